This design comes from an exercise in tuning for small area on the open sky130 flow, not from production work.
RTL that was checked went through simulation tests only; none was proved equivalent to the original.
Runs are listed by start time; runs that overlapped did not see each other's results, and the first one shown may already differ from the original design.
The series may have gaps, and a smaller design here may also do less where the tests do not look.
Function not checked in runs 2 and 3: the RTL went through the layout flow alone.
No activity file was given, so power comes from the tool's default toggle rates.

**flow/design.v**
```verilog
`timescale 1ns / 1ps
module ControlUnit (
    input  logic [31:0] instrCode,
    output logic        regFileWe,
    output logic [ 3:0] aluControl,
    output logic        aluSrcMuxSel,
    output logic        dataWe,
    output logic  [2:0]   RFWDSrcMuxSel,
    output logic        branch,
    output logic        jal,
    output logic        jalr
);
    wire [6:0] opcode = instrCode[6:0];
    wire [3:0] operators = {
        instrCode[30], instrCode[14:12]
    };   
    logic [8:0] signals;
    assign {regFileWe, aluSrcMuxSel, dataWe, RFWDSrcMuxSel, branch, jal,jalr} = signals;
    always_comb begin
        signals = 9'b0;
        case (opcode)
            7'b0110011: signals =  9'b1_0_0_000_0_0_0;
            7'b0100011: signals =  9'b0_1_1_000_0_0_0;
            7'b0000011: signals =  9'b1_1_0_001_0_0_0;
            7'b0010011: signals =  9'b1_1_0_000_0_0_0;
            7'b1100011: signals =  9'b0_0_0_000_1_0_0;
            7'b0110111:signals =  9'b1_0_0_010_0_0_0;
            7'b0010111:signals =  9'b1_0_0_011_0_0_0;
            7'b1101111: signals =  9'b1_0_0_100_0_1_0;
            7'b1100111:signals =  9'b1_0_0_100_0_1_1;
        endcase
    end
    always_comb begin
        aluControl = 4'bx;
        case (opcode)
            7'b0110011: aluControl = operators;   
            7'b0100011: aluControl = 4'b0000;
            7'b0000011: aluControl = 4'b0000;
            7'b0010011: begin
                if (operators == 4'b1101)
                    aluControl = operators;   
                else aluControl = {1'b0, operators[2:0]};   
            end
            7'b1100111: aluControl = 4'b0000;   
            default: aluControl = operators;
        endcase
    end
endmodule
`timescale 1ns / 1ps
module DataPath (
    input  logic        clk,
    input  logic        reset,
    input  logic        regFileWe,
    input  logic [ 3:0] aluControl,
    input  logic        aluSrcMuxSel,
    input  logic [2:0]  RFWDSrcMuxSel,
    input  logic        branch,
    input  logic        jal,
    input  logic        jalr,
    output logic [31:0] instrMemAddr,
    input  logic [31:0] instrCode,
    output logic [31:0] dataAddr,
    output logic [31:0] dataWData,
    input  logic [31:0] dataRData
);
    logic [31:0] aluResult, RFData1, RFData2;
    logic [31:0] PCSrcData, PCOutData, PC_Imm_Adder_SrcMuxOut;
    logic [31:0] immExt, aluSrcMuxOut, RFWDSrcMuxOut;
    logic btaken, PCSrcMuxSel;
    logic [31:0] PC_Imm_AdderResults, PC_4_AdderResult, PCSrcMuxOut;
    assign instrMemAddr = PCOutData;
    assign dataAddr     = aluResult;
    assign dataWData    = RFData2;
    assign PCSrcMuxSel = jal | (btaken & branch);
    RegisterFile U_RegFile (
        .clk(clk),
        .we(regFileWe),
        .RAddr1(instrCode[19:15]),
        .RAddr2(instrCode[24:20]),
        .WAddr(instrCode[11:7]),
        .WData(RFWDSrcMuxOut),
        .RData1(RFData1),
        .RData2(RFData2)
    );
    mux_2x1 U_ALUSrcMux (
        .sel(aluSrcMuxSel),
        .x0 (RFData2),
        .x1 (immExt),
        .y  (aluSrcMuxOut)
    );
    mux_5x1 U_RFWDSrcMux (
        .sel(RFWDSrcMuxSel),
        .x0 (aluResult),
        .x1 (dataRData),
        .x2(immExt),
        .x3(PC_Imm_AdderResults),
        .x4(PC_4_AdderResult),
        .y  (RFWDSrcMuxOut)
    );
    alu U_ALU (
        .aluControl(aluControl),
        .a(RFData1),
        .b(aluSrcMuxOut),
        .btaken(btaken),
        .result(aluResult)
    );
    extend U_ImmExtend (
        .instrCode(instrCode),
        .immExt(immExt)
    );
    mux_2x1 U_PC_Imm_Adder_SrcMux (
        .sel(jalr),
        .x0 (PCOutData),
        .x1 (RFData1),
        .y  (PC_Imm_Adder_SrcMuxOut)
    );
    adder U_PC_Imm_Adder (
        .a(immExt),
        .b(PC_Imm_Adder_SrcMuxOut),
        .y(PC_Imm_AdderResults)
    );
    adder U_PC_4_Adder (
        .a(32'd4),
        .b(PCOutData),
        .y(PC_4_AdderResult)
    );
    mux_2x1 U_PCSrcMux (
        .sel(PCSrcMuxSel),
        .x0 (PC_4_AdderResult),
        .x1 ({PC_Imm_AdderResults[31:1], PC_Imm_AdderResults[0] & ~jalr}),
        .y  (PCSrcMuxOut)
    );
    register U_PC (
        .clk(clk),
        .reset(reset),
        .d(PCSrcMuxOut),
        .q(PCOutData)
    );
endmodule
module alu (
    input  logic [ 3:0] aluControl,
    input  logic [31:0] a,
    input  logic [31:0] b,
    output logic        btaken,
    output logic [31:0] result
);
    always_comb begin
        case (aluControl)
            4'b0000:    result = a + b;
            4'b1000:    result = a - b;
            4'b0001:    result = a << b[4:0];
            4'b0101:    result = a >> b[4:0];
            4'b1101:    result = $signed(a) >>> b[4:0];
            4'b0010:    result = ($signed(a) < $signed(b)) ? 1 : 0;
            4'b0011:   result = (a < b) ? 1 : 0;
            4'b0100:    result = a ^ b;
            4'b0110:     result = a | b;
            4'b0111:    result = a & b;
            default: result = 32'bx;
        endcase
    end
    always_comb begin : branch_processor
        btaken = 1'b0;
        case (aluControl[2:0])
            3'b000:    btaken = (a == b);
            3'b001:    btaken = (a != b);
            3'b100:    btaken = ($signed(a) < $signed(b));
            3'b101:    btaken = ($signed(a) >= $signed(b));
            3'b110:   btaken = (a < b);
            3'b111:   btaken = (a >= b);
            default: btaken = 1'b0;
        endcase
    end
endmodule
module register (
    input  logic        clk,
    input  logic        reset,
    input  logic [31:0] d,
    output logic [31:0] q
);
    always_ff @(posedge clk, posedge reset) begin
        if (reset) q <= 0;
        else q <= d;
    end
endmodule
module adder (
    input  logic [31:0] a,
    input  logic [31:0] b,
    output logic [31:0] y
);
    assign y = a + b;
endmodule
module RegisterFile (
    input  logic        clk,
    input  logic        we,
    input  logic [ 4:0] RAddr1,
    input  logic [ 4:0] RAddr2,
    input  logic [ 4:0] WAddr,
    input  logic [31:0] WData,
    output logic [31:0] RData1,
    output logic [31:0] RData2
);
    logic [31:0] RegFile[0:2**5-1];
    always_ff @(posedge clk) begin
        if (we) RegFile[WAddr] <= WData;
    end
    assign RData1 = (RAddr1 != 0) ? RegFile[RAddr1] : 32'b0;
    assign RData2 = (RAddr2 != 0) ? RegFile[RAddr2] : 32'b0;
endmodule
module mux_2x1 (
    input  logic        sel,
    input  logic [31:0] x0,
    input  logic [31:0] x1,
    output logic [31:0] y
);
    always_comb begin
        case (sel)
            1'b0:    y = x0;
            1'b1:    y = x1;
            default: y = 32'bx;
        endcase
    end
endmodule
module extend (
    input  logic [31:0] instrCode,
    output logic [31:0] immExt
);
    wire [6:0] opcode = instrCode[6:0];
    wire [2:0] func3 = instrCode[14:12];
    always_comb begin
        immExt = 32'bx;
        case (opcode)
            7'b0110011: immExt = 32'bx;
            7'b0000011: immExt = {{20{instrCode[31]}}, instrCode[31:20]};
            7'b0100011:
            immExt = {{20{instrCode[31]}}, instrCode[31:25], instrCode[11:7]};
            7'b0010011: begin
                case (func3)
                    3'b001:  immExt = {27'b0, instrCode[24:20]};
                    3'b101:  immExt = {27'b0, instrCode[24:20]};
                    default: immExt = {{20{instrCode[31]}}, instrCode[31:20]};
                endcase
            end
            7'b1100011:
            immExt = {
                {20{instrCode[31]}},
                instrCode[7],
                instrCode[30:25],
                instrCode[11:8],
                1'b0
            };
            7'b0110111: immExt ={instrCode[31:12], 12'b0};
            7'b0010111: immExt ={instrCode[31:12], 12'b0};
            7'b1101111:  
                immExt = {
                {12{instrCode[31]}},
                instrCode[19:12],
                instrCode[20],
                instrCode[30:21],
                1'b0
            };
            7'b1100111: immExt = {{20{instrCode[31]}}, instrCode[31:20]};
            default: immExt = 32'bx;
        endcase
    end
endmodule
module mux_5x1 (
    input logic [2:0] sel,
    input logic [31:0] x0,
    input logic [31:0] x1,
    input logic [31:0] x2,
    input logic [31:0] x3,
    input logic [31:0] x4,
    output logic [31:0] y
);
    always_comb begin 
        y = 32'bx;
        case (sel)
            3'd0: y = x0;
            3'd1: y = x1;
            3'd2: y = x2;
            3'd3: y = x3;
            3'd4: y = x4; 
            default: y =32'bx; 
        endcase
    end
endmodule
`timescale 1ns / 1ps
module RV32I_Core (
    input  logic        clk,
    input  logic        reset,
    input  logic [31:0] instrCode,
    output logic [31:0] instrMemAddr,
    output logic        dataWe,
    output logic [31:0] dataAddr,
    output logic [31:0] dataWData,
    input  logic [31:0] dataRData
);
    logic       regFileWe; 
    logic [3:0] aluControl;
    logic       aluSrcMuxSel;
    logic    [2:0]    RFWDSrcMuxSel;
    logic       branch;
    logic       jal;
    logic       jalr;
    ControlUnit U_ControlUnit (.*);
    DataPath U_DataPath (.*);
endmodule
```
**flow/run.sh**
```bash
#!/bin/bash
# synth_recipe.tcl (not shown) runs the flow's synth.tcl, then flattens the netlist and writes it again
# the make line also repeats each setting of config.mk as NAME=value (left out here)
make -C /OpenROAD-flow-scripts/flow DESIGN_CONFIG=/design/flow/config.mk WORK_HOME=/design/flow/orfs CLKGATE_MAP_FILE= SYNTH_SCRIPT=/design/flow/synth_recipe.tcl finish
```
**flow/config.mk**
```make
export PLATFORM = sky130hd
export DESIGN_NAME = RV32I_Core
export DESIGN_NICKNAME = RV32I_Core
export VERILOG_FILES = /design/flow/design.v
export SDC_FILE = /design/flow/constraint.sdc
export NUM_CORES = 4
export LEC_CHECK = 0
export CAP_MARGIN = 20
export CORE_MARGIN = 2
export CORE_UTILIZATION = 40
export SLEW_MARGIN = 20
```
**flow/constraint.sdc**
```tcl
create_clock -name core_clock -period 11.0 [get_ports {clk}]
set_input_delay 2.2000 -clock core_clock [delete_from_list [all_inputs] [get_ports {clk}]]
set_output_delay 2.2000 -clock core_clock [all_outputs]
set_load 0.01 [all_outputs]
```
==> results of run 1 <==
[routing by layer]
layer | global-route usage | routed length, um | vias to the layer above
met5 | 0 | 75 | -
met4 | 0.175 | 17000 | 8
met3 | 0.0615 | 27400 | 631
met2 | 0.496 | 117000 | 3185
met1 | 0.424 | 96500 | 24300
li1 | - | - | 19200
[state kept, by name, summed over array words and instances (netlist names)]
signal,flops
U_DataPath.U_PC.q,32
U_DataPath.U_RegFile.RegFile,1024
[layout by cell type (no fill, tap or decap), types with 31 or more instances in the layout]
cell,Yosys,layout
edfxtp_1,1024,1024
mux4_2,495,495
buf_4,21,346
nand2_1,289,289
a21oi_1,268,261
mux2i_1,254,254
nor2_1,261,226
o21ai_0,176,172
clkdlybuf4s50_1,0,152
ha_1,129,129
inv_1,120,118
clkbuf_16,0,111
a22oi_1,102,102
nand3_1,100,99
nor3_1,74,69
a21o_1,60,60
a211oi_1,47,45
o211ai_1,43,43
a221oi_1,37,37
xnor2_1,37,37
a31oi_1,43,33
o22ai_1,33,33
nor2_4,0,33
dfrtp_1,32,32
nand2b_1,32,32
o21bai_1,31,31
xor2_1,31,31
[worst max-delay path: stages]
cell and delay, ns:
clkdlybuf4s50_1 0.46, buf_4 0.19, nor2_1 0.24, o21ai_0 0.11
and3_1 0.24, a31o_2 0.25, or3_1 0.39, and2_1 0.27
nand2_1 0.25, a21boi_0 0.27, inv_1 0.08, ha_1 0.28
or3_1 0.39, o21ai_0 0.38, a21oi_1 0.20, or3_1 0.40
a31oi_2 0.34, o31a_1 0.33, o31ai_1 0.14, o21a_1 0.18
o21ai_0 0.28, buf_4 0.18, or2_1 0.08, clkdlybuf4s50_1 0.53
[cells by family after synthesis]
family | count (synthesis)
and+or+nand+nor | 973
AOI/OAI and AO/OA | 1122
muxes | 770
xor gates and xnor gates | 68
adders and majority gates | 132
DFF | 1056
buffers and inverters | 467
[how the worst min path moves through the flow]
stage | from | endpoint | slack, ns | depth (start not counted)
finish | U_DataPath.U_PC.q[0]$_DFFE_PP0P_ | U_DataPath.U_PC.q[0]$_DFFE_PP0P_ | 0.69 | 2
global route | U_DataPath.U_PC.q[0]$_DFFE_PP0P_ | U_DataPath.U_PC.q[0]$_DFFE_PP0P_ | 0.69 | 2
CTS | U_DataPath.U_PC.q[0]$_DFFE_PP0P_ | U_DataPath.U_PC.q[0]$_DFFE_PP0P_ | 0.66 | 2
detailed placement | U_DataPath.U_PC.q[0]$_DFFE_PP0P_ | U_DataPath.U_PC.q[0]$_DFFE_PP0P_ | 0.65 | 2
global placement | U_DataPath.U_PC.q[0]$_DFFE_PP0P_ | U_DataPath.U_PC.q[0]$_DFFE_PP0P_ | 0.63 | 2
floorplan | U_DataPath.U_PC.q[2]$_DFF_PP0_ | U_DataPath.U_PC.q[2]$_DFF_PP0_ | 0.57 | 1
[cell usage after synthesis, types with 31 or more instances]
master / instances
a211oi_1: 47
a21o_1: 60
a21oi_1: 268
a221oi_1: 37
a22oi_1: 102
a31oi_1: 43
buf_1: 59
buf_2: 54
clkbuf_1: 184
dfrtp_1: 32
edfxtp_1: 1024
ha_1: 129
inv_1: 120
mux2i_1: 254
mux4_2: 495
nand2_1: 289
nand2b_1: 32
nand3_1: 100
nor2_1: 261
nor3_1: 74
o211ai_1: 43
o21a_1: 31
o21ai_0: 176
o21bai_1: 31
o22ai_1: 33
xnor2_1: 37
xor2_1: 31
[stage by stage]
step | setup WS, ns | util | hold WS [ns] | total power [mW] | cells
final | 0.121 | 0.468 | 0.690 | 12.7 | 7027
after global routing | -0.0000675 | 0.468 | 0.685 | 13.1 | 7023
after detailed placement | 0.0884 | 0.442 | 0.652 | 8.64 | 6819
after CTS | 0.0525 | 0.467 | 0.660 | 12.6 | 7022
after global placement | 0.154 | 0.442 | 0.628 | 8.63 | 6818
after floorplan | 0.916 | - | 0.575 | 7.04 | 4588
[repair_timing]
| item | CTS | global route |
|---|---|---|
| endpoints found under the setup margin | 0 | 13 |
| hold buffers | 0 | 0 |
| gates resized for setup | 0 | 15 |
[report_power, final]
part / switching, mW / internal (mW) / total, mW
Clock: 1.69 / 2.34 / 4.02
Combinational: 2.38 / 1.32 / 3.71
Sequential: 0.127 / 4.84 / 4.97
Total: 4.20 / 8.50 / 12.7
[cell type report]
class	count	area, um2	area share
antenna	4	10.0	0.000139
timing repair buffer	529	4680	0.0649
inverter	126	475	0.00659
clock inverter	85	1100	0.0153
sequential	1056	31600	0.437
tap	2044	2560	0.0354
multi-input combinational	3065	29000	0.402
clock buffer	118	2780	0.0386
==> flow_metrics.env, run 1 <==
export IMPL_cts_sinks=1056
export IMPL_finalSetupTns_ns=0
export IMPL_fin_nets=5086
export IMPL_die_area_mm2=0.159
export IMPL_endpoint="dataAddr[27]"
export IMPL_port_buffers=162
export IMPL_clock_latency_ns=0.78
export IMPL_setup_viol=0
export IMPL_cts_made_buffers=110
export IMPL_syn_area_mm2=0.0622
export IMPL_min_period_ns=10.88
export IMPL_synth_xor_area_frac=0.00958
export IMPL_synth_flop_cell="edfxtp_1"
export IMPL_start_util=0.403
export IMPL_relSlewSlack=0.169
export IMPL_num_vias=47400
export IMPL_finalMaxSlewViolations=0
export IMPL_worstPathArrival_ns=8.68
export IMPL_period_share=0.989
export IMPL_grt_max_degree=77
export IMPL_critical_path_startpoint="instrCode[6]"
export IMPL_cts_htree_levels=3
export IMPL_cts_tree="built"
export IMPL_gp_congestion=1.05
export IMPL_ant_nets=0
export IMPL_path_max_fanout=8
export IMPL_r2r_setup_slack_ns=3.90
export IMPL_placed_area_mm2=0.0682
export IMPL_synth_edff_count=1024
export IMPL_end_kind="output pin"
export IMPL_syn_avg_cell_area_um2=13.5
export IMPL_antenna_found_initial=13
export IMPL_drv_cap=0
export IMPL_post_synth_top_area_cell="edfxtp_1"
export IMPL_synth_yosys_warnings=7
export IMPL_skew_ns=0.0799
export IMPL_synth_simple_area_share=0.0743
export IMPL_synth_area_leaders="edfxtp_1 49%, mux4_2 18%, mux2i_1 4.1%"
export IMPL_synth_top_family_by_area="multiplexers"
export IMPL_drive_above_1_share=0.241
export IMPL_worst_slew_pin_slew_ns=1.21
export IMPL_critPathKind="in2out"
export IMPL_firstDrtPassIters=6
export IMPL_dp_hpwl_mm=176
export IMPL_path_clk_slew_ns=0.07
export IMPL_detail_route_wl_per_cell_um=36.7
export IMPL_p_per_area_mw_per_mm2=176
export IMPL_peakVddDrop_uv=168
export IMPL_synthArstFlopShare=0.0303
export IMPL_r2r_start="U_DataPath.U_RegFile.RegFile[21][0]$_DFFE_PP_"
export IMPL_grtUsageTotal=0.320
export IMPL_ys_seq_area_frac=0.508
export IMPL_fmax_mhz=91.9
export IMPL_die_h_um=398
export IMPL_ys_types=102
export IMPL_core_area_mm2=0.154
export IMPL_route_detailed_drc=0
export IMPL_synthMuxAreaShare=0.225
export IMPL_leakagePower_nw=25.1
export IMPL_outcome="complete, no violations"
export IMPL_root_buffer="clkbuf_16"
export IMPL_synth_compound_area_frac=0.123
export IMPL_drtIter0Drc=7009
export IMPL_start_kind="input pin"
export IMPL_post_cts_buffers=0
export IMPL_nFillCells=13600
export IMPL_fin_area_mm2=0.0722
export IMPL_die_w_um=398
export IMPL_wl_mm=258
export IMPL_grt_ovfl_total=0
export IMPL_clk_path_buf_depth=3
export IMPL_reg2reg_to="U_DataPath.U_PC.q[28]$_DFF_PP0_"
export IMPL_synth_cells=4588
export IMPL_synth_top_area_frac=0.495
export IMPL_final_hold_viol_count=0
export IMPL_ys_seq_elements=1056
export IMPL_placementRows=144
export IMPL_min_path_type="reg2reg"
export IMPL_synthAdderAreaFrac=0.0269
export IMPL_io_pins=163
export IMPL_viasPerCell=6.74
export IMPL_first_global_vias=45700
export IMPL_syn_nets=4786
export IMPL_worst_r2r_path_depth=23
export IMPL_critPathRequiredTime_ns=8.80
export IMPL_grt_pass1_wl_mm=356
export IMPL_synthToLayoutAreaGrowth_pct=16.1
==> run 2: changes to the inputs <==
==> flow/design.v (replaced) <==
`timescale 1ns / 1ps
module ControlUnit (
    input  logic [31:0] instrCode,
    output logic        regFileWe,   
    output logic        dataWe,      
    output logic        rs1En,       
    output logic        immSel,      
    output logic        immU,        
    output logic        immS,        
    output logic        pcImmU,      
    output logic        pcImmJ,      
    output logic        sub,         
    output logic        branch,
    output logic        jal,
    output logic        jalr,
    output logic        selSum,      
    output logic        selP,        
    output logic        selG,        
    output logic        selShift,
    output logic        selSlt,
    output logic        selPcImm,
    output logic        selPc4,
    output logic        selLoad,
    output logic        shLeft,
    output logic        shArith,
    output logic        sltU
);
    wire [4:0] o  = instrCode[6:2];
    wire [2:0] f3 = instrCode[14:12];
    wire       f7 = instrCode[30];
    wire isOp    = o[2] & ~o[0];           
    wire isR     = isOp & o[3];
    wire isLoad  = ~o[4] & ~o[3] & ~o[2];
    wire isStore = ~o[4] & o[3] & ~o[2];
    wire isLui   = o[3] & o[2] & o[0];
    wire isAuipc = ~o[3] & o[2] & o[0];
    wire isJ     = o[4] & o[0];            
    wire isJal   = o[1];
    wire isJalr  = o[4] & o[0] & ~o[1];
    wire isB     = o[4] & ~o[0];
    assign regFileWe = ~o[3] | o[2] | o[0];
    assign dataWe    = isStore;
    assign rs1En     = ~isLui;
    assign immSel    = ~(isR | isB);
    assign immU      = isLui;
    assign immS      = ~o[4] & o[3];          
    assign pcImmU    = ~o[4];                 
    assign pcImmJ    = o[1];                  
    assign sub       = isB | (isOp & ((f3 == 3'b000) & f7 & o[3] | (f3[2:1] == 2'b01)));
    assign branch    = isB;
    assign jal       = isJal;
    assign jalr      = isJalr;
    wire aluOp = isOp;
    assign selSum   = isLui | aluOp & (f3 == 3'b000);
    assign selP     = aluOp & (f3 == 3'b100 | f3 == 3'b110);
    assign selG     = aluOp & (f3 == 3'b111 | f3 == 3'b110);
    assign selShift = aluOp & (f3[1:0] == 2'b01);
    assign selSlt   = aluOp & (f3[2:1] == 2'b01);
    assign selPcImm = isAuipc;
    assign selPc4   = isJ;
    assign selLoad  = isLoad;
    assign shLeft   = ~f3[2];
    assign shArith  = f7;
    assign sltU     = f3[0];
endmodule
`timescale 1ns / 1ps
module DataPath (
    input  logic        clk,
    input  logic        reset,
    input  logic [31:0] instrCode,
    input  logic [31:0] dataRData,
    input  logic        regFileWe,
    input  logic        rs1En,
    input  logic        immSel,
    input  logic        immU,
    input  logic        immS,
    input  logic        pcImmU,
    input  logic        pcImmJ,
    input  logic        sub,
    input  logic        branch,
    input  logic        jal,
    input  logic        jalr,
    input  logic        selSum,
    input  logic        selP,
    input  logic        selG,
    input  logic        selShift,
    input  logic        selSlt,
    input  logic        selPcImm,
    input  logic        selPc4,
    input  logic        selLoad,
    input  logic        shLeft,
    input  logic        shArith,
    input  logic        sltU,
    output logic [31:0] instrMemAddr,
    output logic [31:0] dataAddr,
    output logic [31:0] dataWData
);
    logic [31:1] pc;
    logic [31:1] npc;
    assign instrMemAddr = {pc, 1'b0};
    always_ff @(posedge clk, posedge reset) begin
        if (reset) pc <= '0;
        else pc <= npc;
    end
    logic [31:0] wd;
    logic [31:0] rs1, rs2;
    RegisterFile U_RegFile (
        .clk   (clk),
        .we    (regFileWe),
        .en1   (rs1En),
        .RAddr1(instrCode[19:15]),
        .RAddr2(instrCode[24:20]),
        .WAddr (instrCode[11:7]),
        .WData (wd),
        .RData1(rs1),
        .RData2(rs2)
    );
    assign dataWData = rs2;
    wire [31:0] ins = instrCode;
    wire        sgn = ins[31];
    logic [31:0] imm;     
    logic [31:1] pcImm;   
    assign imm[31:20] = immU ? ins[31:20] : {12{sgn}};
    assign imm[19:12] = immU ? ins[19:12] : {8{sgn}};
    assign imm[11:5]  = immU ? 7'b0 : ins[31:25];
    assign imm[4:0]   = immU ? 5'b0 : (immS ? ins[11:7] : ins[24:20]);
    assign pcImm[31:20] = pcImmU ? ins[31:20] : {12{sgn}};
    assign pcImm[19:12] = (pcImmU | pcImmJ) ? ins[19:12] : {8{sgn}};
    assign pcImm[11]    = pcImmU ? 1'b0 : (pcImmJ ? ins[20] : ins[7]);
    assign pcImm[10:5]  = pcImmU ? 6'b0 : ins[30:25];
    assign pcImm[4:1]   = pcImmU ? 4'b0 : (pcImmJ ? ins[24:21] : ins[11:8]);
    wire [31:0] b  = immSel ? imm : rs2;
    wire [31:0] bx = b ^ {32{sub}};
    logic [31:0] sum, p, g;
    logic        cout;
    adder32 U_Adder (
        .a   (rs1),
        .b   (bx),
        .cin (sub),
        .sum (sum),
        .p   (p),
        .g   (g),
        .cout(cout)
    );
    assign dataAddr = sum;
    wire ltu = ~cout;
    wire lts = ltu ^ rs1[31] ^ b[31];
    wire eq  = &p;
    logic taken;
    always_comb begin
        case (instrCode[14:13])
            2'b00:   taken = eq;
            2'b10:   taken = lts;
            2'b11:   taken = ltu;
            default: taken = 1'bx;
        endcase
        taken = taken ^ instrCode[12];
    end
    logic [31:0] shOut;
    shifter U_Shifter (
        .a    (rs1),
        .shamt(b[4:0]),
        .left (shLeft),
        .arith(shArith),
        .y    (shOut)
    );
    logic [31:1] pcSum;
    logic [31:2] pcInc;
    ripple_add31 U_PCAdd (
        .a(pc),
        .b(pcImm),
        .y(pcSum)
    );
    incr30 U_PCInc (
        .a(pc[31:2]),
        .y(pcInc)
    );
    wire [31:0] pc4 = {pcInc, pc[1], 1'b0};
    wire takePcSum = jal | (branch & taken);
    always_comb begin
        if (takePcSum) npc = pcSum;
        else if (jalr) npc = sum[31:1];
        else npc = pc4[31:1];
    end
    wire slt = sltU ? ltu : lts;
    assign wd = ({32{selSum}} & sum)
              | ({32{selP}} & p)
              | ({32{selG}} & g)
              | ({32{selShift}} & shOut)
              | ({32{selPcImm}} & {pcSum, 1'b0})
              | ({32{selPc4}} & pc4)
              | ({32{selLoad}} & dataRData)
              | {31'b0, selSlt & slt};
endmodule
module RegisterFile (
    input  logic        clk,
    input  logic        we,
    input  logic        en1,
    input  logic [ 4:0] RAddr1,
    input  logic [ 4:0] RAddr2,
    input  logic [ 4:0] WAddr,
    input  logic [31:0] WData,
    output logic [31:0] RData1,
    output logic [31:0] RData2
);
    logic [31:1][31:0] rf;
    genvar i;
    generate
        for (i = 1; i < 32; i++) begin : g_reg
            always_ff @(posedge clk) begin
                if (we && WAddr == i) rf[i] <= WData;
            end
        end
    endgenerate
    always_comb begin
        RData1 = '0;
        RData2 = '0;
        for (int k = 1; k < 32; k++) begin
            RData1 = RData1 | ({32{en1 && RAddr1 == k}} & rf[k]);
            RData2 = RData2 | ({32{RAddr2 == k}} & rf[k]);
        end
    end
endmodule
module adder32 (
    input  logic [31:0] a,
    input  logic [31:0] b,
    input  logic        cin,
    output logic [31:0] sum,
    output logic [31:0] p,
    output logic [31:0] g,
    output logic        cout
);
    logic [31:0] G, P;
    assign p = a ^ b;
    assign g = a & b;
    always_comb begin
        G = g;
        P = p;
        G[0] = g[0] | (p[0] & cin);
        for (int l = 0; l < 5; l++)
            for (int i = 0; i < 32; i++)
                if ((i + 1) % (2 << l) == 0) begin
                    G[i] = G[i] | (P[i] & G[i-(1<<l)]);
                    P[i] = P[i] & P[i-(1<<l)];
                end
        for (int l = 3; l >= 0; l--)
            for (int i = 0; i < 32; i++)
                if (((i + 1) % (2 << l) == (1 << l)) && (i > (1 << l))) begin
                    G[i] = G[i] | (P[i] & G[i-(1<<l)]);
                    P[i] = P[i] & P[i-(1<<l)];
                end
    end
    assign sum  = p ^ {G[30:0], cin};
    assign cout = G[31];
endmodule
module shifter (
    input  logic [31:0] a,
    input  logic [ 4:0] shamt,
    input  logic        left,
    input  logic        arith,
    output logic [31:0] y
);
    logic [31:0] x;
    logic fill;
    always_comb begin
        for (int i = 0; i < 32; i++) x[i] = left ? a[31-i] : a[i];
        fill = arith & ~left & a[31];
        for (int k = 0; k < 5; k++)
            if (shamt[k]) x = (x >> (1 << k)) | ({32{fill}} << (32 - (1 << k)));
        for (int i = 0; i < 32; i++) y[i] = left ? x[31-i] : x[i];
    end
endmodule
module ripple_add31 (
    input  logic [31:1] a,
    input  logic [31:1] b,
    output logic [31:1] y
);
    logic [31:1] c;
    always_comb begin
        c[1] = 1'b0;
        for (int i = 1; i < 31; i++) c[i+1] = (a[i] & b[i]) | (a[i] & c[i]) | (b[i] & c[i]);
        for (int i = 1; i < 32; i++) y[i] = a[i] ^ b[i] ^ c[i];
    end
endmodule
module incr30 (
    input  logic [31:2] a,
    output logic [31:2] y
);
    logic [31:2] c;
    always_comb begin
        c[2] = 1'b1;
        for (int i = 2; i < 31; i++) c[i+1] = a[i] & c[i];
        for (int i = 2; i < 32; i++) y[i] = a[i] ^ c[i];
    end
endmodule
`timescale 1ns / 1ps
module RV32I_Core (
    input  logic        clk,
    input  logic        reset,
    input  logic [31:0] instrCode,
    output logic [31:0] instrMemAddr,
    output logic        dataWe,
    output logic [31:0] dataAddr,
    output logic [31:0] dataWData,
    input  logic [31:0] dataRData
);
    logic regFileWe, rs1En, immSel, immU, immS, pcImmU, pcImmJ, sub;
    logic branch, jal, jalr;
    logic selSum, selP, selG, selShift, selSlt, selPcImm, selPc4, selLoad;
    logic shLeft, shArith, sltU;
    ControlUnit U_ControlUnit (.*);
    DataPath U_DataPath (.*);
endmodule
==> run 2 against run 1 <==
Net effect: the layout now fails its checks (negative setup slack); worst hold slack got worse by 0.022 ns; global-route usage is 15 points higher; non-clock buffer count up 397; clock-buffer cell count up 8; sequential power is essentially flat; wire length up 27%; clock skew decreased by 0.024 ns; combinational power up 8.4%; largest cell class unchanged.
==> flow_metrics.env, run 2 <==
export IMPL_outcome="complete, but fails checks"
export IMPL_violations="negative setup slack"
export IMPL_regMostFlops="U_DataPath.U_RegFile.rf"
export IMPL_viasPerCell=7.60
export IMPL_route_detailed_drc=0
export IMPL_antenna_found_initial=28
export IMPL_largest_reg_flops=992
export IMPL_ys_seq_elements=1023
export IMPL_gp_congestion=1.04
export IMPL_dp_hpwl_mm=218
export IMPL_path_clk_slew_ns=0.06
export IMPL_cts_sinks=1023
export IMPL_period_share=1.18
export IMPL_detail_route_wl_per_cell_um=47.4
export IMPL_synth_edff_count=992
export IMPL_die_area_mm2=0.137
export IMPL_cpMostUsedCell="fa_2"
export IMPL_synthToLayoutAreaGrowth_pct=26.6
export IMPL_path_max_fanout=8
export IMPL_firstDrtPassIters=9
export IMPL_root_buffer="clkbuf_16"
export IMPL_first_global_vias=48700
export IMPL_placementRows=134
export IMPL_fin_area_mm2=0.0679
export IMPL_die_w_um=370
export IMPL_start_kind="input pin"
export IMPL_slowest_stage="fa_2"
export IMPL_synth_most_common_cell="edfxtp_1"
export IMPL_ys_types=90
export IMPL_finish_utilization=0.509
export IMPL_final_hold_viol_count=0
export IMPL_worst_r2r_path_depth=38
export IMPL_synth_commonest_cells="992 x edfxtp_1, 533 x a22oi_1, 274 x nand2_1, 263 x clkbuf_1, 204 x nand3_1"
export IMPL_synth_top_area_frac=0.556
export IMPL_syn_area_mm2=0.0536
export IMPL_min_path_type="reg2reg"
export IMPL_syn_avg_cell_area_um2=12.3
export IMPL_cts_tree="built"
export IMPL_die_h_um=370
export IMPL_p_per_area_mw_per_mm2=191
export IMPL_drv_cap=0
export IMPL_post_synth_top_area_cell="edfxtp_1"
export IMPL_min_period_ns=12.97
export IMPL_total_power_mw=13.0
export IMPL_grt_ovfl_total=0
export IMPL_setup_viol=221
export IMPL_critPathRequiredTime_ns=11.52
export IMPL_synth_cells=4347
export IMPL_synth_flop_cell="edfxtp_1"
export IMPL_port_buffers=159
export IMPL_final_cell_mix="992 x edfxtp_1, 649 x buf_4, 531 x a22oi_1"
export IMPL_clk_path_buf_depth=3
export IMPL_finalSetupTns_ns=-244.86
export IMPL_hold_depth=2
export IMPL_synth_yosys_warnings=6
export IMPL_critPathKind="in2reg"
export IMPL_ys_seq_area_frac=0.570
export IMPL_final_common_cell="edfxtp_1"
export IMPL_worstPathArrival_ns=13.49
export IMPL_fin_nets=5170
export IMPL_finalMaxSlewViolations=0
export IMPL_cts_htree_levels=3
export IMPL_io_pins=163
export IMPL_peakVddDrop_uv=147
export IMPL_grt_max_degree=68
export IMPL_worst_slew_pin_slew_ns=1.29
export IMPL_core_area_mm2=0.133
export IMPL_synthArstFlopShare=0.0303
export IMPL_synth_area_leaders="edfxtp_1 56%, a22oi_1 7.5%, mux2i_1 2.1%"
export IMPL_num_vias=52300
export IMPL_skew_ns=0.0556
export IMPL_wl_mm=326
export IMPL_drive_above_1_share=0.252
export IMPL_leakagePower_nw=24.1
export IMPL_drtIter0Drc=10600
export IMPL_start_util=0.402
export IMPL_rsz0062_at_grt="true"
export IMPL_clock_latency_ns=0.80
export IMPL_reg_top3="U_DataPath.U_RegFile.rf: 992 flops, U_DataPath.pc: 31 flops"
export IMPL_nFillCells=11700
export IMPL_relSlewSlack=0.139
export IMPL_fmax_mhz=77.1
export IMPL_crit_path_max_incr_delay_ns=0.61
export IMPL_placed_area_mm2=0.0636
export IMPL_end_kind="register"
export IMPL_hold_ws_ns=0.668
export IMPL_grt_pass1_wl_mm=430
export IMPL_ant_nets=0
export IMPL_worst_slack_ns=-1.97
export IMPL_syn_nets=4519
export IMPL_grtUsageTotal=0.465
export IMPL_cts_made_buffers=111
[run 2: cell count changes after synthesis, moves of 50 or more]
cell	before	now
mux2i_1	254	114
a221oi_1	37	87
nand3_1	100	204
o21ai_0	176	90
a21oi_1	268	122
a22oi_1	102	533
nor2_1	261	169
and3_1	30	87
mux4_2	495	46
clkbuf_1	184	263
ha_1	129	61
inv_1	120	60
nand4_1	26	100
[run 2: through the flow]
stage          worst slack (ns)  std cells
5_1_grt                   -2.24       6866
6_report                  -1.97       6884
3_3_place_gp              -3.41       6639
2_1_floorplan             -2.15       4347
4_1_cts                   -2.11       6854
3_5_place_dp              -3.40       6642
[run 2: repair_timing]
action | in CTS | in global routing
pin swaps | 34 | 15
hold buffers | 0 | 0
buffers inserted | 4 | 4
cloned | 2 | 0
endpoints found under the setup margin | 273 | 291
resized for setup | 51 | 25
[run 2: kinds of logic after synthesis]
kind of cell,share of synthesized area
simple gates,0.105
fa+ha+maj,0.0310
other cells,0.0000700
xor+xnor,0.00899
compound gates,0.199
mux,0.0520
flops,0.570
buf+inv,0.0338
[run 2: final cells by class]
cell class              count  area (um2)  share of cell area
inverters                  61         229             0.00337
clock inverters            81         917              0.0135
diodes                     24        60.1            0.000885
flip-flops and latches   1023       30600               0.450
repair buffers            926        8790               0.130
clock buffers             126        2880              0.0424
multi-input cells        2875       22200               0.327
well taps                1768        2210              0.0326
[run 2: power breakdown]
group	switching (mW)	total (mW)	leakage [nW]	internal [mW]
sequential	0.114	4.96	9.45	4.85
combinational	2.47	4.02	12.8	1.56
clock	1.72	3.98	1.82	2.26
[run 2: worst paths after layout]
check	startpoint	end	slack, ns
setup reg to reg	U_DataPath.pc[1]$_DFFE_PP0P_	U_DataPath.U_RegFile.rf[606]$_DFFE_PP_	-0.52
hold reg to reg	U_DataPath.pc[1]$_DFFE_PP0P_	U_DataPath.pc[1]$_DFFE_PP0P_	0.67
max in group asynchronous	reset	U_DataPath.pc[14]$_DFF_PP0_	8.77
setup / recovery	instrCode[21]	U_DataPath.U_RegFile.rf[606]$_DFFE_PP_	-1.97
hold / removal	U_DataPath.pc[1]$_DFFE_PP0P_	U_DataPath.pc[1]$_DFFE_PP0P_	0.67
min in group asynchronous	reset	U_DataPath.pc[23]$_DFF_PP0_	1.88
[run 2: critical path, delay by kind of cell]
| kind | cells | cell delay, ns |
|---|---|---|
| adders and majority gates | 30 | 9.80 |
| and+or+nand+nor | 1 | 0.11 |
| muxes | 1 | 0.10 |
| buffers and inverters | 7 | 0.59 |
| AOI/OAI and AO/OA | 2 | 0.65 |
[run 2: layer usage]
layer / up-vias / global-route usage / part of all wire
li1: 19200 / - / -
met1: 25600 / 0.578 / 0.34
met2: 5770 / 0.633 / 0.39
met3: 1642 / 0.198 / 0.16
met4: 16 / 0.358 / 0.099
met5: - / 0 / 0.00041
==> run 3: changes to the inputs <==
--- a/flow/design.v
+++ b/flow/design.v
@@ -184,12 +184,8 @@
     end
     wire slt = sltU ? ltu : lts;
-    assign wd = ({32{selSum}} & sum)
-              | ({32{selP}} & p)
-              | ({32{selG}} & g)
-              | ({32{selShift}} & shOut)
-              | ({32{selPcImm}} & {pcSum, 1'b0})
-              | ({32{selPc4}} & pc4)
-              | ({32{selLoad}} & dataRData)
-              | {31'b0, selSlt & slt};
+    assign wd = ((({32{selSum}} & sum) | ({32{selP}} & p))
+               | (({32{selG}} & g) | ({32{selShift}} & shOut)))
+              | ((({32{selPcImm}} & {pcSum, 1'b0}) | ({32{selPc4}} & pc4))
+               | (({32{selLoad}} & dataRData) | {31'b0, selSlt & slt}));
 endmodule
 module RegisterFile (
@@ -213,11 +209,22 @@
         end
     endgenerate
-    always_comb begin
-        RData1 = '0;
-        RData2 = '0;
+    logic [31:1] s1, s2;
+    always_comb
         for (int k = 1; k < 32; k++) begin
-            RData1 = RData1 | ({32{en1 && RAddr1 == k}} & rf[k]);
-            RData2 = RData2 | ({32{RAddr2 == k}} & rf[k]);
+            s1[k] = en1 && RAddr1 == k;
+            s2[k] = RAddr2 == k;
+        end
+    logic [10:0][31:0] t1, t2;
+    always_comb begin
+        for (int j = 0; j < 11; j++) begin
+            t1[j] = '0;
+            t2[j] = '0;
+            for (int k = 3 * j + 1; k < 3 * j + 4 && k < 32; k++) begin
+                t1[j] = t1[j] | ({32{s1[k]}} & rf[k]);
+                t2[j] = t2[j] | ({32{s2[k]}} & rf[k]);
+            end
         end
+        RData1 = ((t1[0] | t1[1]) | (t1[2] | t1[3])) | ((t1[4] | t1[5]) | (t1[6] | t1[7])) | ((t1[8] | t1[9]) | t1[10]);
+        RData2 = ((t2[0] | t2[1]) | (t2[2] | t2[3])) | ((t2[4] | t2[5]) | (t2[6] | t2[7])) | ((t2[8] | t2[9]) | t2[10]);
     end
 endmodule
==> flow/flow/run.sh (new file) <==
#!/bin/bash
# Layout flow: the standard ORFS flow, with two changes:
#  - ABC maps the logic with an area-recovering script (flow/abc_area.script)
#    instead of ORFS's delay-driven one;
#  - ports are buffered with buf_1 instead of the default buffer.
# Everything else (synthesis front end, registers, floorplan, PDN, CTS, routing)
# is ORFS's, run through standard.sh.
set -euo pipefail
W=$PWD
rm -rf "$W/scripts_mod"
cp -r "$FLOW_HOME/scripts" "$W/scripts_mod"
cp "$W/flow/abc_area.script" "$W/scripts_mod/abc_speed.script"
bash "$W/standard.sh" SCRIPTS_DIR="$W/scripts_mod" \
    BUFFER_PORTS_ARGS="-buffer_cell sky130_fd_sc_hd__buf_1" \
    finish > "$W/orfs_make.log" 2>&1
==> flow/flow/abc_area.script (new file) <==
&get -n
&st
&dch -f
&nf -R 1000
&put
==> flow/standard.sh (new file) <==
#!/bin/bash
# synth_recipe.tcl (not shown) runs the flow's synth.tcl, then flattens the netlist and writes it again
# the make line also repeats each setting of config.mk as NAME=value (left out here)
make -C /OpenROAD-flow-scripts/flow DESIGN_CONFIG=/design/flow/config.mk WORK_HOME=/design/flow/orfs CLKGATE_MAP_FILE= SYNTH_SCRIPT=/design/flow/synth_recipe.tcl "${@:-finish}"
--- a/flow/config.mk
+++ b/flow/config.mk
@@ -6,6 +6,7 @@
 export NUM_CORES = 4
 export LEC_CHECK = 0
-export CAP_MARGIN = 20
+export CAP_MARGIN = 5
 export CORE_MARGIN = 2
 export CORE_UTILIZATION = 40
-export SLEW_MARGIN = 20
+export CTS_BUF_LIST = sky130_fd_sc_hd__clkbuf_4 sky130_fd_sc_hd__clkbuf_8
+export SLEW_MARGIN = 5
removed: flow/run.sh
==> run 3 against run 2 <==
Net effect: still fails the layout checks on negative setup slack; power decreased by 15%; sequential cell count did not move; final area decreased by 18%; worst hold slack got worse by 0.0077 ns; wire length shrank 44%; register-to-register slack worse by 0.03 ns; critical path type unchanged; largest cell class unchanged.
==> flow_metrics.env, run 3 <==
export IMPL_outcome="complete, but fails checks"
export IMPL_violations="negative setup slack"
export IMPL_worst_slew_pin_slew_ns=1.31
export IMPL_drtIter0Drc=8352
export IMPL_final_cell_mix="992 x edfxtp_1, 633 x a222oi_1, 222 x buf_4"
export IMPL_p_sw_frac=0.317
export IMPL_viasPerCell=7.05
export IMPL_holdBufCountCts=0
export IMPL_post_synth_top_area_cell="edfxtp_1"
export IMPL_syn_avg_cell_area_um2=14.8
export IMPL_critPathRequiredTime_ns=11.60
export IMPL_ys_types=47
export IMPL_ys_seq_elements=1023
export IMPL_p_seq_frac=0.448
export IMPL_syn_area_mm2=0.0465
export IMPL_antenna_found_initial=6
export IMPL_synth_cells=3140
export IMPL_wl_mm=183
export IMPL_grt_ovfl_total=0
export IMPL_synth_commonest_cells="992 x edfxtp_1, 633 x a222oi_1, 242 x nor2_1, 218 x nand2_1, 200 x nand4_1"
export IMPL_power_switching_mw=3.51
export IMPL_reg2reg_to="U_DataPath.U_RegFile.rf[30]$_DFFE_PP_"
export IMPL_regMostFlops="U_DataPath.U_RegFile.rf"
export IMPL_synth_yosys_warnings=6
export IMPL_final_common_cell="edfxtp_1"
export IMPL_synthAdderAreaFrac=0.0358
export IMPL_slowest_stage="fa_2"
export IMPL_first_global_vias=36800
export IMPL_cpMostUsedCell="fa_2"
export IMPL_min_path_type="reg2reg"
export IMPL_grt_pass1_wl_mm=255
export IMPL_die_h_um=345
export IMPL_firstDrtPassIters=13
export IMPL_worstPathArrival_ns=13.47
export IMPL_clk_path_buf_depth=3
export IMPL_setup_viol=190
export IMPL_cts_tree="built"
export IMPL_synth_top_family_by_area="compound AO/OA/AOI/OAI gates"
export IMPL_worst_r2r_path_depth=40
export IMPL_detail_route_wl_per_cell_um=34.1
export IMPL_drv_cap=0
export IMPL_synth_simple_area_share=0.0787
export IMPL_min_period_ns=12.87
export IMPL_path_max_fanout=8
export IMPL_ys_seq_area_frac=0.657
export IMPL_nFillCells=10100
export IMPL_multiInputGateArea_mm2=0.0168
export IMPL_clkPwrFrac=0.301
export IMPL_gp_congestion=0.990
export IMPL_fin_area_mm2=0.0555
export IMPL_io_pins=163
export IMPL_synth_compound_area_frac=0.184
export IMPL_start_util=0.402
export IMPL_p_comb_frac=0.251
export IMPL_end_kind="register"
export IMPL_final_hold_viol_count=0
export IMPL_drive_above_1_share=0.178
export IMPL_synth_top_area_frac=0.641
export IMPL_ant_nets=0
export IMPL_placementRows=125
export IMPL_place_ws_ns=-3.11
export IMPL_peakVddDrop_uv=84.5
export IMPL_root_buffer="clkbuf_8"
export IMPL_fmax_mhz=77.7
export IMPL_synthArstFlopShare=0.0303
export IMPL_rsz0062_at_grt="true"
export IMPL_r2r_start="U_DataPath.pc[1]$_DFFE_PP0P_"
export IMPL_endpoint="U_DataPath.U_RegFile.rf[30]$_DFFE_PP_"
export IMPL_cts_htree_levels=4
export IMPL_grtUsageTotal=0.298
export IMPL_p_per_area_mw_per_mm2=199
export IMPL_start_kind="input pin"
export IMPL_r2r_setup_slack_ns=-0.55
export IMPL_synth_edff_count=992
export IMPL_largest_reg_flops=992
export IMPL_leakagePower_nw=18.2
export IMPL_critPathKind="in2reg"
export IMPL_synthToLayoutAreaGrowth_pct=19.4
export IMPL_synth_xor_area_frac=0.0102
export IMPL_grt_max_degree=63
export IMPL_die_area_mm2=0.119
export IMPL_relSlewSlack=0.126
export IMPL_port_buffers=159
export IMPL_fin_nets=3887
export IMPL_worst_slack_ns=-1.87
export IMPL_cts_sinks=1023
export IMPL_cts_made_buffers=166
export IMPL_crit_path_max_incr_delay_ns=0.57
export IMPL_synthMuxAreaShare=0.0304
export IMPL_skew_ns=0.0417
export IMPL_core_area_mm2=0.116
export IMPL_reg_top3="U_DataPath.U_RegFile.rf: 992 flops, U_DataPath.pc: 31 flops"
export IMPL_num_vias=37900
export IMPL_critical_path_startpoint="instrCode[3]"
export IMPL_route_detailed_drc=0
export IMPL_finalMaxSlewViolations=0
export IMPL_internal_power_mw=7.54
export IMPL_path_clk_slew_ns=0.06
export IMPL_synth_most_common_cell="edfxtp_1"
export IMPL_synth_flop_cell="edfxtp_1"
export IMPL_syn_nets=3312
export IMPL_finish_utilization=0.480
export IMPL_placed_area_mm2=0.0518
export IMPL_clock_latency_ns=0.87
export IMPL_dp_hpwl_mm=115
export IMPL_synth_area_leaders="edfxtp_1 64%, a222oi_1 14%, mux2i_1 2.8%"
export IMPL_die_w_um=345
export IMPL_seqCellArea_mm2=0.0306
export IMPL_period_share=1.17
## run 3: cell count changes after synthesis, moves of 56 or more
cell	previous run	this run
a22oi_1	533	41
buf_2	63	0
nand4_1	100	200
inv_1	60	0
clkbuf_1	263	0
and3_1	87	3
nand2_1	274	218
a222oi_1	49	633
nand3_1	204	48
a221oi_1	87	15
nor2_1	169	242
## run 3: power by group through the flow
stage	logic, mW	clock network (mW)	registers (mW)
after floorplan	1.37	0	5.04
after global placement	2.54	0	5.02
after detailed placement	2.57	0	5.03
after CTS	2.68	3.35	4.95
after global routing	2.95	3.51	4.96
final	2.77	3.33	4.95
## run 3: final cells by class
class | count | share of cell area
Multi-Input combinational cell | 2077 | 0.302
Inverter | 40 | 0.00333
Timing Repair Buffer | 407 | 0.0500
Clock buffer | 221 | 0.0488
Sequential cell | 1023 | 0.550
Clock inverter | 77 | 0.0105
Tap cell | 1524 | 0.0343
Antenna cell | 2 | 0.0000901
## run 3: timing repair
action,in CTS,in global routing
buffers inserted,3,10
gates cloned,5,2
resized for setup,26,23
endpoints found under the setup margin,196,229
pin swaps,8,23
## run 3: how the worst min path moves through the flow
stage | startpoint | end | cells past startpoint
2_1_floorplan | U_DataPath.pc[1]$_DFFE_PP0P_ | U_DataPath.pc[1]$_DFFE_PP0P_ | 2
3_3_place_gp | U_DataPath.pc[1]$_DFFE_PP0P_ | U_DataPath.pc[1]$_DFFE_PP0P_ | 3
3_5_place_dp | U_DataPath.pc[1]$_DFFE_PP0P_ | U_DataPath.pc[1]$_DFFE_PP0P_ | 3
4_1_cts | U_DataPath.pc[1]$_DFFE_PP0P_ | U_DataPath.pc[1]$_DFFE_PP0P_ | 3
5_1_grt | U_DataPath.pc[1]$_DFFE_PP0P_ | U_DataPath.pc[1]$_DFFE_PP0P_ | 3
6_report | U_DataPath.pc[1]$_DFFE_PP0P_ | U_DataPath.pc[1]$_DFFE_PP0P_ | 3
## run 3: cells by family (layout without fill, tap and decap cells)
group,count (synthesis),after routing
compound gates,994,994
xor+xnor,54,54
fa+ha+maj,106,106
buf+inv,41,745
flops,1023,1023
mux,140,140
other cells,1,3
simple gates,781,782
## run 3: critical path: cells and delay by family
kind,cells,cell delay (ns)
adder cells (fa/ha/maj),30,9.85
buffers and inverters,9,0.78
AND/OR/NAND/NOR,3,0.33
AO/OA/AOI/OAI,2,0.29
## run 3: routing by layer
metal,GRT usage,up-vias,part of all wire
li1,-,15500,-
met1,0.379,18600,0.35
met2,0.465,3268,0.45
met3,0.0799,586,0.14
met4,0.159,4,0.055
met5,0,-,0.000098
## run 3: metrics by stage
step                TNS (ns)  cells  hold slack, ns  power, mW
global placement     -462.68   5054           0.640       7.56
global route         -260.73   5370           0.678       11.4
finish               -219.04   5371           0.661       11.0
floorplan            -279.67   3140           0.603       6.41
CTS                  -227.25   5359           0.658       11.0
detailed placement   -486.58   5054           0.645       7.60
==> run 4: changes to the inputs <==
--- a/flow/design.v
+++ b/flow/design.v
@@ -17,5 +17,6 @@
     output logic        selP,        
     output logic        selG,        
-    output logic        selShift,
+    output logic        selShR,
+    output logic        selShL,
     output logic        selSlt,
     output logic        selPcImm,
@@ -55,5 +56,6 @@
     assign selP     = aluOp & (f3 == 3'b100 | f3 == 3'b110);
     assign selG     = aluOp & (f3 == 3'b111 | f3 == 3'b110);
-    assign selShift = aluOp & (f3[1:0] == 2'b01);
+    assign selShR   = aluOp & (f3 == 3'b101);
+    assign selShL   = aluOp & (f3 == 3'b001);
     assign selSlt   = aluOp & (f3[2:1] == 2'b01);
     assign selPcImm = isAuipc;
@@ -84,5 +86,6 @@
     input  logic        selP,
     input  logic        selG,
-    input  logic        selShift,
+    input  logic        selShR,
+    input  logic        selShL,
     input  logic        selSlt,
     input  logic        selPcImm,
@@ -134,5 +137,5 @@
     logic [31:0] sum, p, g;
     logic        cout;
-    adder32 U_Adder (
+    bk_add #(.N(32)) U_Adder (
         .a   (rs1),
         .b   (bx),
@@ -165,10 +168,16 @@
         .y    (shOut)
     );
+    logic [31:0] shRev;
+    always_comb for (int i = 0; i < 32; i++) shRev[i] = shOut[31-i];
     logic [31:1] pcSum;
     logic [31:2] pcInc;
-    ripple_add31 U_PCAdd (
-        .a(pc),
-        .b(pcImm),
-        .y(pcSum)
+    bk_add #(.N(31)) U_PCAdd (
+        .a   (pc),
+        .b   (pcImm),
+        .cin (1'b0),
+        .sum (pcSum),
+        .p   (),
+        .g   (),
+        .cout()
     );
     incr30 U_PCInc (
@@ -185,5 +194,5 @@
     wire slt = sltU ? ltu : lts;
     assign wd = ((({32{selSum}} & sum) | ({32{selP}} & p))
-               | (({32{selG}} & g) | ({32{selShift}} & shOut)))
+               | (({32{selG}} & g) | ({32{selShR}} & shOut) | ({32{selShL}} & shRev)))
               | ((({32{selPcImm}} & {pcSum, 1'b0}) | ({32{selPc4}} & pc4))
                | (({32{selLoad}} & dataRData) | {31'b0, selSlt & slt}));
@@ -229,14 +238,16 @@
     end
 endmodule
-module adder32 (
-    input  logic [31:0] a,
-    input  logic [31:0] b,
-    input  logic        cin,
-    output logic [31:0] sum,
-    output logic [31:0] p,
-    output logic [31:0] g,
-    output logic        cout
+module bk_add #(
+    parameter int N = 32
+) (
+    input  logic [N-1:0] a,
+    input  logic [N-1:0] b,
+    input  logic         cin,
+    output logic [N-1:0] sum,
+    output logic [N-1:0] p,
+    output logic [N-1:0] g,
+    output logic         cout
 );
-    logic [31:0] G, P;
+    logic [N-1:0] G, P;
     assign p = a ^ b;
     assign g = a & b;
@@ -245,12 +256,12 @@
         P = p;
         G[0] = g[0] | (p[0] & cin);
-        for (int l = 0; l < 5; l++)
-            for (int i = 0; i < 32; i++)
+        for (int l = 0; (1 << l) < N; l++)
+            for (int i = 0; i < N; i++)
                 if ((i + 1) % (2 << l) == 0) begin
                     G[i] = G[i] | (P[i] & G[i-(1<<l)]);
                     P[i] = P[i] & P[i-(1<<l)];
                 end
-        for (int l = 3; l >= 0; l--)
-            for (int i = 0; i < 32; i++)
+        for (int l = 4; l >= 0; l--)
+            for (int i = 0; i < N; i++)
                 if (((i + 1) % (2 << l) == (1 << l)) && (i > (1 << l))) begin
                     G[i] = G[i] | (P[i] & G[i-(1<<l)]);
@@ -258,6 +269,6 @@
                 end
     end
-    assign sum  = p ^ {G[30:0], cin};
-    assign cout = G[31];
+    assign sum  = p ^ {G[N-2:0], cin};
+    assign cout = G[N-1];
 endmodule
 module shifter (
@@ -275,17 +286,5 @@
         for (int k = 0; k < 5; k++)
             if (shamt[k]) x = (x >> (1 << k)) | ({32{fill}} << (32 - (1 << k)));
-        for (int i = 0; i < 32; i++) y[i] = left ? x[31-i] : x[i];
-    end
-endmodule
-module ripple_add31 (
-    input  logic [31:1] a,
-    input  logic [31:1] b,
-    output logic [31:1] y
-);
-    logic [31:1] c;
-    always_comb begin
-        c[1] = 1'b0;
-        for (int i = 1; i < 31; i++) c[i+1] = (a[i] & b[i]) | (a[i] & c[i]) | (b[i] & c[i]);
-        for (int i = 1; i < 32; i++) y[i] = a[i] ^ b[i] ^ c[i];
+        y = x;
     end
 endmodule
@@ -314,5 +313,5 @@
     logic regFileWe, rs1En, immSel, immU, immS, pcImmU, pcImmJ, sub;
     logic branch, jal, jalr;
-    logic selSum, selP, selG, selShift, selSlt, selPcImm, selPc4, selLoad;
+    logic selSum, selP, selG, selShR, selShL, selSlt, selPcImm, selPc4, selLoad;
     logic shLeft, shArith, sltU;
     ControlUnit U_ControlUnit (.*);
==> run 4 against run 3 <==
Net effect: the run now finishes clean; power decreased by 1.3%; fmax rose by 18%; clock-buffer cell count is 1 higher; synthesized cell count up 2.1%; critical path depth is 19 lower; first-iteration DRC count up 3.0%; worst setup slack better by 1.9 ns; critical path type is now in2out; largest power group unchanged.
==> flow_metrics.env, run 4 <==
export IMPL_outcome="complete, no violations"
export IMPL_min_from="U_DataPath.pc[1]$_DFFE_PP0P_"
export IMPL_p_per_area_mw_per_mm2=198
export IMPL_clkPwrFrac=0.297
export IMPL_fin_nets=3941
export IMPL_largest_reg_flops=992
export IMPL_final_common_cell="edfxtp_1"
export IMPL_r2r_start="U_DataPath.pc[2]$_DFF_PP0_"
export IMPL_critPathRequiredTime_ns=8.80
export IMPL_ant_nets=0
export IMPL_final_hold_viol_count=0
export IMPL_internal_power_mw=7.32
export IMPL_clk_path_buf_depth=3
export IMPL_die_w_um=346
export IMPL_holdBufCountCts=0
export IMPL_io_pins=163
export IMPL_synth_most_common_cell="edfxtp_1"
export IMPL_end_kind="output pin"
export IMPL_port_buffers=159
export IMPL_gp_congestion=0.964
export IMPL_reg_top3="U_DataPath.U_RegFile.rf: 992 flops, U_DataPath.pc: 31 flops"
export IMPL_setup_viol=0
export IMPL_synth_flop_cell="edfxtp_1"
export IMPL_ys_seq_area_frac=0.652
export IMPL_finalSetupTns_ns=0
export IMPL_placementRows=125
export IMPL_syn_avg_cell_area_um2=14.6
export IMPL_relSlewSlack=0.147
export IMPL_grt_pass1_wl_mm=258
export IMPL_finalMaxSlewViolations=0
export IMPL_worst_slew_pin_slew_ns=1.28
export IMPL_clock_latency_ns=0.88
export IMPL_cts_htree_levels=4
export IMPL_first_global_vias=36600
export IMPL_synth_commonest_cells="992 x edfxtp_1, 651 x a222oi_1, 240 x nor2_1, 227 x nand2_1, 196 x nand4_1"
export IMPL_wl_mm=184
export IMPL_slowest_stage="fa_1"
export IMPL_viasPerCell=7.06
export IMPL_nFillCells=10200
export IMPL_skew_ns=0.0429
export IMPL_min_path_type="reg2reg"
export IMPL_synth_cells=3207
export IMPL_core_area_mm2=0.116
export IMPL_p_sw_frac=0.328
export IMPL_synth_top_area_frac=0.636
export IMPL_synth_area_leaders="edfxtp_1 64%, a222oi_1 14%, nand4_1 2.6%"
export IMPL_leakagePower_nw=18.0
export IMPL_regMostFlops="U_DataPath.U_RegFile.rf"
export IMPL_path_clk_slew_ns=0.06
export IMPL_syn_nets=3393
export IMPL_syn_area_mm2=0.0469
export IMPL_antenna_found_initial=4
export IMPL_critical_path_startpoint="instrCode[20]"
export IMPL_p_seq_frac=0.457
export IMPL_fmax_mhz=91.6
export IMPL_crit_path_max_incr_delay_ns=0.49
export IMPL_grt_max_degree=58
export IMPL_post_cts_buffers=0
export IMPL_final_cell_mix="992 x edfxtp_1, 651 x a222oi_1, 226 x nand2_1"
export IMPL_synthToLayoutAreaGrowth_pct=17.5
export IMPL_power_switching_mw=3.58
export IMPL_peakVddDrop_uv=113
export IMPL_die_h_um=346
export IMPL_ys_types=45
export IMPL_synth_edff_count=992
export IMPL_ys_seq_elements=1023
export IMPL_period_share=0.993
export IMPL_cts_made_buffers=167
export IMPL_dp_hpwl_mm=118
export IMPL_p_comb_frac=0.246
export IMPL_path_max_fanout=16
export IMPL_critPathTopFamily="compound AO/OA/AOI/OAI gates"
export IMPL_synth_yosys_warnings=6
export IMPL_worstPathArrival_ns=8.72
export IMPL_total_power_mw=10.9
export IMPL_drtIter0Drc=8601
export IMPL_post_synth_top_area_cell="edfxtp_1"
export IMPL_die_area_mm2=0.120
export IMPL_route_detailed_drc=0
export IMPL_synthArstFlopShare=0.0303
export IMPL_crit_buf_inv=3
export IMPL_firstDrtPassIters=13
export IMPL_drv_cap=0
export IMPL_rsz0062_at_grt="false"
export IMPL_num_vias=38300
export IMPL_root_buffer="clkbuf_8"
export IMPL_drive_above_1_share=0.156
export IMPL_grt_ovfl_total=0
export IMPL_cts_sinks=1023
export IMPL_critPathKind="in2out"
export IMPL_min_period_ns=10.92
export IMPL_detail_route_wl_per_cell_um=33.9
export IMPL_start_kind="input pin"
export IMPL_cts_tree="built"
export IMPL_grtUsageTotal=0.296
export IMPL_start_util=0.403
run 4: worst min-delay path, cell delays in order, from the launching register on:
cell     delay (ns)
dfrtp_1        0.40
nand3_1        0.08
nand3_1        0.08
run 4: logic make-up (layout without fill, tap and decap cells):
group | Yosys count | in the layout | share of synthesized area
AOI/OAI and AO/OA | 1025 | 1025 | 0.188
DFF | 1023 | 1023 | 0.652
and+or+nand+nor | 787 | 787 | 0.0787
adders and majority gates | 120 | 120 | 0.0370
muxes | 119 | 119 | 0.0255
xor gates and xnor gates | 68 | 68 | 0.0127
buffers and inverters | 64 | 746 | 0.00521
other | 1 | 4 | 0.0000800
run 4: metrics by stage:
| step | area (um2) | std cells | hold WS (ns) | utilization | setup slack, ns |
|---|---|---|---|---|---|
| final | 55000 | 5416 | 0.604 | 0.474 | 0.0778 |
| after global routing | 55000 | 5414 | 0.647 | 0.474 | 0.0580 |
| after CTS | 55000 | 5413 | 0.593 | 0.473 | 0.246 |
| after detailed placement | 51800 | 5110 | 0.583 | 0.446 | 0.259 |
| after global placement | 51800 | 5110 | 0.576 | 0.446 | 0.261 |
| after floorplan | 46900 | 3207 | 0.599 | - | 0.141 |
run 4: power by group through the flow:
stage	Clock, mW	Sequential (mW)	Combinational, mW
after floorplan	0	5.07	1.42
after global placement	0	5.05	2.58
after detailed placement	0	5.06	2.60
after CTS	3.26	4.98	2.61
after global routing	3.43	5.00	2.87
final	3.23	4.98	2.69
run 4: timing repair:
item                       CTS  global route
hold endpoints to repair     0             0
gates resized for setup      0             4
setup endpoints to repair    0             4
run 4: routing by layer:
metal | vias to the layer above | wire, um | global-route usage
met5 | - | 96 | 0.00320
met4 | 9 | 7670 | 0.122
met3 | 521 | 25500 | 0.0779
met2 | 3197 | 82500 | 0.457
met1 | 18800 | 68000 | 0.396
li1 | 15700 | - | -
run 4: final cells by class:
| type | count | area [um2] | share of cell area |
|---|---|---|---|
| clock inverters | 81 | 467 | 0.00848 |
| multi-input cells | 2120 | 16800 | 0.306 |
| repair buffers | 380 | 2310 | 0.0419 |
| clock buffers | 222 | 2730 | 0.0496 |
| well taps | 1524 | 1910 | 0.0346 |
| inverters | 63 | 236 | 0.00430 |
| diodes | 3 | 7.51 | 0.000136 |
| flip-flops and latches | 1023 | 30600 | 0.555 |
run 4: path summary, 6_finish.rpt:
path / end / slack (ns) / cells past startpoint
min in group asynchronous: U_DataPath.pc[29]$_DFF_PP0_ / 1.40 / 3
setup reg to reg: U_DataPath.U_RegFile.rf[702]$_DFFE_PP_ / 2.93 / 33
hold / removal: U_DataPath.pc[1]$_DFFE_PP0P_ / 0.60 / 2
hold reg to reg: U_DataPath.pc[1]$_DFFE_PP0P_ / 0.60 / 2
setup / recovery: dataAddr[31] / 0.08 / 25
max in group asynchronous: U_DataPath.pc[15]$_DFF_PP0_ / 9.19 / 3
==> run 5: changes to the inputs <==
--- a/flow/design.v
+++ b/flow/design.v
@@ -137,11 +137,15 @@
     logic [31:0] sum, p, g;
     logic        cout;
-    bk_add #(.N(32)) U_Adder (
-        .a   (rs1),
-        .b   (bx),
-        .cin (sub),
-        .sum (sum),
-        .p   (p),
-        .g   (g),
+    wire c1 = sub ? (rs1[0] | ~b[0]) : (rs1[0] & b[0]);
+    assign sum[0] = rs1[0] ^ b[0];
+    assign p[0]   = rs1[0] ^ bx[0];
+    assign g[0]   = rs1[0] & bx[0];
+    bk_add #(.N(31)) U_Adder (
+        .a   (rs1[31:1]),
+        .b   (bx[31:1]),
+        .cin (c1),
+        .sum (sum[31:1]),
+        .p   (p[31:1]),
+        .g   (g[31:1]),
         .cout(cout)
     );
@@ -172,13 +176,23 @@
     logic [31:1] pcSum;
     logic [31:2] pcInc;
-    bk_add #(.N(31)) U_PCAdd (
-        .a   (pc),
-        .b   (pcImm),
-        .cin (1'b0),
-        .sum (pcSum),
+    logic [8:1] pcLo;
+    logic       pcC9;
+    ripple_add #(.N(8)) U_PCAddLo (
+        .a   (pc[8:1]),
+        .b   (pcImm[8:1]),
+        .y   (pcLo),
+        .cout(pcC9)
+    );
+    logic [31:9] pcHi;
+    bk_add #(.N(23)) U_PCAddHi (
+        .a   (pc[31:9]),
+        .b   (pcImm[31:9]),
+        .cin (pcC9),
+        .sum (pcHi),
         .p   (),
         .g   (),
         .cout()
     );
+    assign pcSum = {pcHi, pcLo};
     incr30 U_PCInc (
         .a(pc[31:2]),
@@ -289,4 +303,20 @@
     end
 endmodule
+module ripple_add #(
+    parameter int N = 16
+) (
+    input  logic [N-1:0] a,
+    input  logic [N-1:0] b,
+    output logic [N-1:0] y,
+    output logic         cout
+);
+    logic [N:0] c;
+    always_comb begin
+        c[0] = 1'b0;
+        for (int i = 0; i < N; i++) c[i+1] = (a[i] & b[i]) | (a[i] & c[i]) | (b[i] & c[i]);
+        for (int i = 0; i < N; i++) y[i] = a[i] ^ b[i] ^ c[i];
+    end
+    assign cout = c[N];
+endmodule
 module incr30 (
     input  logic [31:2] a,
==> flow/flow/run.sh (replaced) <==
#!/bin/bash
# Layout flow: the standard ORFS flow (standard.sh) with these changes:
#  - ABC maps the logic with an area-recovering script (flow/abc_area.script)
#    instead of ORFS's delay-driven one; the synthesis front end, and so the
#    registers and their names, are ORFS's own;
#  - ports are buffered with buf_1 instead of the default buffer;
#  - CTS uses clkbuf_16 with larger sink clusters and no dummy loads.
# Each tool's output goes to the ORFS logs under orfs/logs; make's own output
# goes to orfs_make.log in this folder.
set -euo pipefail
W=$PWD
rm -rf "$W/scripts_mod"
cp -r "$FLOW_HOME/scripts" "$W/scripts_mod"
cp "$W/flow/abc_area.script" "$W/scripts_mod/abc_speed.script"
bash "$W/standard.sh" SCRIPTS_DIR="$W/scripts_mod" \
    BUFFER_PORTS_ARGS="-buffer_cell sky130_fd_sc_hd__buf_1" \
    CTS_ARGS="-sink_clustering_enable -repair_clock_nets -dont_use_dummy_load -buf_list sky130_fd_sc_hd__clkbuf_16 -sink_clustering_size 30 -sink_clustering_max_diameter 100" \
    finish > "$W/orfs_make.log" 2>&1
--- a/flow/config.mk
+++ b/flow/config.mk
@@ -9,4 +9,4 @@
 export CORE_MARGIN = 2
 export CORE_UTILIZATION = 40
-export CTS_BUF_LIST = sky130_fd_sc_hd__clkbuf_4 sky130_fd_sc_hd__clkbuf_8
+export SETUP_SLACK_MARGIN = 0.25
 export SLEW_MARGIN = 5
==> run 5 against run 4 <==
Net effect: worst hold slack improved by 0.032 ns; fmax rose by 2.7%; combinational power rose by 3%; critical path depth rose by 5; die area fell by 0.61%; power fell by 12%.
==> flow_metrics.env, run 5 <==
export IMPL_start_util=0.402
export IMPL_wl_mm=181
export IMPL_place_ws_ns=-0.127
export IMPL_hold_ws_ns=0.636
export IMPL_relSlewSlack=0.189
export IMPL_synth_area_leaders="edfxtp_1 64%, a222oi_1 14%, nand4_1 2.8%"
export IMPL_firstDrtPassIters=14
export IMPL_clk_path_buf_depth=3
export IMPL_detail_route_wl_per_cell_um=35.0
export IMPL_core_area_mm2=0.116
export IMPL_regMostFlops="U_DataPath.U_RegFile.rf"
export IMPL_crit_buf_inv=7
export IMPL_reg_top3="U_DataPath.U_RegFile.rf: 992 flops, U_DataPath.pc: 31 flops"
export IMPL_leakagePower_nw=17.4
export IMPL_start_kind="input pin"
export IMPL_synth_edff_count=992
export IMPL_synth_yosys_warnings=7
export IMPL_synthToLayoutAreaGrowth_pct=15.1
export IMPL_port_buffers=159
export IMPL_path_clk_slew_ns=0.06
export IMPL_syn_avg_cell_area_um2=14.8
export IMPL_crit_path_max_incr_delay_ns=0.48
export IMPL_met3_usage=0.0687
export IMPL_end_kind="output pin"
export IMPL_final_hold_viol_count=0
export IMPL_path_max_fanout=5
export IMPL_final_common_cell="edfxtp_1"
export IMPL_cts_sinks=1023
export IMPL_synth_cells=3136
export IMPL_min_path_type="reg2reg"
export IMPL_grt_max_degree=49
export IMPL_total_power_mw=9.61
export IMPL_critPathTopFamily="compound AO/OA/AOI/OAI gates"
export IMPL_synthArstFlopShare=0.0303
export IMPL_use_met2=0.465
export IMPL_synth_commonest_cells="992 x edfxtp_1, 657 x a222oi_1, 251 x nor2_1, 210 x nand2_1, 205 x nand4_1"
export IMPL_finish_utilization=0.463
export IMPL_grt_ovfl_total=0
export IMPL_slowest_stage="fa_1"
export IMPL_final_cell_mix="992 x edfxtp_1, 657 x a222oi_1, 293 x buf_4"
export IMPL_skew_ns=0.128
export IMPL_synth_top_area_frac=0.640
export IMPL_period_share=0.966
export IMPL_ant_nets=0
export IMPL_die_h_um=345
export IMPL_syn_area_mm2=0.0466
export IMPL_critPathKind="in2out"
export IMPL_outcome="complete, no violations"
export IMPL_p_per_area_mw_per_mm2=179
export IMPL_drive_above_1_share=0.139
export IMPL_peakVddDrop_uv=91.5
export IMPL_clock_latency_ns=0.71
export IMPL_cts_tree="built"
export IMPL_ys_types=41
export IMPL_finalSetupTns_ns=0
export IMPL_post_synth_top_area_cell="edfxtp_1"
export IMPL_ys_seq_elements=1023
export IMPL_worstPathArrival_ns=8.43
export IMPL_rsz0062_at_grt="false"
export IMPL_grtUsageTotal=0.293
export IMPL_drv_cap=0
export IMPL_die_w_um=345
export IMPL_use_met1=0.393
export IMPL_first_global_vias=35300
export IMPL_num_vias=37000
export IMPL_cts_htree_levels=2
export IMPL_grt_busiest_layer="met2"
export IMPL_largest_reg_flops=992
export IMPL_antenna_found_initial=7
export IMPL_fmax_mhz=94.1
export IMPL_drtIter0Drc=8646
export IMPL_finalMaxSlewViolations=0
export IMPL_root_buffer="clkbuf_16"
export IMPL_gp_congestion=0.976
export IMPL_worst_slew_pin_slew_ns=1.21
export IMPL_route_detailed_drc=0
export IMPL_dp_hpwl_mm=120
export IMPL_viasPerCell=7.15
export IMPL_setup_viol=0
export IMPL_die_area_mm2=0.119
export IMPL_placementRows=125
export IMPL_ys_seq_area_frac=0.656
export IMPL_synth_most_common_cell="edfxtp_1"
export IMPL_fin_nets=3831
export IMPL_io_pins=163
export IMPL_synth_flop_cell="edfxtp_1"
export IMPL_grt_pass1_wl_mm=256
export IMPL_cts_made_buffers=43
export IMPL_min_period_ns=10.63
export IMPL_syn_nets=3319
export IMPL_worst_slack_ns=0.369
export IMPL_critPathRequiredTime_ns=8.80
-- run 5: layout make-up --
type | count | area (um2)
repair buffers | 468 | 3100
inverters | 44 | 174
flip-flops and latches | 1023 | 30600
fillers | 10100 | 62300
clock buffers | 43 | 1080
diodes | 2 | 5.00
multi-input cells | 2068 | 16800
well taps | 1524 | 1910
-- run 5: path summary, 6_finish.rpt --
path                                               from                                      to  slack, ns  cells past startpoint
hold / removal             U_DataPath.pc[1]$_DFFE_PP0P_            U_DataPath.pc[1]$_DFFE_PP0P_       0.64                      2
hold reg to reg            U_DataPath.pc[1]$_DFFE_PP0P_            U_DataPath.pc[1]$_DFFE_PP0P_       0.64                      2
setup reg to reg           U_DataPath.pc[1]$_DFFE_PP0P_  U_DataPath.U_RegFile.rf[862]$_DFFE_PP_       2.48                     32
max in group asynchronous                         reset             U_DataPath.pc[26]$_DFF_PP0_       8.96                      3
setup / recovery                          instrCode[21]                            dataAddr[31]       0.37                     30
min in group asynchronous                         reset             U_DataPath.pc[16]$_DFF_PP0_       1.61                      3
-- run 5: power breakdown --
| group | internal, mW | total [mW] | leakage, nW | switching [mW] |
|---|---|---|---|---|
| clock | 0.705 | 1.85 | 0.530 | 1.15 |
| sequential | 4.86 | 4.98 | 9.43 | 0.116 |
| combinational | 0.881 | 2.78 | 7.42 | 1.90 |
-- run 5: worst reg2reg max path, delay by kind of cell (launching register included) --
family	cells	cell delay, ns
xor+xnor	1	0.23
fa+ha+maj	11	4.44
buf+inv	4	0.50
compound gates	10	2.18
simple gates	6	0.52
flops	1	0.43
-- run 5: cells by family after synthesis --
| logic type | Yosys count | share of synthesized area |
|---|---|---|
| compound gates | 982 | 0.185 |
| xor+xnor | 63 | 0.0118 |
| fa+ha+maj | 117 | 0.0372 |
| buf+inv | 45 | 0.00371 |
| flops | 1023 | 0.656 |
| mux | 130 | 0.0281 |
| other cells | 1 | 0.0000805 |
| simple gates | 775 | 0.0780 |
-- run 5: per-layer routing --
metal / share of wire / vias to the layer above
met5: 0.00037 / -
met4: 0.042 / 10
met3: 0.13 / 431
met2: 0.46 / 2835
met1: 0.37 / 18400
li1: - / 15300
-- run 5: metrics by stage --
step	cell area, um2	instances
global route	53600	5171
finish	53600	5172
CTS	53500	5162
detailed placement	52300	5114
floorplan	46900	3136
global placement	52300	5114
-- run 5: timing repair --
action / CTS / global route
endpoints found under the setup margin: 6 / 5
buffers inserted: 5 / 8
pin swaps: 7 / 14
gates cloned: 0 / 0
resized for setup: 19 / 20
hold buffers: 0 / 0
==> run 6: changes to the inputs <==
--- a/flow/design.v
+++ b/flow/design.v
@@ -141,5 +141,5 @@
     assign p[0]   = rs1[0] ^ bx[0];
     assign g[0]   = rs1[0] & bx[0];
-    bk_add #(.N(31)) U_Adder (
+    sk_add #(.N(31)) U_Adder (
         .a   (rs1[31:1]),
         .b   (bx[31:1]),
@@ -283,4 +283,32 @@
                 end
     end
+    assign sum  = p ^ {G[N-2:0], cin};
+    assign cout = G[N-1];
+endmodule
+module sk_add #(
+    parameter int N = 32
+) (
+    input  logic [N-1:0] a,
+    input  logic [N-1:0] b,
+    input  logic         cin,
+    output logic [N-1:0] sum,
+    output logic [N-1:0] p,
+    output logic [N-1:0] g,
+    output logic         cout
+);
+    logic [N-1:0] G, P;
+    assign p = a ^ b;
+    assign g = a & b;
+    always_comb begin
+        G = g;
+        P = p;
+        G[0] = g[0] | (p[0] & cin);
+        for (int l = 0; (1 << l) < N; l++)
+            for (int i = N - 1; i >= 0; i--)
+                if ((i >> l) & 1) begin
+                    G[i] = G[i] | (P[i] & G[((i >> l) << l) - 1]);
+                    P[i] = P[i] & P[((i >> l) << l) - 1];
+                end
+    end
     assign sum  = p ^ {G[N-2:0], cin};
     assign cout = G[N-1];
==> run 6 against run 5 <==
Net effect: still clean; final cell count increased by 0.14%; clock power about the same; worst hold slack got worse by 0.015 ns; critical path type unchanged.
==> flow_metrics.env, run 6 <==
export IMPL_num_vias=37400
export IMPL_finish_utilization=0.457
export IMPL_clock_latency_ns=0.68
export IMPL_syn_area_mm2=0.0467
export IMPL_start_kind="input pin"
export IMPL_synth_top_family_by_area="compound AO/OA/AOI/OAI gates"
export IMPL_route_detailed_drc=0
export IMPL_root_buffer="clkbuf_16"
export IMPL_largest_reg_flops=992
export IMPL_worstPathArrival_ns=8.46
export IMPL_first_global_vias=34900
export IMPL_leakagePower_nw=17.0
export IMPL_grt_pass1_wl_mm=253
export IMPL_synthMuxAreaShare=0.0266
export IMPL_viasPerCell=7.21
export IMPL_synth_most_common_cell="edfxtp_1"
export IMPL_period_share=0.969
export IMPL_synth_yosys_warnings=7
export IMPL_cts_htree_levels=2
export IMPL_synthToLayoutAreaGrowth_pct=13.6
export IMPL_finalSetupTns_ns=0
export IMPL_finalMaxSlewViolations=0
export IMPL_synthArstFlopShare=0.0303
export IMPL_synth_xor_area_frac=0.0139
export IMPL_fmax_mhz=93.8
export IMPL_relSlewSlack=0.142
export IMPL_critPathRequiredTime_ns=8.80
export IMPL_wl_mm=182
export IMPL_placementRows=125
export IMPL_skew_ns=0.108
export IMPL_slowest_stage="fa_1"
export IMPL_ant_nets=0
export IMPL_drtIter0Drc=8921
export IMPL_core_area_mm2=0.116
export IMPL_synth_commonest_cells="992 x edfxtp_1, 634 x a222oi_1, 267 x nand2_1, 244 x nor2_1, 198 x nand4_1"
export IMPL_antenna_found_initial=8
export IMPL_grt_max_degree=63
export IMPL_final_common_cell="edfxtp_1"
export IMPL_min_path_type="reg2reg"
export IMPL_drive_above_1_share=0.112
export IMPL_total_power_mw=9.50
export IMPL_synth_flop_cell="edfxtp_1"
export IMPL_critPathTopFamily="compound AO/OA/AOI/OAI gates"
export IMPL_syn_avg_cell_area_um2=14.5
export IMPL_ys_seq_area_frac=0.655
export IMPL_setup_viol=0
export IMPL_final_hold_viol_count=0
export IMPL_synth_compound_area_frac=0.188
export IMPL_drv_cap=0
export IMPL_reg_top3="U_DataPath.U_RegFile.rf: 992 flops, U_DataPath.pc: 31 flops"
export IMPL_die_w_um=346
export IMPL_synth_cells=3212
export IMPL_synth_edff_count=992
export IMPL_post_synth_top_area_cell="edfxtp_1"
export IMPL_fin_nets=3825
export IMPL_detail_route_wl_per_cell_um=35.1
export IMPL_critPathKind="in2out"
export IMPL_path_clk_slew_ns=0.07
export IMPL_regMostFlops="U_DataPath.U_RegFile.rf"
export IMPL_port_buffers=159
export IMPL_synth_area_leaders="edfxtp_1 64%, a222oi_1 14%, nand4_1 2.7%"
export IMPL_dp_hpwl_mm=117
export IMPL_ys_types=44
export IMPL_die_h_um=346
export IMPL_synth_simple_area_share=0.0800
export IMPL_start_util=0.403
export IMPL_syn_nets=3384
export IMPL_crit_buf_inv=9
export IMPL_outcome="complete, no violations"
export IMPL_synthAdderAreaFrac=0.0324
export IMPL_crit_path_max_incr_delay_ns=0.52
export IMPL_die_area_mm2=0.119
export IMPL_path_max_fanout=9
export IMPL_cts_sinks=1023
export IMPL_grtUsageTotal=0.292
export IMPL_worst_slew_pin_slew_ns=1.29
export IMPL_min_period_ns=10.66
export IMPL_io_pins=163
export IMPL_peakVddDrop_uv=109
export IMPL_gp_congestion=0.972
export IMPL_clk_path_buf_depth=3
export IMPL_grt_ovfl_total=0
export IMPL_end_kind="output pin"
export IMPL_cts_tree="built"
export IMPL_p_per_area_mw_per_mm2=179
export IMPL_synth_top_area_frac=0.638
export IMPL_cpMostUsedCell="clkinv_1"
export IMPL_cts_made_buffers=44
export IMPL_final_cell_mix="992 x edfxtp_1, 634 x a222oi_1, 263 x nand2_1"
export IMPL_rsz0062_at_grt="false"
export IMPL_ys_seq_elements=1023
export IMPL_firstDrtPassIters=13
[run 6: area by class of cell]
| cell class | count | area [um2] |
|---|---|---|
| Antenna cell | 4 | 10.0 |
| Fill cell | 10200 | 62900 |
| Inverter | 49 | 184 |
| Clock buffer | 44 | 1100 |
| Timing Repair Buffer | 396 | 2510 |
| Sequential cell | 1023 | 30600 |
| Tap cell | 1524 | 1910 |
| Multi-Input combinational cell | 2139 | 16700 |
[run 6: what timing repair did]
item,4_1_cts,5_1_grt
hold buffers,0,0
setup endpoints to repair,1,4
resized for setup,0,16
pin swaps,1,7
setup buffers,3,2
[run 6: metrics by stage]
stage                     std cells  instance area (um2)  hold slack, ns  setup WS, ns
after floorplan                3212                46800           0.599         0.259
after global placement         5125                51800           0.591         0.200
after detailed placement       5125                51800           0.599         0.193
after CTS                      5172                52900           0.619         0.258
after global routing           5175                53000           0.654         0.280
final                          5179                53000           0.621         0.340
[run 6: per-layer routing]
metal | track usage | wire length [um]
met5 | 0 | 90
met4 | 0.131 | 9330
met3 | 0.0619 | 24400
met2 | 0.449 | 80200
met1 | 0.397 | 67600
[run 6: path summary, 6_finish.rpt]
path                            cells after the start                                endpoint                         start  slack (ns)
worst max register to register                     31  U_DataPath.U_RegFile.rf[829]$_DFFE_PP_  U_DataPath.pc[1]$_DFFE_PP0P_        2.43
worst min register to register                      2            U_DataPath.pc[1]$_DFFE_PP0P_  U_DataPath.pc[1]$_DFFE_PP0P_        0.62
max in group asynchronous                           3              U_DataPath.pc[7]$_DFF_PP0_                         reset        8.96
worst min-delay path                                2            U_DataPath.pc[1]$_DFFE_PP0P_  U_DataPath.pc[1]$_DFFE_PP0P_        0.62
worst max-delay path                               28                            dataAddr[24]                 instrCode[20]        0.34
min in group asynchronous                           3             U_DataPath.pc[20]$_DFF_PP0_                         reset        1.65
[run 6: logic make-up after synthesis]
| group | Yosys count |
|---|---|
| compound gates | 1023 |
| flops | 1023 |
| simple gates | 812 |
| mux | 123 |
| fa+ha+maj | 106 |
| xor+xnor | 74 |
| buf+inv | 50 |
| other cells | 1 |
[run 6: worst min-delay path, cell delays in order, from the launching register on]
cell	delay (ns)
dfrtp_1	0.42
nand3_1	0.09
nand3_1	0.09
[run 6: power by group]
group / switching, mW / internal (mW)
Combinational: 1.88 / 0.779
Clock: 1.15 / 0.719
Sequential: 0.115 / 4.86
Total: 3.15 / 6.36
==> run 7: changes to the inputs <==
--- a/flow/flow/run.sh
+++ b/flow/flow/run.sh
@@ -15,4 +15,4 @@
 bash "$W/standard.sh" SCRIPTS_DIR="$W/scripts_mod" \
     BUFFER_PORTS_ARGS="-buffer_cell sky130_fd_sc_hd__buf_1" \
-    CTS_ARGS="-sink_clustering_enable -repair_clock_nets -dont_use_dummy_load -buf_list sky130_fd_sc_hd__clkbuf_16 -sink_clustering_size 30 -sink_clustering_max_diameter 100" \
+    CTS_ARGS="-sink_clustering_enable -repair_clock_nets -dont_use_dummy_load -buf_list sky130_fd_sc_hd__clkbuf_16 -sink_clustering_size 25 -sink_clustering_max_diameter 90" \
     finish > "$W/orfs_make.log" 2>&1
--- a/flow/config.mk
+++ b/flow/config.mk
@@ -8,5 +8,6 @@
 export CAP_MARGIN = 5
 export CORE_MARGIN = 2
-export CORE_UTILIZATION = 40
+export CORE_UTILIZATION = 60
+export PLACE_DENSITY = 0.85
 export SETUP_SLACK_MARGIN = 0.25
 export SLEW_MARGIN = 5
==> run 7 against run 6 <==
Net effect: die area shrank 33%; sequential cell count unchanged; final cell count decreased by 9.8%; largest power group unchanged; sequential share of layout area increased by 1.1 points; worst setup slack gained 0.038 ns; combinational power about the same; clock skew decreased by 0.021 ns; critical endpoint unchanged; still clean on timing, DRC and antenna; register-to-register slack worse by 0.03 ns.
==> flow_metrics.env, run 7 <==
export IMPL_path_max_fanout=18
export IMPL_ys_seq_elements=1023
export IMPL_synth_top_area_frac=0.638
export IMPL_critPathRequiredTime_ns=8.80
export IMPL_total_power_mw=9.59
export IMPL_die_h_um=283
export IMPL_core_area_mm2=0.0772
export IMPL_path_clk_slew_ns=0.07
export IMPL_start_util=0.604
export IMPL_nFillCells=5185
export IMPL_layoutNonFillerInstCount=4670
export IMPL_synthToLayoutAreaGrowth_pct=11.6
export IMPL_finalMaxSlewViolations=0
export IMPL_route_detailed_drc=0
export IMPL_post_synth_top_area_cell="edfxtp_1"
export IMPL_synthMuxAreaShare=0.0266
export IMPL_synth_top_family_by_area="compound AO/OA/AOI/OAI gates"
export IMPL_io_pins=163
export IMPL_synth_flop_cell="edfxtp_1"
export IMPL_fmax_mhz=94.1
export IMPL_fin_nets=3802
export IMPL_syn_nets=3384
export IMPL_synth_compound_area_frac=0.188
export IMPL_period_share=0.966
export IMPL_synth_area_leaders="edfxtp_1 64%, a222oi_1 14%, nand4_1 2.7%"
export IMPL_synth_xor_area_frac=0.0139
export IMPL_setup_viol=0
export IMPL_largest_reg_flops=992
export IMPL_synthAdderAreaFrac=0.0324
export IMPL_grt_max_degree=51
export IMPL_finalSetupTns_ns=0
export IMPL_num_vias=39300
export IMPL_firstDrtPassIters=17
export IMPL_leakagePower_nw=16.8
export IMPL_synth_commonest_cells="992 x edfxtp_1, 634 x a222oi_1, 267 x nand2_1, 244 x nor2_1, 198 x nand4_1"
export IMPL_placed_cells=4611
export IMPL_crit_path_max_incr_delay_ns=0.73
export IMPL_synth_most_common_cell="edfxtp_1"
export IMPL_gp_congestion=1.04
export IMPL_wl_mm=172
export IMPL_regMostFlops="U_DataPath.U_RegFile.rf"
export IMPL_worst_slew_pin_slew_ns=1.33
export IMPL_worstPathArrival_ns=8.42
export IMPL_critPathTopFamily="compound AO/OA/AOI/OAI gates"
export IMPL_min_period_ns=10.62
export IMPL_syn_avg_cell_area_um2=14.5
export IMPL_skew_ns=0.0866
export IMPL_port_buffers=159
export IMPL_dp_hpwl_mm=110
export IMPL_end_kind="output pin"
export IMPL_final_common_cell="edfxtp_1"
export IMPL_cts_htree_levels=2
export IMPL_fin_area_mm2=0.0521
export IMPL_grt_pass1_wl_mm=245
export IMPL_antenna_found_initial=9
export IMPL_wl_met2_mm=73.7
export IMPL_ant_nets=0
export IMPL_dr_wl_met3_mm=32.4
export IMPL_root_buffer="clkbuf_16"
export IMPL_syn_area_mm2=0.0467
export IMPL_top_layer="met5"
export IMPL_drv_cap=0
export IMPL_outcome="complete, no violations"
export IMPL_reg_top3="U_DataPath.U_RegFile.rf: 992 flops, U_DataPath.pc: 31 flops"
export IMPL_clock_latency_ns=0.66
export IMPL_die_w_um=283
export IMPL_final_hold_viol_count=0
export IMPL_rsz0062_at_grt="false"
export IMPL_finish_utilization=0.674
export IMPL_peakVddDrop_uv=111
export IMPL_synth_cells=3212
export IMPL_grtUsageTotal=0.420
export IMPL_holdBufCountCts=0
export IMPL_start_kind="input pin"
export IMPL_cts_made_buffers=49
export IMPL_viasPerCell=8.41
export IMPL_placed_area_mm2=0.0507
export IMPL_wl_met1_mm=52.5
export IMPL_grt_ovfl_total=0
export IMPL_p_per_area_mw_per_mm2=184
export IMPL_placementRows=102
export IMPL_clk_path_buf_depth=3
export IMPL_detail_route_wl_per_cell_um=36.9
export IMPL_first_global_vias=37500
export IMPL_drtIter0Drc=10300
export IMPL_synth_edff_count=992
export IMPL_cts_sinks=1023
export IMPL_critPathKind="in2out"
export IMPL_synthArstFlopShare=0.0303
export IMPL_ys_types=44
export IMPL_relSlewSlack=0.111
export IMPL_final_cell_mix="992 x edfxtp_1, 634 x a222oi_1, 265 x nand2_1"
export IMPL_synth_yosys_warnings=7
export IMPL_slowest_stage="nor3_4"
export IMPL_multiInputGateArea_mm2=0.0166
export IMPL_die_area_mm2=0.0800
export IMPL_min_path_type="reg2reg"
export IMPL_drive_above_1_share=0.104
export IMPL_seqCellArea_mm2=0.0306
export IMPL_crit_buf_inv=8
export IMPL_cts_tree="built"
export IMPL_ys_seq_area_frac=0.655
export IMPL_synth_simple_area_share=0.0800
==> run 7: stage by stage <==
step	setup WS [ns]	hold slack (ns)
2_1_floorplan	0.259	0.599
3_3_place_gp	0.299	0.565
3_5_place_dp	0.164	0.571
4_1_cts	0.450	0.590
5_1_grt	0.271	0.643
6_report	0.378	0.592
==> run 7: timing repair <==
action	4_1_cts	5_1_grt
resized for setup	0	13
setup endpoints to repair	0	71
buffers inserted	0	5
==> run 7: logic make-up after synthesis <==
group | after synthesis
AO/OA/AOI/OAI | 1023
XOR/XNOR | 74
adder cells (fa/ha/maj) | 106
buffers and inverters | 50
flip-flops | 1023
multiplexers | 123
other | 1
AND/OR/NAND/NOR | 812
==> run 7: path summary, 6_finish.rpt <==
path / start / to / slack (ns) / cells after the start
worst min-delay path: U_DataPath.pc[1]$_DFFE_PP0P_ / U_DataPath.pc[1]$_DFFE_PP0P_ / 0.59 / 2
max in group asynchronous: reset / U_DataPath.pc[27]$_DFF_PP0_ / 8.99 / 3
worst min register to register: U_DataPath.pc[1]$_DFFE_PP0P_ / U_DataPath.pc[1]$_DFFE_PP0P_ / 0.59 / 2
worst max register to register: U_DataPath.pc[1]$_DFFE_PP0P_ / U_DataPath.U_RegFile.rf[924]$_DFFE_PP_ / 2.40 / 29
min in group asynchronous: reset / U_DataPath.pc[18]$_DFF_PP0_ / 1.65 / 3
worst max-delay path: instrCode[24] / dataAddr[24] / 0.38 / 27
==> run 7: area by class of cell <==
type                       instances  share of cell area
clock buffer                      49              0.0236
timing repair buffer             368              0.0424
tap                             1040              0.0250
multi-input combinational       2139               0.318
antenna                            2           0.0000961
sequential                      1023               0.587
inverter                          49             0.00368
==> run 7: where the power goes <==
| part | leakage, nW | internal (mW) | switching, mW |
|---|---|---|---|
| clock network | 0.604 | 0.795 | 1.14 |
| registers | 9.43 | 4.86 | 0.115 |
| logic | 6.81 | 0.800 | 1.88 |
| total | 16.8 | 6.46 | 3.14 |
==> run 7: routing by layer <==
layer	vias to the layer above	GRT usage
met5	-	0.00305
met4	12	0.253
met3	1089	0.160
met2	4604	0.638
met1	18300	0.512
li1	15300	-
==> run 7: tightest hold or removal path, cell delays in order, from the launching register on <==
cell     delay, ns
dfrtp_1       0.39
nand3_1       0.08
nand3_1       0.08
==> run 8: changes to the inputs <==
--- a/flow/design.v
+++ b/flow/design.v
@@ -321,12 +321,23 @@
     output logic [31:0] y
 );
-    logic [31:0] x;
+    logic [31:0] x0, x1, x2;
+    logic [63:0] e;
     logic fill;
+    logic [3:0] d0, d1;   
     always_comb begin
-        for (int i = 0; i < 32; i++) x[i] = left ? a[31-i] : a[i];
+        for (int i = 0; i < 32; i++) x0[i] = left ? a[31-i] : a[i];
         fill = arith & ~left & a[31];
-        for (int k = 0; k < 5; k++)
-            if (shamt[k]) x = (x >> (1 << k)) | ({32{fill}} << (32 - (1 << k)));
-        y = x;
+        for (int j = 0; j < 4; j++) begin
+            d0[j] = (shamt[1:0] == j);
+            d1[j] = (shamt[3:2] == j);
+        end
+        e = {{32{fill}}, x0};
+        for (int i = 0; i < 32; i++)
+            x1[i] = (d0[0] & e[i]) | (d0[1] & e[i+1]) | (d0[2] & e[i+2]) | (d0[3] & e[i+3]);
+        e = {{32{fill}}, x1};
+        for (int i = 0; i < 32; i++)
+            x2[i] = (d1[0] & e[i]) | (d1[1] & e[i+4]) | (d1[2] & e[i+8]) | (d1[3] & e[i+12]);
+        e = {{32{fill}}, x2};
+        for (int i = 0; i < 32; i++) y[i] = shamt[4] ? e[i+16] : e[i];
     end
 endmodule
==> run 8 against run 7 <==
Net effect: now fails the layout checks on antenna violations; first-iteration DRC count rose by 7.4%; register-to-register slack improved by 0.19 ns; non-clock buffer count decreased by 6; clock skew increased by 0.021 ns; worst setup slack worse by 0.041 ns; fmax decreased by 0.39%; wire length is 0.90% higher; sequential share of layout area is 0.25 points higher; power shrank 0.54%; largest power group unchanged.
==> flow_metrics.env, run 8 <==
export IMPL_outcome="complete, but fails checks"
export IMPL_violations="antenna violations"
export IMPL_gp_congestion=1.06
export IMPL_placementRows=102
export IMPL_die_w_um=282
export IMPL_worst_r2r_path_depth=32
export IMPL_cts_htree_levels=2
export IMPL_clock_latency_ns=0.68
export IMPL_syn_nets=3389
export IMPL_r2r_start="U_DataPath.pc[2]$_DFF_PP0_"
export IMPL_largest_reg_flops=992
export IMPL_antenna_found_initial=16
export IMPL_drive_above_1_share=0.102
export IMPL_worst_slew_pin_slew_ns=1.33
export IMPL_dr_wl_met3_mm=33.7
export IMPL_syn_area_mm2=0.0465
export IMPL_min_path_type="reg2reg"
export IMPL_ys_types=49
export IMPL_synth_most_common_cell="edfxtp_1"
export IMPL_wl_met1_mm=53.4
export IMPL_grtUsageTotal=0.428
export IMPL_die_h_um=282
export IMPL_leakagePower_nw=16.4
export IMPL_synthArstFlopShare=0.0303
export IMPL_final_cell_mix="992 x edfxtp_1, 642 x a222oi_1, 237 x nand2_1"
export IMPL_holdBufCountCts=0
export IMPL_synth_cells=3217
export IMPL_wl_met2_mm=73.8
export IMPL_drv_cap=0
export IMPL_synth_commonest_cells="992 x edfxtp_1, 642 x a222oi_1, 250 x nor2_1, 241 x nand2_1, 197 x nand4_1"
export IMPL_final_hold_viol_count=0
export IMPL_setup_viol=0
export IMPL_io_pins=163
export IMPL_critPathKind="in2out"
export IMPL_ys_seq_area_frac=0.658
export IMPL_die_area_mm2=0.0797
export IMPL_worst_slack_ns=0.337
export IMPL_final_common_cell="edfxtp_1"
export IMPL_route_detailed_drc=0
export IMPL_synthToLayoutAreaGrowth_pct=11.6
export IMPL_peakVddDrop_uv=125
export IMPL_place_ws_ns=-0.00834
export IMPL_critPathRequiredTime_ns=8.80
export IMPL_viasPerCell=8.42
export IMPL_critical_path_startpoint="instrCode[21]"
export IMPL_grt_pass1_wl_mm=247
export IMPL_grt_max_degree=63
export IMPL_wl_mm=174
export IMPL_cts_tree="built"
export IMPL_path_clk_slew_ns=0.05
export IMPL_synth_top_area_frac=0.641
export IMPL_cts_sinks=1023
export IMPL_nFillCells=5209
export IMPL_synth_area_leaders="edfxtp_1 64%, a222oi_1 14%, nand4_1 2.7%"
export IMPL_drtIter0Drc=11000
export IMPL_skew_ns=0.107
export IMPL_rsz0062_at_grt="false"
export IMPL_relSlewSlack=0.116
export IMPL_path_max_fanout=30
export IMPL_synth_yosys_warnings=7
export IMPL_core_area_mm2=0.0771
export IMPL_reg2reg_to="U_DataPath.U_RegFile.rf[541]$_DFFE_PP_"
export IMPL_finalMaxSlewViolations=0
export IMPL_clk_path_buf_depth=3
export IMPL_seqCellArea_mm2=0.0306
export IMPL_p_per_area_mw_per_mm2=184
export IMPL_grt_ovfl_total=0
export IMPL_ys_seq_elements=1023
export IMPL_end_kind="output pin"
export IMPL_reg_top3="U_DataPath.U_RegFile.rf: 992 flops, U_DataPath.pc: 31 flops"
export IMPL_detail_route_wl_per_cell_um=37.2
export IMPL_dp_hpwl_mm=112
export IMPL_top_layer="met5"
export IMPL_root_buffer="clkbuf_16"
export IMPL_worstPathArrival_ns=8.46
export IMPL_start_kind="input pin"
export IMPL_synth_edff_count=992
export IMPL_layoutNonFillerInstCount=4675
export IMPL_regMostFlops="U_DataPath.U_RegFile.rf"
export IMPL_num_vias=39400
export IMPL_multiInputGateArea_mm2=0.0163
export IMPL_endpoint="dataAddr[31]"
export IMPL_post_synth_top_area_cell="edfxtp_1"
export IMPL_min_period_ns=10.66
export IMPL_firstDrtPassIters=15
export IMPL_r2r_setup_slack_ns=2.59
export IMPL_ant_nets=1
export IMPL_period_share=0.969
export IMPL_fin_nets=3801
export IMPL_fmax_mhz=93.8
export IMPL_first_global_vias=37000
export IMPL_start_util=0.603
export IMPL_cts_made_buffers=49
export IMPL_port_buffers=159
export IMPL_placed_cells=4615
export IMPL_synth_flop_cell="edfxtp_1"
export IMPL_total_power_mw=9.54
export IMPL_syn_avg_cell_area_um2=14.4
-- run 8: cell types whose count changed after synthesis, moves of 8 or more --
cell / before / now
o22ai_1: 0 / 93
mux2i_1: 116 / 31
a21oi_1: 109 / 80
nand2_1: 267 / 241
o221ai_1: 10 / 30
a22o_1: 31 / 12
o211ai_1: 9 / 27
or3_1: 1 / 19
clkinv_1: 49 / 60
a222oi_1: 634 / 642
a22oi_1: 18 / 10
and3_1: 7 / 15
nor2b_1: 19 / 11
-- run 8: metal layers --
| layer | track usage | vias up |
|---|---|---|
| met4 | 0.237 | 22 |
| met3 | 0.168 | 984 |
| met1 | 0.539 | 18300 |
| met2 | 0.635 | 4589 |
| met5 | 0.00794 | - |
| li1 | - | 15400 |
-- run 8: worst min path at each step --
stage                                  from                           end  slack (ns)  depth (start not counted)
4_1_cts        U_DataPath.pc[1]$_DFFE_PP0P_  U_DataPath.pc[1]$_DFFE_PP0P_        0.61                          2
6_report       U_DataPath.pc[1]$_DFFE_PP0P_  U_DataPath.pc[1]$_DFFE_PP0P_        0.60                          2
2_1_floorplan  U_DataPath.pc[1]$_DFFE_PP0P_  U_DataPath.pc[1]$_DFFE_PP0P_        0.60                          2
3_5_place_dp   U_DataPath.pc[1]$_DFFE_PP0P_  U_DataPath.pc[1]$_DFFE_PP0P_        0.60                          2
3_3_place_gp   U_DataPath.pc[1]$_DFFE_PP0P_  U_DataPath.pc[1]$_DFFE_PP0P_        0.56                          2
5_1_grt        U_DataPath.pc[1]$_DFFE_PP0P_  U_DataPath.pc[1]$_DFFE_PP0P_        0.63                          2
-- run 8: metrics by stage --
stage | util | cell area, um2 | hold slack [ns] | TNS [ns]
floorplan | - | 46500 | 0.597 | 0
global placement | 0.655 | 50500 | 0.557 | -0.244
detailed placement | 0.655 | 50500 | 0.599 | -0.297
CTS | 0.671 | 51800 | 0.607 | 0
global route | 0.672 | 51800 | 0.626 | 0
finish | 0.672 | 51800 | 0.602 | 0
-- run 8: worst max-delay path, cell delays in order --
cell       delay (ns)
clkbuf_2         0.18
buf_4            0.23
nor2_1           0.14
and3_1           0.23
buf_4            0.31
a222oi_1         0.48
nand4_1          0.36
nor2_1           0.37
nand4_1          0.28
a21oi_1          0.30
xnor2_1          0.14
fa_1             0.48
a31o_1           0.24
a21oi_2          0.18
nor2_1           0.09
a2111oi_2        0.36
buf_4            0.19
o21ai_0          0.15
a21oi_1          0.20
buf_4            0.17
o31a_1           0.16
clkinv_1         0.07
a21oi_1          0.20
clkinv_1         0.09
a21oi_1          0.19
xnor2_1          0.21
buf_1            0.23
-- run 8: layout make-up --
cell class,count,share of cell area
multi-input cells,2133,0.314
repair buffers,362,0.0432
clock buffers,49,0.0237
inverters,60,0.00437
well taps,1040,0.0251
flip-flops and latches,1023,0.590
diodes,8,0.000386
-- run 8: logic make-up after synthesis --
kind of cell / count (synthesis) / synth area share
other: 1 / 0.0000807
XOR/XNOR: 74 / 0.0140
flip-flops: 1023 / 0.658
multiplexers: 32 / 0.00692
buffers and inverters: 61 / 0.00501
AND/OR/NAND/NOR: 812 / 0.0818
adder cells (fa/ha/maj): 106 / 0.0326
AO/OA/AOI/OAI: 1108 / 0.202
-- run 8: timing repair --
item,in CTS,in global routing
pin swaps,0,5
resized for setup,11,14
endpoints found under the hold margin,0,0
buffers inserted,1,1
setup endpoints to repair,4,71
-- run 8: power breakdown --
| group | switching [mW] | internal [mW] | total, mW |
|---|---|---|---|
| clock | 1.13 | 0.795 | 1.93 |
| combinational | 1.88 | 0.774 | 2.65 |
| sequential | 0.116 | 4.85 | 4.96 |
==> run 9: changes to the inputs <==
--- a/flow/flow/run.sh
+++ b/flow/flow/run.sh
@@ -5,5 +5,5 @@
 #    registers and their names, are ORFS's own;
 #  - ports are buffered with buf_1 instead of the default buffer;
-#  - CTS uses clkbuf_16 with larger sink clusters and no dummy loads.
+#  - CTS uses clkbuf_8 with sink clusters of up to 16 and no dummy loads.
 # Each tool's output goes to the ORFS logs under orfs/logs; make's own output
 # goes to orfs_make.log in this folder.
@@ -15,4 +15,4 @@
 bash "$W/standard.sh" SCRIPTS_DIR="$W/scripts_mod" \
     BUFFER_PORTS_ARGS="-buffer_cell sky130_fd_sc_hd__buf_1" \
-    CTS_ARGS="-sink_clustering_enable -repair_clock_nets -dont_use_dummy_load -buf_list sky130_fd_sc_hd__clkbuf_16 -sink_clustering_size 25 -sink_clustering_max_diameter 90" \
+    CTS_ARGS="-sink_clustering_enable -repair_clock_nets -dont_use_dummy_load -buf_list sky130_fd_sc_hd__clkbuf_8 -sink_clustering_size 16 -sink_clustering_max_diameter 60" \
     finish > "$W/orfs_make.log" 2>&1
==> run 9 against run 8 <==
Net effect: worst hold slack improved by 0.0027 ns; wire length fell by 0.46%; critical path type unchanged; non-clock buffer count is the same; sequential cell count stayed put; register-to-register slack got worse by 0.04 ns; final area decreased by 0.34%; critical endpoint is now dataAddr[24]; now clean on timing, DRC and antenna; highest routed layer unchanged; synthesized cell count unchanged; area after synthesis unchanged; clock skew decreased by 0.017 ns; largest power group unchanged; first-iteration DRC count grew 0.25%; worst setup slack improved by 0.035 ns; die area did not move.
==> flow_metrics.env, run 9 <==
export IMPL_outcome="complete, no violations"
export IMPL_synth_most_common_cell="edfxtp_1"
export IMPL_finalMaxSlewViolations=0
export IMPL_dp_hpwl_mm=112
export IMPL_wl_mm=173
export IMPL_synthToLayoutAreaGrowth_pct=11.2
export IMPL_fin_area_mm2=0.0517
export IMPL_finalSetupTns_ns=0
export IMPL_drive_above_1_share=0.108
export IMPL_min_path_type="reg2reg"
export IMPL_die_h_um=282
export IMPL_path_max_fanout=30
export IMPL_grtUsageTotal=0.428
export IMPL_num_vias=39300
export IMPL_synthArstFlopShare=0.0303
export IMPL_first_global_vias=37000
export IMPL_start_util=0.603
export IMPL_path_clk_slew_ns=0.07
export IMPL_synth_top_area_frac=0.641
export IMPL_crit_path_max_incr_delay_ns=0.48
export IMPL_p_per_area_mw_per_mm2=182
export IMPL_grt_max_degree=63
export IMPL_regMostFlops="U_DataPath.U_RegFile.rf"
export IMPL_worstPathArrival_ns=8.43
export IMPL_final_common_cell="edfxtp_1"
export IMPL_synth_edff_count=992
export IMPL_drtIter0Drc=11100
export IMPL_antenna_found_initial=14
export IMPL_slowest_stage="fa_1"
export IMPL_p_comb_frac=0.282
export IMPL_skew_ns=0.0899
export IMPL_period_share=0.966
export IMPL_internal_power_mw=6.24
export IMPL_fmax_mhz=94.1
export IMPL_syn_area_mm2=0.0465
export IMPL_die_w_um=282
export IMPL_post_synth_top_area_cell="edfxtp_1"
export IMPL_syn_avg_cell_area_um2=14.4
export IMPL_clock_latency_ns=0.76
export IMPL_root_buffer="clkbuf_8"
export IMPL_critPathTopFamily="compound AO/OA/AOI/OAI gates"
export IMPL_gp_congestion=1.06
export IMPL_worst_slew_pin_slew_ns=1.45
export IMPL_placed_cells=4615
export IMPL_synth_area_leaders="edfxtp_1 64%, a222oi_1 14%, nand4_1 2.7%"
export IMPL_synth_flop_cell="edfxtp_1"
export IMPL_cpMostUsedCell="clkinv_1"
export IMPL_grt_ovfl_total=0
export IMPL_worst_slack_ns=0.372
export IMPL_leakagePower_nw=16.3
export IMPL_end_kind="output pin"
export IMPL_critPathKind="in2out"
export IMPL_synth_yosys_warnings=7
export IMPL_rsz0062_at_grt="false"
export IMPL_p_sw_frac=0.335
export IMPL_port_buffers=159
export IMPL_reg_top3="U_DataPath.U_RegFile.rf: 992 flops, U_DataPath.pc: 31 flops"
export IMPL_syn_nets=3389
export IMPL_min_period_ns=10.63
export IMPL_detail_route_wl_per_cell_um=36.8
export IMPL_ant_nets=0
export IMPL_synth_commonest_cells="992 x edfxtp_1, 642 x a222oi_1, 250 x nor2_1, 241 x nand2_1, 197 x nand4_1"
export IMPL_core_area_mm2=0.0771
export IMPL_peakVddDrop_uv=88.7
export IMPL_ys_seq_area_frac=0.658
export IMPL_cts_tree="built"
export IMPL_synth_cells=3217
export IMPL_clkPwrFrac=0.190
export IMPL_ys_seq_elements=1023
export IMPL_die_area_mm2=0.0797
export IMPL_start_kind="input pin"
export IMPL_drv_cap=0
export IMPL_cts_made_buffers=76
export IMPL_cts_sinks=1023
export IMPL_io_pins=163
export IMPL_viasPerCell=8.36
export IMPL_critPathRequiredTime_ns=8.80
export IMPL_crit_buf_inv=10
export IMPL_p_seq_frac=0.529
export IMPL_placementRows=102
export IMPL_placed_area_mm2=0.0505
export IMPL_route_detailed_drc=0
export IMPL_fin_nets=3828
export IMPL_firstDrtPassIters=15
export IMPL_layoutNonFillerInstCount=4704
export IMPL_cts_htree_levels=3
export IMPL_clk_path_buf_depth=3
export IMPL_grt_pass1_wl_mm=247
export IMPL_ys_types=49
export IMPL_setup_viol=0
export IMPL_final_cell_mix="992 x edfxtp_1, 642 x a222oi_1, 237 x nand2_1"
export IMPL_power_switching_mw=3.14
export IMPL_place_ws_ns=-0.00834
export IMPL_largest_reg_flops=992
export IMPL_relSlewSlack=0.0306
export IMPL_final_hold_viol_count=0
==> run 9: cell counts after synthesis <==
Identical to the previous run, type by type.
==> run 9: cells by family (layout without fill, tap and decap cells) <==
family / count (synthesis) / in the layout / synth area share
DFF: 1023 / 1023 / 0.658
other: 1 / 11 / 0.0000807
and+or+nand+nor: 812 / 812 / 0.0818
muxes: 32 / 32 / 0.00692
adders and majority gates: 106 / 106 / 0.0326
buffers and inverters: 61 / 498 / 0.00501
xor gates and xnor gates: 74 / 74 / 0.0140
AOI/OAI and AO/OA: 1108 / 1108 / 0.202
==> run 9: power by group through the flow <==
stage / registers (mW) / logic, mW / clock network, mW
final: 4.96 / 2.64 / 1.78
after global routing: 4.98 / 2.79 / 1.89
after CTS: 4.96 / 2.49 / 1.75
after detailed placement: 5.05 / 2.47 / 0
after global placement: 5.03 / 2.42 / 0
after floorplan: 5.05 / 1.35 / 0
==> run 9: area by class of cell <==
type	instances	area, um2
flip-flops and latches	1023	30600
inverters	60	226
well taps	1040	1300
diodes	10	25.0
fillers	5210	25400
clock buffers	76	1050
repair buffers	362	2250
multi-input cells	2133	16300
==> run 9: final timing paths <==
check                                                         end  slack [ns]                          from  cells past startpoint
max                                                  dataAddr[24]        0.37                 instrCode[21]                     29
min                                  U_DataPath.pc[1]$_DFFE_PP0P_        0.60  U_DataPath.pc[1]$_DFFE_PP0P_                      2
max reg2reg                U_DataPath.U_RegFile.rf[445]$_DFFE_PP_        2.55  U_DataPath.pc[1]$_DFFE_PP0P_                     33
min reg2reg                          U_DataPath.pc[1]$_DFFE_PP0P_        0.60  U_DataPath.pc[1]$_DFFE_PP0P_                      2
max in group asynchronous              U_DataPath.pc[7]$_DFF_PP0_        9.07                         reset                      3
min in group asynchronous             U_DataPath.pc[17]$_DFF_PP0_        1.53                         reset                      3
==> run 9: metrics by stage <==
stage          utilization  total power [mW]  hold slack, ns
2_1_floorplan            -              6.40           0.597
3_3_place_gp         0.655              7.45           0.557
3_5_place_dp         0.655              7.52           0.599
4_1_cts              0.669              9.19           0.611
5_1_grt              0.670              9.65           0.631
6_report             0.670              9.38           0.605
==> run 9: what timing repair did <==
item                                    in CTS  in global routing
gates cloned                                 0                  0
resized for setup                           10                 15
hold buffers                                 0                  0
setup buffers                                0                  2
endpoints found under the setup margin       4                 90
pin swaps                                    0                  6
==> run 9: per-layer routing <==
layer	share of wire	vias up	track usage
met5	0.00053	-	0.00794
met4	0.074	14	0.241
met3	0.19	962	0.174
met2	0.43	4530	0.637
met1	0.31	18300	0.534
li1	-	15500	-
==> run 9: worst min-delay path: cells and delay by family, from the launching register on <==
| kind | cells | cell delay [ns] |
|---|---|---|
| flops | 1 | 0.40 |
| simple gates | 2 | 0.17 |
==> run 10: changes to the inputs <==
--- a/flow/config.mk
+++ b/flow/config.mk
@@ -9,5 +9,5 @@
 export CORE_MARGIN = 2
 export CORE_UTILIZATION = 60
-export PLACE_DENSITY = 0.85
-export SETUP_SLACK_MARGIN = 0.25
+export PLACE_DENSITY = 0.8
+export SETUP_SLACK_MARGIN = 0.2
 export SLEW_MARGIN = 5
==> run 10 against run 9 <==
Net effect: highest routed layer unchanged; still clean; synthesized cell count unchanged; first-iteration DRC count decreased by 2.9%; die area unchanged; register-to-register slack improved by 0.12 ns; power increased by 0.68%.
==> flow_metrics.env, run 10 <==
export IMPL_outcome="complete, no violations"
export IMPL_critPathRequiredTime_ns=8.80
export IMPL_worst_r2r_path_depth=34
export IMPL_num_vias=39500
export IMPL_synth_most_common_cell="edfxtp_1"
export IMPL_placed_cells=4648
export IMPL_holdBufCountCts=0
export IMPL_dp_hpwl_mm=115
export IMPL_synth_flop_cell="edfxtp_1"
export IMPL_synth_top_area_frac=0.641
export IMPL_synthArstFlopShare=0.0303
export IMPL_place_ws_ns=0.000602
export IMPL_antenna_found_initial=16
export IMPL_first_global_vias=37600
export IMPL_fmax_mhz=93.1
export IMPL_finalMaxSlewViolations=0
export IMPL_placementRows=102
export IMPL_finalSetupTns_ns=0
export IMPL_grt_pass1_wl_mm=252
export IMPL_die_h_um=282
export IMPL_syn_nets=3389
export IMPL_hold_ws_ns=0.605
export IMPL_crit_path_max_incr_delay_ns=0.49
export IMPL_root_buffer="clkbuf_8"
export IMPL_critPathKind="in2out"
export IMPL_fin_area_mm2=0.0520
export IMPL_io_pins=163
export IMPL_worstPathArrival_ns=8.55
export IMPL_final_common_cell="edfxtp_1"
export IMPL_die_w_um=282
export IMPL_worst_slack_ns=0.254
export IMPL_synth_area_leaders="edfxtp_1 64%, a222oi_1 14%, nand4_1 2.7%"
export IMPL_end_kind="output pin"
export IMPL_layoutNonFillerInstCount=4737
export IMPL_critPathTopFamily="compound AO/OA/AOI/OAI gates"
export IMPL_detail_route_wl_per_cell_um=37.7
export IMPL_cts_made_buffers=76
export IMPL_clkPwrFrac=0.188
export IMPL_cpMostUsedCell="buf_4"
export IMPL_ys_seq_area_frac=0.658
export IMPL_start_kind="input pin"
export IMPL_leakagePower_nw=16.5
export IMPL_fin_nets=3863
export IMPL_endpoint="dataAddr[31]"
export IMPL_synth_yosys_warnings=7
export IMPL_synthToLayoutAreaGrowth_pct=12.0
export IMPL_ant_nets=0
export IMPL_min_path_type="reg2reg"
export IMPL_gp_congestion=1.07
export IMPL_cts_sinks=1023
export IMPL_peakVddDrop_uv=99.9
export IMPL_p_per_area_mw_per_mm2=182
export IMPL_syn_avg_cell_area_um2=14.4
export IMPL_power_switching_mw=3.17
export IMPL_regMostFlops="U_DataPath.U_RegFile.rf"
export IMPL_r2r_start="U_DataPath.pc[1]$_DFFE_PP0P_"
export IMPL_p_comb_frac=0.288
export IMPL_synth_commonest_cells="992 x edfxtp_1, 642 x a222oi_1, 250 x nor2_1, 241 x nand2_1, 197 x nand4_1"
export IMPL_skew_ns=0.109
export IMPL_port_buffers=159
export IMPL_core_area_mm2=0.0771
export IMPL_reg2reg_to="U_DataPath.U_RegFile.rf[957]$_DFFE_PP_"
export IMPL_path_max_fanout=31
export IMPL_post_synth_top_area_cell="edfxtp_1"
export IMPL_largest_reg_flops=992
export IMPL_path_clk_slew_ns=0.07
export IMPL_route_detailed_drc=0
export IMPL_die_area_mm2=0.0797
export IMPL_p_sw_frac=0.335
export IMPL_rsz0062_at_grt="true"
export IMPL_wl_mm=179
export IMPL_final_hold_viol_count=0
export IMPL_cts_htree_levels=3
export IMPL_syn_area_mm2=0.0465
export IMPL_critical_path_startpoint="instrCode[22]"
export IMPL_drive_above_1_share=0.117
export IMPL_synth_cells=3217
export IMPL_worst_slew_pin_slew_ns=1.17
export IMPL_r2r_setup_slack_ns=2.67
export IMPL_grt_ovfl_total=0
export IMPL_ys_types=49
export IMPL_start_util=0.603
export IMPL_grt_max_degree=63
export IMPL_cp_depth=29
export IMPL_final_cell_mix="992 x edfxtp_1, 642 x a222oi_1, 237 x nand2_1"
export IMPL_drtIter0Drc=10800
export IMPL_crit_buf_inv=9
export IMPL_drv_cap=0
export IMPL_clock_latency_ns=0.74
export IMPL_reg_top3="U_DataPath.U_RegFile.rf: 992 flops, U_DataPath.pc: 31 flops"
export IMPL_firstDrtPassIters=14
export IMPL_placed_area_mm2=0.0508
export IMPL_p_seq_frac=0.524
export IMPL_finish_utilization=0.675
export IMPL_viasPerCell=8.34
export IMPL_cts_tree="built"
export IMPL_internal_power_mw=6.28
export IMPL_period_share=0.977
export IMPL_min_period_ns=10.75
export IMPL_relSlewSlack=0.218
export IMPL_setup_viol=0
export IMPL_synth_edff_count=992
export IMPL_ys_seq_elements=1023
export IMPL_grtUsageTotal=0.439
export IMPL_total_power_mw=9.45
export IMPL_slowest_stage="fa_1"
export IMPL_clk_path_buf_depth=3
## run 10: final cells by class
type	count	area [um2]
sequential	1023	30600
clock buffer	76	1050
timing repair buffer	397	2490
antenna	8	20.0
fill	5298	25100
multi-input combinational	2133	16400
inverter	60	226
tap	1040	1300
## run 10: tightest hold or removal path: stages, from the launching register on
cell and delay [ns]:
dfrtp_1 0.40, nand3_1 0.09, nand3_1 0.08
## run 10: timing repair
item	4_1_cts	5_1_grt
gates resized for setup	8	21
setup buffers	0	5
pin swaps	0	7
endpoints found under the setup margin	4	71
## run 10: cell families (layout without fill, tap and decap cells)
logic type                 after synthesis  count (layout)  share of synthesized area
AOI/OAI and AO/OA                     1108            1108                      0.202
xor gates and xnor gates                74              74                     0.0140
adders and majority gates              106             106                     0.0326
buffers and inverters                   61             533                    0.00501
DFF                                   1023            1023                      0.658
muxes                                   32              32                    0.00692
other                                    1               9                  0.0000807
and+or+nand+nor                        812             812                     0.0818
## run 10: how the worst min path moves through the flow
stage | end | slack (ns) | start | cells past startpoint
detailed placement | U_DataPath.pc[1]$_DFFE_PP0P_ | 0.59 | U_DataPath.pc[1]$_DFFE_PP0P_ | 2
global placement | U_DataPath.pc[1]$_DFFE_PP0P_ | 0.56 | U_DataPath.pc[1]$_DFFE_PP0P_ | 2
floorplan | U_DataPath.pc[1]$_DFFE_PP0P_ | 0.60 | U_DataPath.pc[1]$_DFFE_PP0P_ | 2
finish | U_DataPath.pc[1]$_DFFE_PP0P_ | 0.61 | U_DataPath.pc[1]$_DFFE_PP0P_ | 2
CTS | U_DataPath.pc[1]$_DFFE_PP0P_ | 0.61 | U_DataPath.pc[1]$_DFFE_PP0P_ | 2
global route | U_DataPath.pc[1]$_DFFE_PP0P_ | 0.67 | U_DataPath.pc[1]$_DFFE_PP0P_ | 2
## run 10: power by group through the flow
stage / logic, mW / clock network [mW] / registers, mW
after CTS: 2.58 / 1.75 / 4.95
after global routing: 2.87 / 1.89 / 4.97
after floorplan: 1.35 / 0 / 5.05
final: 2.72 / 1.77 / 4.95
after detailed placement: 2.57 / 0 / 5.04
after global placement: 2.54 / 0 / 5.03
## run 10: routing by layer
metal | routed length, um | up-vias | GRT usage
met4 | 14300 | 14 | 0.271
met1 | 54800 | 18500 | 0.541
met3 | 33000 | 999 | 0.171
met5 | 187 | - | 0.00977
li1 | - | 15600 | -
met2 | 76400 | 4457 | 0.655

separate check: timing with driven ports:
No port has a modelled driver above. Below, the same layouts with a new extraction and two added sets of constraints.
Step 1 assumes that a clkbuf_16 drives the clock port and a buf_2 every other input.
Step 2 adds t to the input delays and takes it off the output delays; t is the mean of the earliest and latest rising clock arrival at the registers after step 1. Input paths then give back, and output paths get back, about the clock's delay inside the block.
Slacks: no drivers / after step 1 / after step 2; pairs: no drivers / after step 1.
run | shift t [ns] | setup WS [ns] | worst data-port slew with drivers (ns) | cell pins on the clock port's net
run 1 | 0.809 | 0.121 / 0.090 / 0.090 | 0.17 | 1
run 2 | 0.851 | -1.974 / -1.933 / -2.784 | 0.08 | 1
run 3 | 0.920 | -1.871 / -1.852 / -2.772 | 0.06 | 1
run 4 | 0.924 | 0.078 / 0.055 / 0.055 | 0.13 | 1
run 5 | 0.724 | 0.369 / 0.342 / 0.251 | 0.07 | 1
run 6 | 0.703 | 0.340 / 0.303 / 0.126 | 0.13 | 1
run 7 | 0.675 | 0.378 / 0.354 / 0.110 | 0.18 | 1
run 8 | 0.693 | 0.337 / 0.309 / -0.089 | 0.25 | 1
run 9 | 0.774 | 0.372 / 0.328 / -0.092 | 0.18 | 1
run 10 | 0.752 | 0.254 / 0.230 / 0.057 | 0.09 | 1
For run 3, which loses most, drivers alone change the setup slack by +0.019 ns; drivers and shift together by -0.901 ns.
